Source: an optimization exercise on an open RTL-to-GDS flow (aim: small area). Production flows keep margins and buffers that such runs may drop. At most, simulation tests tie the RTL to the original design; equivalence was not proved. Order is by start time. A run may have started before the one above it ended, and the first run may already hold edits. The series may have gaps, and a smaller design here may also do less where the tests do not look. Only the layout flow was run in runs 1 to 3; the RTL was not checked for function there. Power and IR drop assume default switching activity.

### design/flow/config.mk
export PLATFORM = sky130hd
export DESIGN_NAME = ucsbece154a_mips
export DESIGN_NICKNAME = ucsbece154a_mips
export VERILOG_FILES = /design/flow/design.v
export SDC_FILE = /design/flow/constraint.sdc
export NUM_CORES = 4
export LEC_CHECK = 0
export CAP_MARGIN = 20
export CORE_MARGIN = 2
export CORE_UTILIZATION = 40
export SETUP_SLACK_MARGIN = 0.4
export SLEW_MARGIN = 20
### design/flow/constraint.sdc
create_clock -name core_clock -period 9.5 [get_ports {clk}]
set_input_delay 1.9000 -clock core_clock [delete_from_list [all_inputs] [get_ports {clk}]]
set_output_delay 1.9000 -clock core_clock [all_outputs]
set_load 0.01 [all_outputs]
### design/flow/design.v
localparam    [2:0] ALUOp_and = 3'b000;
localparam    [2:0] ALUOp_or  = 3'b001;
localparam    [2:0] ALUOp_add = 3'b010;
localparam    [2:0] ALUOp_sub = 3'b110;
localparam    [2:0] ALUOp_slt = 3'b111;
localparam          RegDst_Itype = 1'b0;
localparam          RegDst_Rtype = 1'b1;
localparam          ALUSrc_reg = 1'b0;
localparam          ALUSrc_imm = 1'b1;
localparam    [5:0] instr_add_funct = 6'h20;
localparam    [5:0] instr_sub_funct = 6'h22;
localparam    [5:0] instr_and_funct = 6'h24;
localparam    [5:0] instr_or_funct = 6'h25;
localparam    [5:0] instr_slt_funct = 6'h2a;
localparam    [5:0] instr_Rtype_op = 6'h00;
localparam    [5:0] instr_j_op = 6'h02;
localparam    [5:0] instr_beq_op = 6'h04;
localparam    [5:0] instr_bne_op = 6'h05;
localparam    [5:0] instr_addi_op = 6'h08;
localparam    [5:0] instr_ori_op = 6'h0d;
localparam    [5:0] instr_lw_op = 6'h23;
localparam    [5:0] instr_sw_op = 6'h2b;
module ucsbece154a_alu (
    input        [31:0] a_i, b_i,
    input         [2:0] f_i,
    output reg   [31:0] y_o,
    output wire         zero_o
);
localparam    [2:0] ALUOp_and = 3'b000;
localparam    [2:0] ALUOp_or  = 3'b001;
localparam    [2:0] ALUOp_add = 3'b010;
localparam    [2:0] ALUOp_sub = 3'b110;
localparam    [2:0] ALUOp_slt = 3'b111;
localparam          RegDst_Itype = 1'b0;
localparam          RegDst_Rtype = 1'b1;
localparam          ALUSrc_reg = 1'b0;
localparam          ALUSrc_imm = 1'b1;
localparam    [5:0] instr_add_funct = 6'h20;
localparam    [5:0] instr_sub_funct = 6'h22;
localparam    [5:0] instr_and_funct = 6'h24;
localparam    [5:0] instr_or_funct = 6'h25;
localparam    [5:0] instr_slt_funct = 6'h2a;
localparam    [5:0] instr_Rtype_op = 6'h00;
localparam    [5:0] instr_j_op = 6'h02;
localparam    [5:0] instr_beq_op = 6'h04;
localparam    [5:0] instr_bne_op = 6'h05;
localparam    [5:0] instr_addi_op = 6'h08;
localparam    [5:0] instr_ori_op = 6'h0d;
localparam    [5:0] instr_lw_op = 6'h23;
localparam    [5:0] instr_sw_op = 6'h2b;
always @ * begin
    case (f_i)
        ALUOp_and: y_o = a_i & b_i;
        ALUOp_or: y_o = a_i | b_i;
        ALUOp_add: y_o = a_i + b_i;
        ALUOp_sub: y_o = a_i - b_i;
        ALUOp_slt: y_o = {31'b0, ($signed(a_i)<$signed(b_i))};
        default: begin
            y_o = 32'b0;
        end
    endcase
end
assign zero_o = (y_o == 32'b0);
endmodule
module ucsbece154a_rf (
    input               clk,
    input         [4:0] a1_i, a2_i, a3_i,
    output wire  [31:0] rd1_o, rd2_o,
    input               we3_i,
    input        [31:0] wd3_i
);
reg [31:0] registers[31:0];  
always @ (posedge clk) begin  
    if(we3_i && a3_i !=0)  
        registers[a3_i] <= wd3_i;  
end
assign rd1_o = (a1_i != 0) ? registers[a1_i] : 0;  
assign rd2_o = (a2_i != 0) ? registers[a2_i] : 0;  
endmodule
module ucsbece154a_controller (
    input         [5:0] op_i, funct_i,
    output reg          RegWrite_o, RegDst_o,
    output reg          ALUSrc_o,
    output reg          Branch_o, MemWrite_o,
    output reg          MemToReg_o,
    output reg    [2:0] ALUControl_o,
    output reg          Jump_o,
    output reg          BranchZero_o,
    output reg          ZeroExtImm_o
);
localparam    [2:0] ALUOp_and = 3'b000;
localparam    [2:0] ALUOp_or  = 3'b001;
localparam    [2:0] ALUOp_add = 3'b010;
localparam    [2:0] ALUOp_sub = 3'b110;
localparam    [2:0] ALUOp_slt = 3'b111;
localparam          RegDst_Itype = 1'b0;
localparam          RegDst_Rtype = 1'b1;
localparam          ALUSrc_reg = 1'b0;
localparam          ALUSrc_imm = 1'b1;
localparam    [5:0] instr_add_funct = 6'h20;
localparam    [5:0] instr_sub_funct = 6'h22;
localparam    [5:0] instr_and_funct = 6'h24;
localparam    [5:0] instr_or_funct = 6'h25;
localparam    [5:0] instr_slt_funct = 6'h2a;
localparam    [5:0] instr_Rtype_op = 6'h00;
localparam    [5:0] instr_j_op = 6'h02;
localparam    [5:0] instr_beq_op = 6'h04;
localparam    [5:0] instr_bne_op = 6'h05;
localparam    [5:0] instr_addi_op = 6'h08;
localparam    [5:0] instr_ori_op = 6'h0d;
localparam    [5:0] instr_lw_op = 6'h23;
localparam    [5:0] instr_sw_op = 6'h2b;
always @ * begin
   {
        RegWrite_o,
        RegDst_o,
        ALUSrc_o,
        Branch_o,
        MemWrite_o,
        MemToReg_o,
        ALUControl_o,
        Jump_o,
        BranchZero_o,
        ZeroExtImm_o
    } = {12{1'b0}};
    case (op_i)
        instr_Rtype_op: begin
            RegWrite_o = 1'b1;
            RegDst_o = RegDst_Rtype;
            ALUSrc_o = ALUSrc_reg;
            Branch_o = 1'b0;
            MemWrite_o = 1'b0;
            MemToReg_o = 1'b0;
            Jump_o = 1'b0;
            case (funct_i)
                instr_add_funct: ALUControl_o = ALUOp_add;
                instr_sub_funct: ALUControl_o = ALUOp_sub;
                instr_and_funct: ALUControl_o = ALUOp_and;
                instr_or_funct: ALUControl_o = ALUOp_or;
                instr_slt_funct: ALUControl_o = ALUOp_slt;
                default:
                    ;
            endcase
        end
        instr_j_op: begin
            RegWrite_o = 1'b0;
            Branch_o = 1'b0;
            MemWrite_o = 1'b0;
            Jump_o = 1'b1;
        end
        instr_beq_op: begin
            RegWrite_o = 1'b0;
            ALUSrc_o = ALUSrc_reg;
            Branch_o = 1'b1;
            MemWrite_o = 1'b0;
            ALUControl_o = ALUOp_sub;
            Jump_o = 1'b0;
        end
        instr_bne_op: begin
            RegWrite_o = 1'b0;
            ALUSrc_o = ALUSrc_reg;
            Branch_o = 1'b1;
            MemWrite_o = 1'b0;
            ALUControl_o = ALUOp_sub;
            Jump_o = 1'b0;
            BranchZero_o = 1'b1;
        end
        instr_addi_op: begin
            RegWrite_o = 1'b1;
            RegDst_o = RegDst_Itype;
            ALUSrc_o = ALUSrc_imm;
            Branch_o = 1'b0;
            MemWrite_o = 1'b0;
            MemToReg_o = 1'b0;
            ALUControl_o = ALUOp_add;
            Jump_o = 1'b0;
        end
        instr_ori_op: begin
            RegWrite_o = 1'b1;
            RegDst_o = RegDst_Itype;
            ALUSrc_o = ALUSrc_imm;
            Branch_o = 1'b0;
            MemWrite_o = 1'b0;
            MemToReg_o = 1'b0;
            ALUControl_o = ALUOp_or;
            Jump_o = 1'b0;
            ZeroExtImm_o = 1'b1;
        end
        instr_lw_op: begin
            RegWrite_o = 1'b1;
            RegDst_o = RegDst_Itype;
            ALUSrc_o = ALUSrc_imm;
            Branch_o = 1'b0;
            MemWrite_o = 1'b0;
            MemToReg_o = 1'b1;
            ALUControl_o = ALUOp_add;
            Jump_o = 1'b0;
        end
        instr_sw_op: begin
            RegWrite_o = 1'b0;
            ALUSrc_o = ALUSrc_imm;
            Branch_o = 1'b0;
            MemWrite_o = 1'b1;
            ALUControl_o = ALUOp_add;
            Jump_o = 1'b0;
        end
        default:
            ;
    endcase
end
endmodule
module ucsbece154a_datapath (
    input               clk, reset,
    input               RegWrite_i,
    input               RegDst_i,
    input               ALUSrc_i,
    input               Branch_i,
    input               MemToReg_i,
    input         [2:0] ALUControl_i,
    input               Jump_i,
    input               BranchZero_i,  
    input               ZeroExtImm_i,  
    output reg   [31:0] pc_o,
    input        [31:0] instr_i,
    output wire  [31:0] aluout_o, writedata_o,
    input        [31:0] readdata_i
);
localparam    [2:0] ALUOp_and = 3'b000;
localparam    [2:0] ALUOp_or  = 3'b001;
localparam    [2:0] ALUOp_add = 3'b010;
localparam    [2:0] ALUOp_sub = 3'b110;
localparam    [2:0] ALUOp_slt = 3'b111;
localparam          RegDst_Itype = 1'b0;
localparam          RegDst_Rtype = 1'b1;
localparam          ALUSrc_reg = 1'b0;
localparam          ALUSrc_imm = 1'b1;
localparam    [5:0] instr_add_funct = 6'h20;
localparam    [5:0] instr_sub_funct = 6'h22;
localparam    [5:0] instr_and_funct = 6'h24;
localparam    [5:0] instr_or_funct = 6'h25;
localparam    [5:0] instr_slt_funct = 6'h2a;
localparam    [5:0] instr_Rtype_op = 6'h00;
localparam    [5:0] instr_j_op = 6'h02;
localparam    [5:0] instr_beq_op = 6'h04;
localparam    [5:0] instr_bne_op = 6'h05;
localparam    [5:0] instr_addi_op = 6'h08;
localparam    [5:0] instr_ori_op = 6'h0d;
localparam    [5:0] instr_lw_op = 6'h23;
localparam    [5:0] instr_sw_op = 6'h2b;
wire pc_src, alu_zero;
wire [4:0] write_reg;
wire[31:0] pc_next, pc_branch, pc_jump;
wire[31:0] result, rd1, rd2, alusrc_b, imm_ext;
assign pc_src = Branch_i && (alu_zero != BranchZero_i);  
assign imm_ext = ZeroExtImm_i ? {16'b0,instr_i[15:0]} : {{16{instr_i[15]}},instr_i[15:0]};  
assign pc_jump = {pc_o[31:28], instr_i[25:0], 2'b0};  
assign pc_branch = (pc_o + 4) + (imm_ext << 2);  
assign pc_next = Jump_i ? pc_jump : (pc_src ? pc_branch : (pc_o + 4));  
assign result = MemToReg_i ? readdata_i : aluout_o;  
always @(posedge clk) begin  
    if (reset) pc_o <= 0;
    else pc_o <= pc_next;
end
ucsbece154a_rf rf (
    .clk(clk), 
    .a1_i(instr_i[25:21]), .a2_i(instr_i[20:16]), .a3_i(write_reg),  
    .rd1_o(rd1), .rd2_o(rd2),
    .we3_i(RegWrite_i),
    .wd3_i(result)
);
ucsbece154a_alu alu (
    .a_i(rd1), .b_i(alusrc_b),
    .f_i(ALUControl_i), 
    .y_o(aluout_o),
    .zero_o(alu_zero)
);
assign writedata_o = rd2; 
assign write_reg = RegDst_i ? instr_i[15:11] : instr_i[20:16];  
assign alusrc_b = ALUSrc_i ? imm_ext: rd2;  
endmodule
module ucsbece154a_mips (
    input               clk, reset,
    output wire  [31:0] pc_o,
    input        [31:0] instr_i,
    output wire         MemWrite_o,
    output wire  [31:0] aluout_o, writedata_o,
    input        [31:0] readdata_i
);
wire MemToReg, Branch, ALUSrc, RegDst, RegWrite, Jump;
wire BranchZero, ZeroExtImm;
wire [2:0] ALUControl;
ucsbece154a_controller c (
    .op_i(instr_i[31:26]), .funct_i(instr_i[5:0]),
    .RegWrite_o(RegWrite), .RegDst_o(RegDst),
    .ALUSrc_o(ALUSrc),
    .Branch_o(Branch), .MemWrite_o(MemWrite_o),
    .MemToReg_o(MemToReg),
    .ALUControl_o(ALUControl),
    .Jump_o(Jump),
    .BranchZero_o(BranchZero),
    .ZeroExtImm_o(ZeroExtImm)
);
ucsbece154a_datapath dp (
    .clk(clk), .reset(reset),
    .RegWrite_i(RegWrite),
    .RegDst_i(RegDst),
    .ALUSrc_i(ALUSrc),
    .Branch_i(Branch),
    .MemToReg_i(MemToReg),
    .ALUControl_i(ALUControl),
    .Jump_i(Jump),
    .BranchZero_i(BranchZero),
    .ZeroExtImm_i(ZeroExtImm),
    .pc_o(pc_o),
    .instr_i(instr_i),
    .aluout_o(aluout_o),
    .writedata_o(writedata_o),
    .readdata_i(readdata_i)
);
endmodule
### design/flow/run.sh
#!/bin/bash
# synth_recipe.tcl (not shown) runs the flow's synth.tcl, then flattens the netlist and writes it again
# the make line also repeats each setting of config.mk as NAME=value (left out here)
make -C /OpenROAD-flow-scripts/flow DESIGN_CONFIG=/design/flow/config.mk WORK_HOME=/design/flow/orfs CLKGATE_MAP_FILE= SYNTH_SCRIPT=/design/flow/synth_recipe.tcl finish
==> impl_metrics.csv, run 1 <==
group,metric,value,unit
grt,grt_pass1_wl,256000,um
cts,clock_sinks,1054,
worst_setup_path,cp.required,7.60,ns
drt,first_iter_violations,4168,
power,cellPowerDensity,176,nW/um2
cts,hold_buffers,0,
drt,via_count,35800,
worst_setup_path,start_kind,"input pin",
grt,globalRouteOverflowTotal,0,
synth,synthFlopType,"edfxtp_1",
sta,fmax,112,MHz
drt,finalWirelength,181000,um
floorplanning,rows,137,
grt,grt_pass1_vias,35300,
worst_setup_path,crit_type,"input pin to output pin",
worst_setup_path,worstPathCellList,"buf_12 > buf_12 > buf_12 > buf_16 > mux4_2 > mux4_2 > nand2b_1 > a21oi_1 > ha_2 > nand2_2 > nor2_1 > nand3_1 > nor4_1 > a221oi_2 > a22oi_1 > xnor2_1 > o221ai_2 > clkdlybuf4s50_1",
drt,firstDrtPassIters,7,
cts,cts_tree,"yes",
drt,drc,0,
power,peakVddDrop,0.000147,V
cts,numCtsBuffers,105,
power,power.total,11700,uW
final_layout,final_core_util,47.7,%
final_layout,drive_gt1_share,32.2,%
synth,syn_area,56300,um2
place,dp_hpwl,116000,um
grt,grt_max_degree,71,
final_layout,synthToLayoutAreaGrowth,18.1,%
synth,synth_area_leaders,"edfxtp_1, mux4_2, ha_1, nand2_1, a21oi_1",
run_status,status,"complete, no violations",
worst_hold_path,min_path_type,"flop to flop",
worst_setup_path,cp_top_family,"buffers and inverters",
synth,yosysSeqAreaShare,55.7,%
sta,finalCritPeriodShare,94.4,%
worst_setup_path,crit_slowest_cell,"clkdlybuf4s50_1",
cts,clk_latency,0.73,ns
synth,syn_area_per_cell,16.5,um2
synth,synth_seq_cells,1054,
synth,yosysTopAreaCellShare,54.6,%
worst_setup_path,path_buf_inv,5,
worst_setup_path,cpPeakStageDelay,0.61,ns
worst_setup_path,crit_fanout,23,
floorplanning,die_area,144000,um2
drt,ant_nets,0,
sta,finalSetupViolCount,0,
grt,grt_usage,25.1,%
flow_run,maxCapViolCount,0,
sta,worst_pin_slew,1.01,ns
sta,slew-limit-headroom,32.5,%
cts,cts.clk_slew.worst_paths,0.06,ns
sta,period_minus_slack,8.96,ns
final_layout,final_common_cell,"edfxtp_1",
final_layout,most-common-layout-cells,"edfxtp_1, mux4_2, buf_4",
place,place_inst,5506,
sta,finClkSkew,0.0360,ns
synth,synth_edf_count,1024,
final_layout,fin_nets,3973,
drt,wl_per_cell,31.6,um
final_layout,layoutNonFillerInstCount,5744,
drt,via_per_inst,6.23,
synth,synth_top_cell_by_area,"edfxtp_1",
sta,finalMaxSlewViolations,0,
sta,final_hold_viol_count,0,
sta,rsz0062_at_grt,"yes",
floorplanning,die_x,379,um
floorplanning,die_y,379,um
floorplanning,start_util,40.3,%
floorplanning,pin_count,163,
worst_setup_path,critPathArrivalTime,7.06,ns
cts,htreeDepth,3,
cts,cts-root-buf,"clkbuf_16",
worst_setup_path,endpoint_kind,"output pin",
floorplanning,coreArea,140000,um2
synth,async_reset_ff_share,0,%
place,port_buffers,160,
synth,syn_inst,3420,
place,place_congestion,0.959,
synth,synthDistinctLibCells,80,
power,leakage,0.0226,uW
grt,antenna_found_initial,5,
synth,ys.warnings.count,4,
cts,cts_max_path_buffers,3,
worst_setup_path,path_common_cell,"buf_12",
## routing by layer
| metal | GRT usage (%) | vias to the layer above | share of wire (%) |
|---|---|---|---|
| met4 | 7.91 | 2 | 3.2 |
| met2 | 40.7 | 1789 | 48 |
| met3 | 4.64 | 278 | 9.0 |
| met5 | 0 | - | 0.0072 |
| met1 | 34.4 | 18900 | 40 |
| li1 | - | 14800 | - |
## power breakdown
part	switching [uW]	internal, uW
sequential	15.2	5310
clock	1810	2320
combinational	1310	922
total	3130	8550
## kinds of logic (layout without fill, tap and decap cells)
group,Yosys count,in the layout,share of synthesized area (%)
DFF,1054,1054,55.7
muxes,725,725,27.2
and+or+nand+nor,630,630,5.28
AOI/OAI and AO/OA,452,452,5.31
buffers and inverters,354,767,2.44
adders and majority gates,129,129,2.91
xor gates and xnor gates,75,75,1.17
other,1,36,0.00666
## tightest hold or removal path, delay by kind of cell, from the launching register on
kind / cells / cell delay, ns
AOI/OAI and AO/OA: 1 / 0.05
and+or+nand+nor: 1 / 0.08
DFF: 1 / 0.37
## path summary, 6_finish.rpt
path / startpoint / end / slack, ns / cells past startpoint
max reg2reg: dp.rf.registers[15][0] / dp.pc_o[31] / 2.45 / 25
max: instr_i[21] / aluout_o[26] / 0.54 / 18
min reg2reg: dp.pc_o[29] / dp.pc_o[29] / 0.55 / 2
min: dp.pc_o[29] / dp.pc_o[29] / 0.55 / 2
## synth_stat cells (8+ instances only)
master,n
nand4_1,13
or2_2,10
a221oi_1,10
nand2b_1,59
nand3_1,35
mux2_2,33
inv_1,116
nor4_1,11
o21ai_0,58
o221ai_1,22
ha_1,126
a21oi_1,147
nor2b_1,17
nand2_1,236
o211ai_1,9
edfxtp_1,1024
nor2_1,158
xor2_1,13
buf_1,63
nor3_1,30
buf_2,8
and3_1,12
or4_1,9
a211oi_1,40
a21o_1,35
a31oi_1,17
o21bai_1,18
clkbuf_1,160
xnor2_1,62
mux2i_1,51
mux4_2,640
dfxtp_1,30
o31ai_1,16
## stage by stage
stage	hold slack, ns	setup WS, ns	TNS [ns]	instance area (um2)
6_report	0.551	0.536	0	66500
5_1_grt	0.586	0.303	0	66500
4_1_cts	0.548	0.325	0	65800
3_5_place_dp	0.537	-0.0131	-0.0131	62200
3_3_place_gp	0.520	0.0337	0	62200
2_1_floorplan	0.521	0.415	0	56400
## area by class of cell
type / instances / area, um2
Tap cell: 1876 / 2350
Clock buffer: 128 / 2740
Clock inverter: 67 / 626
Sequential cell: 1054 / 31400
Fill cell: 11800 / 73000
Multi-Input combinational cell: 2045 / 24300
Inverter: 117 / 439
Timing Repair Buffer: 455 / 4690
Antenna cell: 2 / 5.00
## state kept, by name, indices dropped and copies added, names as in the netlist
signal           cells
dp.rf.registers   1024
dp.pc_o             30
## what timing repair did
action / CTS / global route
gates resized for setup: 31 / 73
setup endpoints to repair: 17 / 21
buffers inserted: 5 / 27
cloned: 4 / 5
pin swaps: 2 / 12
==> inputs of run 2 (changes only) <==
==> design/flow/design.v (replaced) <==
localparam    [2:0] ALUOp_and = 3'b000;
localparam    [2:0] ALUOp_or  = 3'b001;
localparam    [2:0] ALUOp_add = 3'b010;
localparam    [2:0] ALUOp_sub = 3'b110;
localparam    [2:0] ALUOp_slt = 3'b111;
localparam          RegDst_Itype = 1'b0;
localparam          RegDst_Rtype = 1'b1;
localparam          ALUSrc_reg = 1'b0;
localparam          ALUSrc_imm = 1'b1;
localparam    [5:0] instr_add_funct = 6'h20;
localparam    [5:0] instr_sub_funct = 6'h22;
localparam    [5:0] instr_and_funct = 6'h24;
localparam    [5:0] instr_or_funct = 6'h25;
localparam    [5:0] instr_slt_funct = 6'h2a;
localparam    [5:0] instr_Rtype_op = 6'h00;
localparam    [5:0] instr_j_op = 6'h02;
localparam    [5:0] instr_beq_op = 6'h04;
localparam    [5:0] instr_bne_op = 6'h05;
localparam    [5:0] instr_addi_op = 6'h08;
localparam    [5:0] instr_ori_op = 6'h0d;
localparam    [5:0] instr_lw_op = 6'h23;
localparam    [5:0] instr_sw_op = 6'h2b;
module ucsbece154a_alu (
    input        [31:0] a_i, b_i,
    input               sub_i, logic_i, or_i, slt_i,
    output wire  [31:0] y_o,
    output wire         eq_o
);
wire [31:0] bx = b_i ^ {32{sub_i}};
wire [31:0] p  = a_i ^ bx;
wire [31:0] g  = a_i & bx;
reg  [31:0] G, P;
integer i, d;
always @* begin
    G = g;
    P = p;
    G[0] = g[0] | (p[0] & sub_i);
    for (d = 1; d < 32; d = d * 2)
        for (i = 2 * d - 1; i < 32; i = i + 2 * d) begin
            G[i] = G[i] | (P[i] & G[i - d]);
            P[i] = P[i] & P[i - d];
        end
    for (d = 8; d >= 1; d = d / 2)
        for (i = 3 * d - 1; i < 32; i = i + 2 * d) begin
            G[i] = G[i] | (P[i] & G[i - d]);
            P[i] = P[i] & P[i - d];
        end
end
wire [31:0] sum = p ^ {G[30:0], sub_i};
wire        lt  = (a_i[31] ^ b_i[31]) ? a_i[31] : sum[31];
wire [31:0] lg  = or_i ? (p | g) : g;
assign y_o  = logic_i ? lg : slt_i ? {31'b0, lt} : sum;
assign eq_o = &p;
endmodule
module ucsbece154a_rf (
    input               clk,
    input         [4:0] a1_i, a2_i, a3_i,
    output wire  [31:0] rd1_o, rd2_o,
    input               we3_i,
    input        [31:0] wd3_i
);
reg  [31:0] q [1:31];
wire [31:1] s1, s2;      
genvar gi, gb;
generate
    for (gi = 1; gi < 32; gi = gi + 1) begin : g_reg
        always @(posedge clk)
            if (we3_i && a3_i == gi) q[gi] <= wd3_i;
        assign s1[gi] = (a1_i == gi);
        assign s2[gi] = (a2_i == gi);
    end
endgenerate
generate
    for (gb = 0; gb < 32; gb = gb + 1) begin : g_bit
        wire [10:0] n1, n2;
        for (gi = 0; gi < 10; gi = gi + 1) begin : g_grp
            ucsbece154a_rf_sel3 m1 (
                .s_i({s1[3*gi+3], s1[3*gi+2], s1[3*gi+1]}),
                .d_i({q[3*gi+3][gb], q[3*gi+2][gb], q[3*gi+1][gb]}),
                .y_n(n1[gi]));
            ucsbece154a_rf_sel3 m2 (
                .s_i({s2[3*gi+3], s2[3*gi+2], s2[3*gi+1]}),
                .d_i({q[3*gi+3][gb], q[3*gi+2][gb], q[3*gi+1][gb]}),
                .y_n(n2[gi]));
        end
        assign n1[10] = ~(s1[31] & q[31][gb]);
        assign n2[10] = ~(s2[31] & q[31][gb]);
        assign rd1_o[gb] = ~&n1;
        assign rd2_o[gb] = ~&n2;
    end
endgenerate
endmodule
module ucsbece154a_rf_sel3 (
    input  [2:0] s_i, d_i,
    output       y_n
);
assign y_n = ~|(s_i & d_i);
endmodule
module ucsbece154a_controller (
    input         [5:0] op_i, funct_i,
    output wire         RegWrite_o, RegDst_o,
    output wire         ALUSrc_o,
    output wire         Branch_o, MemWrite_o,
    output wire         MemToReg_o,
    output wire         Sub_o,       
    output wire         Logic_o,     
    output wire         Or_o,        
    output wire         Slt_o,       
    output wire         Jump_o,
    output wire         BranchNe_o,
    output wire         ZeroExtImm_o
);
wire rtype = ~(op_i[3] | op_i[2] | op_i[1]);
wire ori   = op_i[3] & op_i[2];
assign RegWrite_o   = rtype | (op_i[3] ^ op_i[5]);
assign RegDst_o     = rtype;
assign ALUSrc_o     = op_i[3] | op_i[5];
assign Branch_o     = op_i[2] & ~op_i[3];
assign BranchNe_o   = op_i[0];
assign MemWrite_o   = op_i[5] & op_i[3];
assign MemToReg_o   = op_i[5];
assign Jump_o       = op_i[1] & ~op_i[5];
assign ZeroExtImm_o = ori;
assign Sub_o        = (rtype & funct_i[1]) | Branch_o;
assign Logic_o      = (rtype & funct_i[2]) | ori;
assign Or_o         = ~rtype | funct_i[0];
assign Slt_o        = rtype & funct_i[3];
endmodule
module ucsbece154a_datapath (
    input               clk, reset,
    input               RegWrite_i,
    input               RegDst_i,
    input               ALUSrc_i,
    input               Branch_i,
    input               MemToReg_i,
    input               Sub_i, Logic_i, Or_i, Slt_i,
    input               Jump_i,
    input               BranchNe_i,
    input               ZeroExtImm_i,
    output wire  [31:0] pc_o,
    input        [31:0] instr_i,
    output wire  [31:0] aluout_o, writedata_o,
    input        [31:0] readdata_i
);
reg  [29:0] pcw;
wire        eq;
wire [31:0] rd1, rd2;
wire [31:0] imm_ext = {{16{instr_i[15] & ~ZeroExtImm_i}}, instr_i[15:0]};
wire        taken   = Branch_i & (eq ^ BranchNe_i);
wire [29:0] pc_seq  = pcw + (taken ? imm_ext[29:0] : 30'b0) + 30'd1;
wire [29:0] pc_next = Jump_i ? {pcw[29:26], instr_i[25:0]} : pc_seq;
always @(posedge clk) begin
    if (reset) pcw <= 30'b0;
    else pcw <= pc_next;
end
assign pc_o = {pcw, 2'b00};
ucsbece154a_rf rf (
    .clk(clk),
    .a1_i(instr_i[25:21]), .a2_i(instr_i[20:16]),
    .a3_i(RegDst_i ? instr_i[15:11] : instr_i[20:16]),
    .rd1_o(rd1), .rd2_o(rd2),
    .we3_i(RegWrite_i & ~reset),
    .wd3_i(MemToReg_i ? readdata_i : aluout_o)
);
ucsbece154a_alu alu (
    .a_i(rd1), .b_i(ALUSrc_i ? imm_ext : rd2),
    .sub_i(Sub_i), .logic_i(Logic_i), .or_i(Or_i), .slt_i(Slt_i),
    .y_o(aluout_o),
    .eq_o(eq)
);
assign writedata_o = rd2;
endmodule
module ucsbece154a_mips (
    input               clk, reset,
    output wire  [31:0] pc_o,
    input        [31:0] instr_i,
    output wire         MemWrite_o,
    output wire  [31:0] aluout_o, writedata_o,
    input        [31:0] readdata_i
);
wire MemToReg, Branch, ALUSrc, RegDst, RegWrite, Jump;
wire BranchNe, ZeroExtImm, Sub, Logic, Or, Slt;
ucsbece154a_controller c (
    .op_i(instr_i[31:26]), .funct_i(instr_i[5:0]),
    .RegWrite_o(RegWrite), .RegDst_o(RegDst),
    .ALUSrc_o(ALUSrc),
    .Branch_o(Branch), .MemWrite_o(MemWrite_o),
    .MemToReg_o(MemToReg),
    .Sub_o(Sub), .Logic_o(Logic), .Or_o(Or), .Slt_o(Slt),
    .Jump_o(Jump),
    .BranchNe_o(BranchNe),
    .ZeroExtImm_o(ZeroExtImm)
);
ucsbece154a_datapath dp (
    .clk(clk), .reset(reset),
    .RegWrite_i(RegWrite),
    .RegDst_i(RegDst),
    .ALUSrc_i(ALUSrc),
    .Branch_i(Branch),
    .MemToReg_i(MemToReg),
    .Sub_i(Sub), .Logic_i(Logic), .Or_i(Or), .Slt_i(Slt),
    .Jump_i(Jump),
    .BranchNe_i(BranchNe),
    .ZeroExtImm_i(ZeroExtImm),
    .pc_o(pc_o),
    .instr_i(instr_i),
    .aluout_o(aluout_o),
    .writedata_o(writedata_o),
    .readdata_i(readdata_i)
);
endmodule
==> design/flow/flow/run.sh (new file) <==
#!/bin/bash
# Standard layout, with plain buffers (not delay cells) on the ports.
set -euo pipefail
export BUFFER_PORTS_ARGS="-buffer_cell sky130_fd_sc_hd__buf_2"
bash standard.sh > standard.log 2>&1
==> design/flow/standard.sh (new file) <==
#!/bin/bash
# synth_recipe.tcl (not shown) runs the flow's synth.tcl, then flattens the netlist and writes it again
# the make line also repeats each setting of config.mk as NAME=value (left out here)
make -C /OpenROAD-flow-scripts/flow DESIGN_CONFIG=/design/flow/config.mk WORK_HOME=/design/flow/orfs CLKGATE_MAP_FILE= SYNTH_SCRIPT=/design/flow/synth_recipe.tcl "${@:-finish}"
--- a/design/flow/config.mk
+++ b/design/flow/config.mk
@@ -7,6 +7,8 @@
 export LEC_CHECK = 0
 export CAP_MARGIN = 20
 export CORE_MARGIN = 2
-export CORE_UTILIZATION = 40
-export SETUP_SLACK_MARGIN = 0.4
+export CORE_UTILIZATION = 50
+export CTS_BUF_LIST = sky130_fd_sc_hd__clkbuf_4 sky130_fd_sc_hd__clkbuf_8
+export SETUP_SLACK_MARGIN = 0.1
 export SLEW_MARGIN = 20
+export SYNTH_HIERARCHICAL = 1
removed: design/flow/run.sh
==> run 2 against run 1 <==
Net effect:
- critical path type unchanged
- global-route usage rose by 13 points
- die area fell by 35%
- still clean on timing, DRC and antenna
- critical endpoint is now aluout_o[9]
- critical path depth rose by 4
==> impl_metrics.csv, run 2 <==
group,metric,value,unit
run_status,status,"complete, no violations",
grt,grt_pass1_wl,250000,um
floorplanning,coreArea,90000,um2
floorplanning,start_util,50.5,%
sta,final_hold_viol_count,0,
sta,finalMaxSlewViolations,0,
synth,yosysTopAreaCellShare,65.5,%
floorplanning,rows,110,
final_layout,fin_nets,3710,
power,peakVddDrop,0.000149,V
final_layout,reg.largest.list,"dp.rf.q x992, dp.pcw x30",
power,netSwitchingFraction,28.5,%
synth,ys_top_cells_by_count,"edfxtp_1, a222oi_1, nor2_1",
drt,firstDrtPassIters,12,
grt,grt_max_degree,47,
drt,drc,0,
synth,synth_seq_cells,1022,
worst_setup_path,cp_top_family,"compound AO/OA/AOI/OAI gates",
grt,grt_pass1_vias,35600,
synth,synthAdderAreaFrac,3.36,%
synth,syn_inst,2930,
worst_setup_path,cp.required,7.60,ns
cts,cts.clk_slew.worst_paths,0.06,ns
synth,synth_top_cell_by_area,"edfxtp_1",
place,dpl_cell_area,50900,um2
cts,cts-root-buf,"clkbuf_8",
final_layout,synthToLayoutAreaGrowth,20.0,%
cts,htreeDepth,4,
final_layout,drive_gt1_share,25.4,%
place,port_buffers,159,
synth,synth_most_common_cell,"edfxtp_1",
final_layout,largest_register_ffs,992,
worst_setup_path,path_buf_inv,8,
place,place_congestion,0.982,
final_layout,multiInputGateArea,15100,um2
final_layout,most-common-layout-cells,"edfxtp_1, a222oi_1, buf_4",
floorplanning,die_y,306,um
synth,synth_edf_count,992,
worst_setup_path,path_common_cell,"buf_4",
drt,via_count,36300,
synth,synthFlopType,"edfxtp_1",
worst_hold_path,min_path_type,"flop to flop",
power,cellPowerDensity,202,nW/um2
sta,fin_ws,0.190,ns
floorplanning,pin_count,163,
cts,clock_sinks,1022,
power,power_frac_comb,16.6,%
floorplanning,die_x,306,um
worst_setup_path,endpoint_kind,"output pin",
synth,yosysSeqAreaShare,66.8,%
power,power_frac_seq,48.4,%
final_layout,fillCellCount,6907,
place,dp_slack,-0.204,ns
sta,period_minus_slack,9.31,ns
sta,fmax,107,MHz
grt,grt_usage,37.8,%
synth,synth_compound_area_share,19.0,%
synth,ys.warnings.count,10,
worst_setup_path,critPathArrivalTime,7.41,ns
synth,syn_area,45500,um2
sta,slew-limit-headroom,19.4,%
power,power_frac_clock,35.1,%
sta,worst_pin_slew,1.21,ns
power,p_switching,3150,uW
worst_setup_path,start_kind,"input pin",
synth,synth_xor_area_share,1.33,%
worst_setup_path,cpPeakStageDelay,0.58,ns
cts,cts_max_path_buffers,3,
drt,finalWirelength,181000,um
worst_setup_path,crit_slowest_cell,"a2111o_1",
sta,finalCritPeriodShare,98.0,%
cts,hold_buffers,0,
sta,finClkSkew,0.0756,ns
worst_setup_path,crit_fanout,24,
floorplanning,die_area,93400,um2
final_layout,final_common_cell,"edfxtp_1",
synth,synth-simple-area-share,6.15,%
cts,clk_latency,0.91,ns
worst_setup_path,worstPathCellList,"buf_2 > or3b_4 > buf_4 > nor2_4 > buf_12 > a222oi_1 > nand4_1 > a2111o_1 > mux2_2 > mux2_2 > fa_1 > nand3_1 > a21oi_2 > a2111oi_4 > buf_4 > buf_4 > inv_1 > fa_1 > xnor2_1 > o21ai_0 > buf_4 > buf_2",
drt,via_per_inst,7.49,
power,internal-power,7900,uW
final_layout,regArea,30400,um2
grt,antenna_found_initial,2,
power,leakage,0.0191,uW
flow_run,maxCapViolCount,0,
cts,numCtsBuffers,167,
drt,first_iter_violations,7928,
synth,synth_top_family_by_area,"compound AO/OA/AOI/OAI gates",
sta,finalSetupViolCount,0,
final_layout,largest_register,"dp.rf.q",
grt,globalRouteOverflowTotal,0,
synth,async_reset_ff_share,0,%
drt,wl_per_cell,37.3,um
sta,rsz0062_at_grt,"no",
final_layout,finalInstanceArea,54600,um2
worst_setup_path,crit_type,"input pin to output pin",
synth,synthDistinctLibCells,75,
synth,synth_area_leaders,"edfxtp_1, a222oi_1, ha_1, nand4_1, a2111o_1",
cts,cts_tree,"yes",
place,dp_hpwl,114000,um
synth,syn_area_per_cell,15.5,um2
synth,synth_mux_area_share,1.67,%
drt,ant_nets,0,
==> run 2: path summary, 6_finish.rpt <==
path                        from           to  slack [ns]  cells past startpoint
hold / removal        dp.pcw[27]   dp.pcw[27]        0.55                      2
setup / recovery     instr_i[19]  aluout_o[9]        0.19                     22
hold reg to reg       dp.pcw[27]   dp.pcw[27]        0.55                      2
setup reg to reg  dp.rf.q[22][7]   dp.pcw[29]        2.37                     24
==> run 2: cells by family after synthesis <==
| group | count (synthesis) |
|---|---|
| buffers and inverters | 166 |
| AND/OR/NAND/NOR | 558 |
| adder cells (fa/ha/maj) | 112 |
| multiplexers | 69 |
| AO/OA/AOI/OAI | 933 |
| other | 1 |
| XOR/XNOR | 69 |
| flip-flops | 1022 |
==> run 2: power by group through the flow <==
stage / Clock [uW] / Combinational (uW) / Sequential, uW
final: 3870 / 1830 / 5340
after global placement: 0 / 1730 / 5430
after detailed placement: 0 / 1770 / 5430
after floorplan: 0 / 850 / 5420
after global routing: 4090 / 1930 / 5340
after CTS: 3900 / 1780 / 5340
==> run 2: through the flow <==
step	setup TNS, ns	util (%)	power, uW	std cells	hold slack, ns
after floorplan	0	-	6270	2931	0.538
after global placement	-0.167	56.6	7150	4514	0.534
after detailed placement	-0.210	56.6	7210	4515	0.543
after CTS	0	60.3	11000	4824	0.557
after global routing	0	60.6	11400	4845	0.575
final	0	60.6	11000	4846	0.555
==> run 2: modules after synthesis (local to each module, per instance), a selection <==
module                  flip-flops and latches  cells  copies in the design
ucsbece154a_controller                       0     19                     1
ucsbece154a_rf                             992   1398                     1
ucsbece154a_datapath                        30    468                     1
ucsbece154a_rf_sel3                          0      1                   640
ucsbece154a_alu                              0    405                     1
==> run 2: cell type report <==
cell class,count,area share (%)
Sequential cell,1022,55.7
Multi-Input combinational cell,1747,27.6
Timing Repair Buffer,494,7.21
Clock buffer,201,4.68
Tap cell,1176,2.70
Clock inverter,104,1.42
Inverter,100,0.688
Antenna cell,2,0.00917
==> run 2: per-layer routing <==
metal  global-route usage [%]  routed length [um]  vias up  part of all wire, %
li1                         -                   -    14600                    -
met2                     57.6               80800     3201                   45
met4                     25.5               13600        0                  7.5
met3                     9.88               25200      559                   14
met5                        0                   0        -                    0
met1                     47.6               61200    18000                   34
==> run 2: what timing repair did <==
item	in CTS	in global routing
cloned	1	3
resized for setup	2	15
setup buffers	3	15
setup endpoints to repair	3	7
pin swaps	2	15
==> run 2: worst register-to-register path: cells and delay by family, from the launching register on <==
kind / cells / cell delay [ns]
fa+ha+maj: 2 / 0.61
compound gates: 8 / 2.27
simple gates: 7 / 2.11
buf+inv: 3 / 0.59
xor+xnor: 2 / 0.38
flops: 1 / 0.38
mux: 2 / 0.67
==> inputs of run 3 (changes only) <==
--- a/design/flow/design.v
+++ b/design/flow/design.v
@@ -60,19 +60,23 @@
     input        [31:0] wd3_i
 );
 reg  [31:0] q [1:31];
-wire [31:1] s1, s2;      
+wire [31:1] s1l, s1h, s2l, s2h;
+ucsbece154a_rf_dec d1l (.a_i(a1_i), .s_o(s1l));
+ucsbece154a_rf_dec d1h (.a_i(a1_i), .s_o(s1h));
+ucsbece154a_rf_dec d2l (.a_i(a2_i), .s_o(s2l));
+ucsbece154a_rf_dec d2h (.a_i(a2_i), .s_o(s2h));
 genvar gi, gb;
 generate
     for (gi = 1; gi < 32; gi = gi + 1) begin : g_reg
         always @(posedge clk)
             if (we3_i && a3_i == gi) q[gi] <= wd3_i;
-        assign s1[gi] = (a1_i == gi);
-        assign s2[gi] = (a2_i == gi);
     end
 endgenerate
 generate
     for (gb = 0; gb < 32; gb = gb + 1) begin : g_bit
         wire [10:0] n1, n2;
+        wire [31:1] s1 = (gb < 16) ? s1l : s1h;
+        wire [31:1] s2 = (gb < 16) ? s2l : s2h;
         for (gi = 0; gi < 10; gi = gi + 1) begin : g_grp
             ucsbece154a_rf_sel3 m1 (
                 .s_i({s1[3*gi+3], s1[3*gi+2], s1[3*gi+1]}),
@@ -87,6 +91,17 @@
         assign n2[10] = ~(s2[31] & q[31][gb]);
         assign rd1_o[gb] = ~&n1;
         assign rd2_o[gb] = ~&n2;
+    end
+endgenerate
+endmodule
+module ucsbece154a_rf_dec (
+    input   [4:0] a_i,
+    output [31:1] s_o
+);
+genvar gi;
+generate
+    for (gi = 1; gi < 32; gi = gi + 1) begin : g_s
+        assign s_o[gi] = (a_i == gi);
     end
 endgenerate
 endmodule
--- a/design/flow/config.mk
+++ b/design/flow/config.mk
@@ -8,7 +8,9 @@
 export CAP_MARGIN = 20
 export CORE_MARGIN = 2
 export CORE_UTILIZATION = 50
-export CTS_BUF_LIST = sky130_fd_sc_hd__clkbuf_4 sky130_fd_sc_hd__clkbuf_8
-export SETUP_SLACK_MARGIN = 0.1
+export CTS_BUF_LIST = sky130_fd_sc_hd__clkbuf_16
+export CTS_CLUSTER_DIAMETER = 100
+export CTS_CLUSTER_SIZE = 24
+export SETUP_SLACK_MARGIN = 0.05
 export SLEW_MARGIN = 20
 export SYNTH_HIERARCHICAL = 1
==> run 3 against run 2 <==
Net effect:
- fmax down 0.77%
- synthesized area up 0.88%
- worst setup slack worse by 0.072 ns
- still clean on timing, DRC and antenna
- final area down 3.7%
- sequential share of layout area up 2.1 points
- highest routed layer is now met5
- critical path type unchanged
==> impl_metrics.csv, run 3 <==
group,metric,value,unit
run_status,status,"complete, no violations",
final_layout,largest_register,"dp.rf.q",
synth,syn_inst,3018,
sta,fmax,107,MHz
final_layout,fin_nets,3681,
floorplanning,die_x,307,um
place,dp_hpwl,115000,um
power,netSwitchingFraction,27.9,%
place,place_congestion,1.00,
power,leakage,0.0183,uW
grt,grt_max_degree,60,
sta,finalMaxSlewViolations,0,
final_layout,final_common_cell,"edfxtp_1",
cts,cts_tree,"yes",
floorplanning,die_y,307,um
worst_hold_path,min_path_type,"flop to flop",
cts,clock_sinks,1022,
final_layout,largest_register_ffs,992,
worst_setup_path,path_buf_inv,8,
grt,antenna_found_initial,12,
grt,grt_busiest_layer,"met2",
cts,htreeDepth,2,
drt,firstDrtPassIters,12,
drt,drc,0,
place,place_inst,4618,
worst_setup_path,start_kind,"input pin",
drt,finalWirelength,168000,um
power,power_frac_seq,56.1,%
floorplanning,die_area,94200,um2
flow_run,maxCapViolCount,0,
sta,slew-limit-headroom,23.5,%
worst_setup_path,cp.required,7.60,ns
grt,use_met1,50.0,%
synth,synth_seq_cells,1022,
worst_setup_path,crit_fanout,16,
worst_setup_path,endpoint_kind,"output pin",
worst_hold_path,hold_depth,2,
final_layout,regArea,30400,um2
worst_hold_path,hold_end,"dp.pcw[27]",
sta,rsz0062_at_grt,"no",
final_layout,final_core_util,57.6,%
worst_setup_path,worstPathCellList,"buf_2 > or3b_4 > buf_4 > nor2_1 > buf_6 > a222oi_1 > nand4_1 > a2111o_1 > mux2_2 > xor2_1 > buf_4 > ha_2 > a21oi_2 > nor2_1 > a2111oi_4 > buf_4 > buf_4 > o21bai_1 > fa_1 > nand2b_1 > o21ai_0 > buf_4 > buf_2",
worst_setup_path,crit_type,"input pin to output pin",
drt,first_iter_violations,8246,
synth,ys_top_cells_by_count,"edfxtp_1, a222oi_1, nor2_1",
floorplanning,rows,111,
grt,met2_usage,51.3,%
final_layout,multiInputGateArea,15200,um2
cts,hold_buffers,0,
synth,synth_top_cell_by_area,"edfxtp_1",
power,power_frac_clock,25.1,%
sta,final_hold_viol_count,0,
worst_hold_path,worstHoldStart,"dp.pcw[27]",
final_layout,layoutNonFillerInstCount,4711,
worst_setup_path,r2r_start,"dp.rf.q[1][4]",
worst_setup_path,path_common_cell,"buf_4",
synth,yosysTopAreaCellShare,64.9,%
worst_setup_path,r2r-end,"dp.pcw[29]",
place,port_buffers,159,
worst_setup_path,cp_top_family,"compound AO/OA/AOI/OAI gates",
synth,syn_area_per_cell,15.2,um2
power,peakVddDrop,0.000142,V
power,p_switching,2650,uW
synth,synth_area_leaders,"edfxtp_1, a222oi_1, ha_1, nand4_1, nor2_1",
cts,numCtsBuffers,49,
power,power_frac_comb,18.8,%
worst_setup_path,rr_worst_depth,25,
cts,cts-root-buf,"clkbuf_16",
sta,whs,0.559,ns
floorplanning,pin_count,163,
grt,grt_pass1_wl,235000,um
worst_setup_path,crit_slowest_cell,"o21ai_0",
synth,async_reset_ff_share,0,%
cts,clk_latency,0.67,ns
sta,worst_pin_slew,1.15,ns
floorplanning,coreArea,91200,um2
synth,synth_edf_count,992,
sta,finalSetupViolCount,0,
sta,period_minus_slack,9.38,ns
grt,grt.met3_usage,9.24,%
grt,grt_usage,34.6,%
final_layout,drive_gt1_share,21.6,%
final_layout,reg.largest.list,"dp.rf.q x992, dp.pcw x30",
drt,via_per_inst,7.58,
synth,synthDistinctLibCells,75,
drt,via_count,35700,
final_layout,most-common-layout-cells,"edfxtp_1, a222oi_1, buf_4",
cts,cts.clk_slew.worst_paths,0.09,ns
synth,syn_area,45900,um2
worst_setup_path,critPathArrivalTime,7.48,ns
drt,ant_nets,0,
worst_setup_path,rrSetupSlack,2.38,ns
sta,finalCritPeriodShare,98.8,%
drt,wl_per_cell,35.7,um
sta,finClkSkew,0.0393,ns
grt,globalRouteOverflowTotal,0,
synth,yosysSeqAreaShare,66.3,%
floorplanning,start_util,50.3,%
synth,synth_most_common_cell,"edfxtp_1",
final_layout,fillCellCount,7120,
synth,synthFlopType,"edfxtp_1",
grt,grt_pass1_vias,33700,
power,internal-power,6850,uW
cts,cts_max_path_buffers,3,
synth,ys.warnings.count,10,
final_layout,synthToLayoutAreaGrowth,14.6,%
power,cellPowerDensity,181,nW/um2
worst_setup_path,cpPeakStageDelay,0.66,ns
-- run 3: how the worst max path moves through the flow --
| stage | cells after the start | end | startpoint |
|---|---|---|---|
| final | 23 | aluout_o[12] | instr_i[16] |
| after global routing | 26 | aluout_o[0] | instr_i[17] |
| after CTS | 25 | aluout_o[0] | instr_i[16] |
| after detailed placement | 30 | dp.pcw[29] | instr_i[18] |
| after global placement | 22 | aluout_o[0] | instr_i[17] |
| after floorplan | 19 | aluout_o[0] | instr_i[20] |
-- run 3: final cells by class --
| type | instances | share of cell area, % |
|---|---|---|
| clock buffer | 50 | 2.38 |
| tap | 1186 | 2.82 |
| antenna | 3 | 0.0143 |
| multi-input combinational | 1823 | 29.0 |
| sequential | 1022 | 57.8 |
| inverter | 100 | 0.714 |
| clock inverter | 20 | 0.295 |
| timing repair buffer | 507 | 6.94 |
-- run 3: power by group through the flow --
stage	Clock (uW)	Combinational, uW	Sequential [uW]
3_3_place_gp	0	1630	5430
4_1_cts	2420	1710	5330
6_report	2380	1790	5330
3_5_place_dp	0	1690	5430
5_1_grt	2550	1890	5330
2_1_floorplan	0	859	5420
-- run 3: cell families after synthesis --
group / after synthesis / synth area share [%]
adder cells (fa/ha/maj): 112 / 3.33
flip-flops: 1022 / 66.3
other: 1 / 0.00818
multiplexers: 69 / 1.66
AO/OA/AOI/OAI: 933 / 18.8
XOR/XNOR: 69 / 1.32
buffers and inverters: 174 / 1.62
AND/OR/NAND/NOR: 638 / 6.98
-- run 3: routing by layer --
layer	vias to the layer above	part of all wire, %
met4	12	3.7
met3	372	15
met2	3069	43
met1	17700	38
li1	14500	-
met5	-	0.039
-- run 3: Yosys stat by module (local to each module, per instance), a selection --
module | times used | cells inside | area (um2) | flip-flops and latches
ucsbece154a_alu | 1 | 405 | 2990 | 0
ucsbece154a_controller | 1 | 19 | 119 | 0
ucsbece154a_datapath | 1 | 468 | 3670 | 30
ucsbece154a_rf | 1 | 1302 | 31800 | 992
ucsbece154a_rf_dec | 4 | 46 | 218 | 0
ucsbece154a_rf_sel3 | 640 | 1 | 10.0 | 0
-- run 3: metrics by stage --
step	setup WS, ns	area (um2)	power, uW	setup TNS [ns]
5_1_grt	0.0453	52500	9770	0
3_5_place_dp	-0.181	50700	7120	-0.316
4_1_cts	0.0880	52200	9450	0
2_1_floorplan	1.29	45900	6280	0
6_report	0.118	52600	9500	0
3_3_place_gp	-0.312	50500	7060	-0.556
-- run 3: timing repair --
item	4_1_cts	5_1_grt
setup endpoints to repair	1	10
resized for setup	20	44
buffers inserted	2	17
pin swaps	7	44
hold endpoints to repair	0	0
-- run 3: worst register-to-register path, cell delays in order (launching register included) --
cell and delay, ns:
edfxtp_1 0.38, a222oi_1 0.47, nand4_1 0.41, a2111o_1 0.50
mux2_2 0.30, xor2_1 0.20, inv_1 0.08, ha_1 0.30
nand4_1 0.15, buf_4 0.18, or4_1 0.50, nor4_1 0.27
buf_4 0.20, xor2_1 0.19, and2_1 0.17, nand2_1 0.11
inv_1 0.31, ha_1 0.36, a21oi_1 0.20, o21ai_0 0.13
a21o_1 0.19, a221o_1 0.32, or4_1 0.40, a21o_1 0.16
o211ai_1 0.14, mux2_1 0.35
==> inputs of run 4 (changes only) <==
--- a/design/flow/design.v
+++ b/design/flow/design.v
@@ -26,27 +26,27 @@
     output wire  [31:0] y_o,
     output wire         eq_o
 );
-wire [31:0] bx = b_i ^ {32{sub_i}};
-wire [31:0] p  = a_i ^ bx;
-wire [31:0] g  = a_i & bx;
-reg  [31:0] G, P;
+wire [31:0] ax = a_i ^ {32{sub_i}};
+wire [31:0] p  = ax ^ b_i;
+wire [31:0] g  = ax & b_i;
+reg  [31:0] G, P, Gn, Pn;
 integer i, d;
 always @* begin
     G = g;
     P = p;
-    G[0] = g[0] | (p[0] & sub_i);
-    for (d = 1; d < 32; d = d * 2)
-        for (i = 2 * d - 1; i < 32; i = i + 2 * d) begin
-            G[i] = G[i] | (P[i] & G[i - d]);
-            P[i] = P[i] & P[i - d];
-        end
-    for (d = 8; d >= 1; d = d / 2)
-        for (i = 3 * d - 1; i < 32; i = i + 2 * d) begin
-            G[i] = G[i] | (P[i] & G[i - d]);
-            P[i] = P[i] & P[i - d];
-        end
-end
-wire [31:0] sum = p ^ {G[30:0], sub_i};
+    for (d = 1; d < 32; d = d * 2) begin
+        Gn = G;
+        Pn = P;
+        for (i = 0; i < 32; i = i + 1)
+            if (i % (2 * d) >= d) begin
+                Gn[i] = G[i] | (P[i] & G[(i / (2 * d)) * (2 * d) + d - 1]);
+                Pn[i] = P[i] & P[(i / (2 * d)) * (2 * d) + d - 1];
+            end
+        G = Gn;
+        P = Pn;
+    end
+end
+wire [31:0] sum = (p ^ {32{sub_i}}) ^ {G[30:0], 1'b0};
 wire        lt  = (a_i[31] ^ b_i[31]) ? a_i[31] : sum[31];
 wire [31:0] lg  = or_i ? (p | g) : g;
 assign y_o  = logic_i ? lg : slt_i ? {31'b0, lt} : sum;
@@ -162,8 +162,12 @@
 wire [31:0] rd1, rd2;
 wire [31:0] imm_ext = {{16{instr_i[15] & ~ZeroExtImm_i}}, instr_i[15:0]};
 wire        taken   = Branch_i & (eq ^ BranchNe_i);
-wire [29:0] pc_seq  = pcw + (taken ? imm_ext[29:0] : 30'b0) + 30'd1;
-wire [29:0] pc_next = Jump_i ? {pcw[29:26], instr_i[25:0]} : pc_seq;
+wire [29:0] pc_next;
+ucsbece154a_pcnext pn (
+    .pc_i(pcw), .instr_i(instr_i[25:0]),
+    .taken_i(taken), .jump_i(Jump_i),
+    .pc_o(pc_next)
+);
 always @(posedge clk) begin
     if (reset) pcw <= 30'b0;
     else pcw <= pc_next;
@@ -184,6 +188,50 @@
     .eq_o(eq)
 );
 assign writedata_o = rd2;
+endmodule
+module ucsbece154a_pcnext (
+    input        [29:0] pc_i,
+    input        [25:0] instr_i,
+    input               taken_i, jump_i,
+    output wire  [29:0] pc_o
+);
+wire [15:0] x = instr_i[15:0] & {16{taken_i}};
+wire        t = instr_i[15] & taken_i;
+wire [15:0] p = pc_i[15:0] ^ x;
+wire [15:0] g = pc_i[15:0] & x;
+reg  [15:0] G, P, Gn, Pn;
+integer i, d;
+always @* begin
+    G = g;
+    P = p;
+    G[0] = g[0] | p[0];      
+    for (d = 1; d < 16; d = d * 2) begin
+        Gn = G;
+        Pn = P;
+        for (i = 0; i < 16; i = i + 1)
+            if (i % (2 * d) >= d) begin
+                Gn[i] = G[i] | (P[i] & G[(i / (2 * d)) * (2 * d) + d - 1]);
+                Pn[i] = P[i] & P[(i / (2 * d)) * (2 * d) + d - 1];
+            end
+        G = Gn;
+        P = Pn;
+    end
+end
+wire [15:0] lo  = p ^ {G[14:0], 1'b1};
+wire        c16 = G[15];
+reg  [13:0] ones, zeros;
+always @* begin
+    ones[0]  = 1'b1;
+    zeros[0] = 1'b1;
+    for (i = 1; i < 14; i = i + 1) begin
+        ones[i]  = ones[i - 1] & pc_i[15 + i];
+        zeros[i] = zeros[i - 1] & ~pc_i[15 + i];
+    end
+end
+wire        up = ~t & c16;       
+wire        dn = t & ~c16;       
+wire [13:0] hi = pc_i[29:16] ^ (({14{up}} & ones) | ({14{dn}} & zeros));
+assign pc_o = jump_i ? {pc_i[29:26], instr_i} : {hi, lo};
 endmodule
 module ucsbece154a_mips (
     input               clk, reset,
==> design/flow/flow/run.sh (replaced) <==
#!/bin/bash
# Standard layout, with plain buffers (not delay cells) on the ports.
set -euo pipefail
export BUFFER_PORTS_ARGS="-buffer_cell sky130_fd_sc_hd__buf_1"
bash standard.sh > standard.log 2>&1
--- a/design/flow/config.mk
+++ b/design/flow/config.mk
@@ -9,8 +9,8 @@
 export CORE_MARGIN = 2
 export CORE_UTILIZATION = 50
 export CTS_BUF_LIST = sky130_fd_sc_hd__clkbuf_16
-export CTS_CLUSTER_DIAMETER = 100
-export CTS_CLUSTER_SIZE = 24
+export CTS_CLUSTER_DIAMETER = 110
+export CTS_CLUSTER_SIZE = 30
 export SETUP_SLACK_MARGIN = 0.05
 export SLEW_MARGIN = 20
 export SYNTH_HIERARCHICAL = 1
==> run 4 against run 3 <==
Net effect:
- largest power group unchanged
- count of clock-buffer cells in the layout down 7
- highest routed layer unchanged
- sequential power barely moved
- still clean
- critical endpoint is now aluout_o[31]
- critical path type unchanged
- non-clock buffer count decreased by 104
==> impl_metrics.csv, run 4 <==
group,metric,value,unit
cts,htreeDepth,2,
final_layout,reg.largest.list,"dp.rf.q x992, dp.pcw x30",
grt,grt_max_degree,50,
power,peakVddDrop,0.000145,V
flow_run,maxCapViolCount,0,
power,leakage,0.0172,uW
worst_setup_path,crit_fanout,16,
final_layout,synthToLayoutAreaGrowth,11.7,%
worst_hold_path,hold_end,"dp.pcw[29]",
place,dp_hpwl,110000,um
drt,first_iter_violations,8362,
place,dp_slack,-0.287,ns
sta,finalSetupTns,0,ns
synth,ys.warnings.count,11,
sta,period_minus_slack,9.33,ns
worst_setup_path,start_kind,"input pin",
floorplanning,start_util,50.3,%
drt,via_per_inst,7.61,
power,power_frac_seq,57.1,%
floorplanning,pin_count,163,
final_layout,drive_gt1_share,13.7,%
worst_hold_path,hold_depth,2,
power,power_frac_comb,19.0,%
drt,wl_per_cell,36.4,um
run_status,status,"complete, no violations",
power,p_switching,2670,uW
final_layout,largest_register,"dp.rf.q",
synth,synth_edf_count,992,
grt,grt_usage,34.2,%
synth,synth_most_common_cell,"edfxtp_1",
sta,final_hold_viol_count,0,
sta,rsz0062_at_grt,"no",
final_layout,final_common_cell,"edfxtp_1",
floorplanning,die_y,307,um
synth,ys_top_cells_by_count,"edfxtp_1, a222oi_1, nor2_1",
sta,slew-limit-headroom,22.5,%
power,cellPowerDensity,182,nW/um2
synth,synth_area_leaders,"edfxtp_1, a222oi_1, ha_1, nand4_1, a2111o_1",
drt,finalWirelength,167000,um
sta,fin_ws,0.173,ns
sta,fmax,107,MHz
cts,cts_max_path_buffers,3,
synth,yosysTopAreaCellShare,65.0,%
final_layout,most-common-layout-cells,"edfxtp_1, a222oi_1, buf_4",
grt,grt_pass1_vias,32800,
worst_setup_path,critPathArrivalTime,7.43,ns
worst_setup_path,r2r_start,"dp.rf.q[16][19]",
sta,finClkSkew,0.0513,ns
final_layout,regArea,30400,um2
cts,numCtsBuffers,41,
worst_setup_path,crit_type,"input pin to output pin",
floorplanning,rows,111,
synth,syn_inst,2990,
cts,clock_sinks,1022,
synth,async_reset_ff_share,0,%
grt,grt_pass1_wl,232000,um
final_layout,fin_nets,3522,
cts,clk_latency,0.66,ns
sta,finalCritPeriodShare,98.2,%
sta,finalSetupViolCount,0,
floorplanning,die_x,307,um
synth,syn_area,45900,um2
worst_setup_path,rr_worst_depth,28,
final_layout,largest_register_ffs,992,
floorplanning,coreArea,91200,um2
power,internal-power,6680,uW
synth,yosysSeqAreaShare,66.3,%
sta,finalMaxSlewViolations,0,
drt,drc,0,
drt,firstDrtPassIters,13,
cts,cts_tree,"yes",
synth,synth_top_cell_by_area,"edfxtp_1",
drt,ant_nets,0,
worst_setup_path,crit_start,"instr_i[19]",
floorplanning,die_area,94200,um2
grt,globalRouteOverflowTotal,0,
place,place_congestion,0.965,
drt,via_count,34800,
cts,hold_buffers,0,
worst_setup_path,endpoint_kind,"output pin",
power,power_frac_clock,23.8,%
final_layout,multiInputGateArea,15000,um2
power,netSwitchingFraction,28.5,%
worst_hold_path,min_path_type,"flop to flop",
worst_setup_path,cp.required,7.60,ns
sta,worst_pin_slew,1.16,ns
cts,cts.clk_slew.worst_paths,0.11,ns
worst_setup_path,r2r-end,"dp.pcw[29]",
synth,synthDistinctLibCells,86,
worst_hold_path,worstHoldStart,"dp.pcw[29]",
place,port_buffers,159,
grt,antenna_found_initial,10,
final_layout,fillCellCount,7201,
worst_setup_path,rrSetupSlack,2.51,ns
cts,cts-root-buf,"clkbuf_16",
synth,synthFlopType,"edfxtp_1",
synth,syn_area_per_cell,15.3,um2
synth,synth_seq_cells,1022,
[run 4: cell types whose count changed in the layout (fill, tap and decap cells not counted), sizes merged, moves of 12 or more]
| cell | before | now |
|---|---|---|
| o22ai | 3 | 17 |
| ha | 95 | 83 |
| nor2b | 10 | 32 |
| o211ai | 28 | 9 |
| and3 | 21 | 5 |
| xnor2 | 18 | 39 |
| buf | 506 | 401 |
| xor2 | 51 | 65 |
| and2 | 4 | 21 |
| nor2 | 220 | 180 |
| fa | 17 | 4 |
| a21oi | 60 | 36 |
[run 4: final cells by class]
cell class,instances,area share (%)
flip-flops and latches,1022,59.3
inverters,116,0.850
multi-input cells,1785,29.3
clock inverters,15,0.266
well taps,1186,2.90
repair buffers,403,5.22
clock buffers,43,2.10
diodes,3,0.0147
[run 4: power groups by stage]
| stage | registers (uW) | logic [uW] | clock network [uW] |
|---|---|---|---|
| after floorplan | 5430 | 988 | 0 |
| after global placement | 5440 | 1670 | 0 |
| after detailed placement | 5440 | 1720 | 0 |
| after CTS | 5340 | 1730 | 2250 |
| after global routing | 5350 | 1890 | 2380 |
| final | 5340 | 1780 | 2230 |
[run 4: cell families (layout without fill, tap and decap cells)]
logic type               count (synthesis)  after routing  share of synthesized area, %
AO/OA/AOI/OAI                          901            901                          18.3
XOR/XNOR                               104            104                          1.99
multiplexers                            77             77                          2.19
buffers and inverters                  184            577                          1.77
other                                    1              5                       0.00818
adder cells (fa/ha/maj)                 87             87                          2.44
AND/OR/NAND/NOR                        614            614                          6.99
flip-flops                            1022           1022                          66.3
[run 4: repair_timing]
| item | 4_1_cts | 5_1_grt |
|---|---|---|
| buffers inserted | 0 | 0 |
| endpoints found under the setup margin | 2 | 24 |
| pin swaps | 0 | 1 |
| resized for setup | 2 | 21 |
| cloned | 0 | 0 |
[run 4: metal layers]
metal	part of all wire (%)	vias up	wire length [um]	global-route usage, %
met5	0.043	-	71	0
met4	2.9	12	4860	9.33
met3	16	363	26500	11.2
met2	43	2926	71900	50.7
met1	38	17300	63200	48.5
li1	-	14200	-	-
[run 4: critical path, stage by stage]
cell	delay (ns)
buf_1	0.40
buf_4	0.22
nand2b_1	0.18
buf_4	0.20
nor2_1	0.05
buf_4	0.24
a222oi_1	0.46
nand4_1	0.34
a2111o_1	0.57
mux2_4	0.32
inv_1	0.06
ha_1	0.26
a21oi_1	0.18
o21ai_0	0.23
a221o_2	0.51
o21ai_0	0.31
a21oi_1	0.15
o31ai_1	0.58
buf_1	0.22
[run 4: per-stage QoR]
stage / hold slack [ns] / instances / utilization [%] / area, um2 / total power (uW)
final: 0.587 / 4573 / 56.1 / 51200 / 9350
after global placement: 0.561 / 4505 / 54.6 / 49800 / 7100
after global routing: 0.632 / 4571 / 56.1 / 51200 / 9620
after floorplan: 0.605 / 2991 / - / 45900 / 6420
after detailed placement: 0.572 / 4510 / 54.7 / 49900 / 7170
after CTS: 0.598 / 4568 / 56.0 / 51100 / 9320
[run 4: worst max path at each step]
stage                              end  slack (ns)
after CTS                 aluout_o[19]        0.14
after detailed placement    dp.pcw[29]       -0.29
after global placement      dp.pcw[22]       -0.36
final                     aluout_o[31]        0.17
after global routing        dp.pcw[29]        0.08
after floorplan             dp.pcw[22]        1.27
[run 4: Yosys stat by module (local to each module, per instance), a selection]
| module | flip-flops and latches | cells | times used | cell area, um2 |
|---|---|---|---|---|
| ucsbece154a_datapath | 30 | 164 | 1 | 1870 |
| ucsbece154a_rf_sel3 | 0 | 1 | 640 | 10.0 |
| ucsbece154a_rf | 992 | 1302 | 1 | 31800 |
| ucsbece154a_controller | 0 | 19 | 1 | 119 |
| ucsbece154a_pcnext | 0 | 204 | 1 | 1420 |
| ucsbece154a_alu | 0 | 477 | 1 | 3360 |
| ucsbece154a_rf_dec | 0 | 46 | 4 | 218 |
==> inputs of run 5 (changes only) <==
==> design/flow/flow/run.sh (replaced) <==
#!/bin/bash
# Standard layout, with plain buffers (not delay cells) on the ports.
set -euo pipefail
export BUFFER_PORTS_ARGS="-buffer_cell sky130_fd_sc_hd__buf_2"
bash standard.sh > standard.log 2>&1
--- a/design/flow/config.mk
+++ b/design/flow/config.mk
@@ -9,8 +9,8 @@
 export CORE_MARGIN = 2
 export CORE_UTILIZATION = 50
 export CTS_BUF_LIST = sky130_fd_sc_hd__clkbuf_16
-export CTS_CLUSTER_DIAMETER = 110
-export CTS_CLUSTER_SIZE = 30
-export SETUP_SLACK_MARGIN = 0.05
+export CTS_CLUSTER_DIAMETER = 100
+export CTS_CLUSTER_SIZE = 24
+export SETUP_SLACK_MARGIN = 0.2
 export SLEW_MARGIN = 20
 export SYNTH_HIERARCHICAL = 1
==> run 5 against run 4 <==
Net effect:
- clock skew shrank 0.010 ns
- total power is 1.8% higher
- highest routed layer unchanged
- clock power up 8%
- utilization about the same
- sequential share of layout area is essentially flat
- fmax up 2.2%
- cell count shrank 0.55%
- synthesized area stayed put
- die area stayed put
==> impl_metrics.csv, run 5 <==
group,metric,value,unit
drt,via_per_inst,7.63,
sta,fmax,110,MHz
power,leakage,0.0175,uW
cts,htreeDepth,2,
worst_setup_path,r2r_start,"dp.rf.q[1][16]",
grt,grt_usage,33.9,%
cts,numCtsBuffers,49,
place,port_buffers,159,
sta,finalSetupTns,0,ns
cts,cts_max_path_buffers,3,
grt,grt_pass1_vias,32900,
worst_setup_path,rr_worst_depth,29,
drt,drc,0,
sta,finClkSkew,0.0410,ns
grt,antenna_found_initial,8,
sta,finalCritPeriodShare,96.0,%
power,peakVddDrop,0.000103,V
sta,whs,0.571,ns
synth,syn_area_per_cell,15.3,um2
final_layout,synthToLayoutAreaGrowth,11.7,%
worst_setup_path,r2r-end,"dp.pcw[29]",
synth,synth_most_common_cell,"edfxtp_1",
worst_setup_path,cp.required,7.60,ns
drt,first_iter_violations,8513,
worst_setup_path,crit_path_end,"aluout_o[19]",
floorplanning,rows,111,
floorplanning,die_y,307,um
synth,yosysSeqAreaShare,66.3,%
grt,globalRouteOverflowTotal,0,
synth,synth_seq_cells,1022,
floorplanning,pin_count,163,
sta,final_hold_viol_count,0,
place,dp_hpwl,109000,um
final_layout,fillCellCount,7220,
sta,slew-limit-headroom,24.7,%
worst_setup_path,crit_type,"input pin to output pin",
sta,fin_ws,0.376,ns
final_layout,final_common_cell,"edfxtp_1",
worst_setup_path,start_kind,"input pin",
synth,synthDistinctLibCells,86,
worst_setup_path,crit_start,"instr_i[22]",
floorplanning,die_x,307,um
sta,period_minus_slack,9.12,ns
final_layout,largest_register_ffs,992,
grt,grt_pass1_wl,231000,um
synth,ys_top_cells_by_count,"edfxtp_1, a222oi_1, nor2_1",
run_status,status,"complete, no violations",
cts,clk_latency,0.67,ns
drt,firstDrtPassIters,13,
synth,ys.warnings.count,11,
synth,synth_area_leaders,"edfxtp_1, a222oi_1, ha_1, nand4_1, a2111o_1",
final_layout,largest_register,"dp.rf.q",
final_layout,reg.largest.list,"dp.rf.q x992, dp.pcw x30",
drt,ant_nets,0,
worst_setup_path,endpoint_kind,"output pin",
floorplanning,die_area,94200,um2
synth,async_reset_ff_share,0,%
synth,synthFlopType,"edfxtp_1",
worst_setup_path,rrSetupSlack,2.63,ns
synth,synth_edf_count,992,
final_layout,final_core_util,56.1,%
sta,finalSetupViolCount,0,
flow_run,maxCapViolCount,0,
place,dp_slack,-0.00192,ns
drt,via_count,34700,
synth,synth_top_cell_by_area,"edfxtp_1",
drt,wl_per_cell,36.2,um
grt,grt_max_degree,35,
cts,cts_tree,"yes",
cts,clock_sinks,1022,
worst_hold_path,min_path_type,"flop to flop",
synth,syn_area,45900,um2
place,place_congestion,0.957,
drt,finalWirelength,165000,um
cts,postCtsSetupRepairBufs,0,
synth,syn_inst,2990,
final_layout,fin_nets,3504,
worst_setup_path,critPathArrivalTime,7.22,ns
floorplanning,coreArea,91200,um2
final_layout,most-common-layout-cells,"edfxtp_1, a222oi_1, buf_4",
sta,finalMaxSlewViolations,0,
power,cellPowerDensity,186,nW/um2
sta,worst_pin_slew,1.13,ns
cts,cts.clk_slew.worst_paths,0.09,ns
sta,rsz0062_at_grt,"no",
floorplanning,start_util,50.3,%
worst_setup_path,crit_fanout,16,
cts,cts-root-buf,"clkbuf_16",
final_layout,drive_gt1_share,17.7,%
synth,yosysTopAreaCellShare,65.0,%
==> run 5: report_power, final <==
part	total [uW]	internal [uW]	switching [uW]
Combinational	1780	532	1240
Clock	2400	1010	1390
Sequential	5340	5310	27.3
==> run 5: per-layer routing <==
layer	track usage, %	routed length (um)	vias to the layer above
met5	0	179	-
met4	8.69	4720	12
met3	10.1	24900	335
met2	51.4	72400	2915
met1	48.0	62400	17300
li1	-	-	14100
==> run 5: what timing repair did <==
action / 4_1_cts / 5_1_grt
gates resized for setup: 0 / 17
setup endpoints to repair: 0 / 14
hold buffers: 0 / 0
hold endpoints to repair: 0 / 0
==> run 5: cell type report <==
class / instances / area, um2 / area share (%)
clock buffer: 50 / 1250 / 2.44
timing repair buffer: 377 / 2540 / 4.96
antenna: 3 / 7.51 / 0.0147
multi-input combinational: 1785 / 15000 / 29.3
sequential: 1022 / 30400 / 59.3
tap: 1186 / 1480 / 2.90
inverter: 116 / 435 / 0.850
clock inverter: 9 / 133 / 0.259
==> run 5: worst max-delay path, cell delays in order <==
cell and delay, ns:
buf_2 0.24, buf_4 0.21, nand3b_1 0.28, nor2_1 0.09, buf_4 0.26, a222oi_1 0.41
nand4_1 0.23, a2111o_1 0.52, xor2_1 0.29, inv_1 0.08, ha_1 0.33, nand2_1 0.08
o21ai_0 0.50, a221o_1 0.53, o21ai_0 0.22, a21boi_0 0.42, nor3_1 0.09, nand3b_1 0.30
buf_2 0.22
==> run 5: cells by family (layout without fill, tap and decap cells) <==
| group | Yosys count | in the layout | share of synthesized area, % |
|---|---|---|---|
| and+or+nand+nor | 614 | 614 | 6.99 |
| AOI/OAI and AO/OA | 901 | 901 | 18.3 |
| DFF | 1022 | 1022 | 66.3 |
| xor gates and xnor gates | 104 | 104 | 1.99 |
| other | 1 | 5 | 0.00818 |
| adders and majority gates | 87 | 87 | 2.44 |
| muxes | 77 | 77 | 2.19 |
| buffers and inverters | 184 | 552 | 1.77 |
==> run 5: worst min path at each step <==
| stage | startpoint | endpoint | slack (ns) | cells after the start |
|---|---|---|---|---|
| final | dp.pcw[29] | dp.pcw[29] | 0.57 | 2 |
| after global routing | dp.pcw[29] | dp.pcw[29] | 0.62 | 2 |
| after CTS | dp.pcw[29] | dp.pcw[29] | 0.58 | 2 |
| after detailed placement | dp.pcw[29] | dp.pcw[29] | 0.56 | 2 |
| after global placement | dp.pcw[29] | dp.pcw[29] | 0.56 | 2 |
| after floorplan | dp.pcw[29] | dp.pcw[29] | 0.60 | 2 |
==> run 5: through the flow <==
step                area (um2)  instances  power [uW]
floorplan                45900       2991        6420
detailed placement       49800       4485        7160
CTS                      51100       4544        9480
global placement         49700       4485        7100
global route             51200       4546        9800
finish                   51200       4548        9510
==> run 5: modules after synthesis, one instance, submodules excluded, excerpt <==
module	flops+latches	cells inside
ucsbece154a_datapath	30	164
ucsbece154a_rf	992	1302
ucsbece154a_rf_sel3	0	1
ucsbece154a_rf_dec	0	46
ucsbece154a_controller	0	19
ucsbece154a_pcnext	0	204
ucsbece154a_alu	0	477
==> inputs of run 6 (changes only) <==
--- a/design/flow/design.v
+++ b/design/flow/design.v
@@ -195,10 +195,9 @@
     input               taken_i, jump_i,
     output wire  [29:0] pc_o
 );
-wire [15:0] x = instr_i[15:0] & {16{taken_i}};
-wire        t = instr_i[15] & taken_i;
-wire [15:0] p = pc_i[15:0] ^ x;
-wire [15:0] g = pc_i[15:0] & x;
+wire [15:0] off = instr_i[15:0];
+wire [15:0] p = pc_i[15:0] ^ off;
+wire [15:0] g = pc_i[15:0] & off;
 reg  [15:0] G, P, Gn, Pn;
 integer i, d;
 always @* begin
@@ -217,20 +216,27 @@
         P = Pn;
     end
 end
-wire [15:0] lo  = p ^ {G[14:0], 1'b1};
-wire        c16 = G[15];
-reg  [13:0] ones, zeros;
+wire [15:0] lo_t = p ^ {G[14:0], 1'b1};      
+reg  [16:0] ones;
+reg  [13:0] hones, hzeros;
 always @* begin
-    ones[0]  = 1'b1;
-    zeros[0] = 1'b1;
+    ones[0] = 1'b1;
+    for (i = 1; i < 17; i = i + 1)
+        ones[i] = ones[i - 1] & pc_i[i - 1];
+    hones[0]  = 1'b1;
+    hzeros[0] = 1'b1;
     for (i = 1; i < 14; i = i + 1) begin
-        ones[i]  = ones[i - 1] & pc_i[15 + i];
-        zeros[i] = zeros[i - 1] & ~pc_i[15 + i];
-    end
-end
-wire        up = ~t & c16;       
-wire        dn = t & ~c16;       
-wire [13:0] hi = pc_i[29:16] ^ (({14{up}} & ones) | ({14{dn}} & zeros));
+        hones[i]  = hones[i - 1] & pc_i[15 + i];
+        hzeros[i] = hzeros[i - 1] & ~pc_i[15 + i];
+    end
+end
+wire [15:0] lo_n = pc_i[15:0] ^ ones[15:0];  
+wire [15:0] lo  = taken_i ? lo_t : lo_n;
+wire        c16 = taken_i ? G[15] : ones[16];
+wire        t   = taken_i & off[15];
+wire        up  = ~t & c16;       
+wire        dn  = t & ~c16;       
+wire [13:0] hi  = pc_i[29:16] ^ (({14{up}} & hones) | ({14{dn}} & hzeros));
 assign pc_o = jump_i ? {pc_i[29:26], instr_i} : {hi, lo};
 endmodule
 module ucsbece154a_mips (
==> design/flow/flow/run.sh (replaced) <==
#!/bin/bash
# Standard layout, with plain buffers (not delay cells) on the ports.
set -euo pipefail
export BUFFER_PORTS_ARGS="-buffer_cell sky130_fd_sc_hd__buf_1"
bash standard.sh > standard.log 2>&1
--- a/design/flow/config.mk
+++ b/design/flow/config.mk
@@ -7,10 +7,10 @@
 export LEC_CHECK = 0
 export CAP_MARGIN = 20
 export CORE_MARGIN = 2
-export CORE_UTILIZATION = 50
+export CORE_UTILIZATION = 45
 export CTS_BUF_LIST = sky130_fd_sc_hd__clkbuf_16
 export CTS_CLUSTER_DIAMETER = 100
-export CTS_CLUSTER_SIZE = 24
+export CTS_CLUSTER_SIZE = 28
 export SETUP_SLACK_MARGIN = 0.2
 export SLEW_MARGIN = 20
 export SYNTH_HIERARCHICAL = 1
==> run 6 against run 5 <==
Net effect:
- synthesized cell count increased by 0.70%
- routed wire length rose by 0.62%
- cell count up 3.9%
- global-route usage fell by 3.3 points
- highest routed layer unchanged
- worst setup slack improved by 0.025 ns
- sequential cell count stayed put
- fmax up 0.28%
- non-clock buffer count shrank 29
- register-to-register slack better by 0.63 ns
- first-iteration DRC count grew 5.2%
- count of clock-buffer cells in the layout is 6 lower
==> impl_metrics.csv, run 6 <==
group,metric,value,unit
grt,antenna_found_initial,12,
grt,grt_max_degree,52,
worst_hold_path,hold_depth,2,
worst_setup_path,crit_fanout,9,
power,netSwitchingFraction,28.4,%
final_layout,largest_register,"dp.rf.q",
floorplanning,start_util,45.3,%
final_layout,fillCellCount,8495,
worst_setup_path,start_kind,"input pin",
flow_run,maxCapViolCount,0,
sta,slew-limit-headroom,27.1,%
worst_setup_path,rr_worst_depth,22,
cts,cts-root-buf,"clkbuf_16",
worst_setup_path,cp_top_family,"compound AO/OA/AOI/OAI gates",
worst_setup_path,cp.required,7.60,ns
power,power_frac_comb,19.0,%
synth,synth_area_leaders,"edfxtp_1, a222oi_1, ha_1, nand4_1, a2111o_1",
power,power_frac_seq,57.2,%
worst_setup_path,path_buf_inv,4,
power,peakVddDrop,0.000136,V
drt,drc,0,
floorplanning,coreArea,102000,um2
worst_setup_path,crit_path_end,"aluout_o[0]",
drt,firstDrtPassIters,12,
worst_setup_path,critPathArrivalTime,7.20,ns
grt,grt_usage,30.6,%
synth,synthFlopType,"edfxtp_1",
floorplanning,die_y,324,um
worst_setup_path,critical_path_depth,18,
power,power.total,9330,uW
power,cellPowerDensity,182,nW/um2
synth,syn_area_per_cell,15.3,um2
worst_hold_path,min_path_type,"flop to flop",
drt,finalWirelength,166000,um
synth,ys.warnings.count,11,
sta,finalSetupViolCount,0,
final_layout,drive_gt1_share,11.9,%
grt,grt_pass1_wl,232000,um
drt,wl_per_cell,35.1,um
run_status,status,"complete, no violations",
floorplanning,die_x,324,um
cts,clk_latency,0.67,ns
floorplanning,die_area,105000,um2
sta,worst_pin_slew,1.09,ns
synth,yosysSeqAreaShare,65.9,%
final_layout,synthToLayoutAreaGrowth,11.0,%
final_layout,reg.largest.list,"dp.rf.q x992, dp.pcw x30",
drt,via_count,34900,
synth,yosysTopAreaCellShare,64.6,%
floorplanning,rows,117,
synth,synth_seq_cells,1022,
sta,finClkSkew,0.0356,ns
final_layout,final_common_cell,"edfxtp_1",
synth,synth_edf_count,992,
worst_setup_path,crit_slowest_cell,"nand2b_1",
power,p_switching,2650,uW
place,port_buffers,159,
sta,finalCritPeriodShare,95.8,%
power,leakage,0.0169,uW
sta,fmax,110,MHz
drt,ant_nets,0,
worst_setup_path,endpoint_kind,"output pin",
cts,numCtsBuffers,43,
cts,cts_tree,"yes",
synth,ys_top_cells_by_count,"edfxtp_1, a222oi_1, nor2_1",
grt,globalRouteOverflowTotal,0,
sta,final_hold_viol_count,0,
synth,async_reset_ff_share,0,%
worst_setup_path,cpPeakStageDelay,0.50,ns
worst_setup_path,worstPathCellList,"buf_2 > nand2b_1 > nor2_1 > buf_4 > a222oi_1 > nand4_1 > a2111o_1 > xor2_1 > inv_1 > ha_1 > a21o_1 > a211oi_1 > o21a_1 > o32ai_1 > or3b_1 > a31oi_2 > o221ai_1 > buf_1",
cts,clock_sinks,1022,
cts,cts_max_path_buffers,3,
cts,htreeDepth,2,
synth,syn_area,46100,um2
power,power_frac_clock,23.7,%
final_layout,multiInputGateArea,15300,um2
final_layout,regArea,30400,um2
synth,synth_top_cell_by_area,"edfxtp_1",
worst_setup_path,crit_type,"input pin to output pin",
sta,rsz0062_at_grt,"yes",
synth,synth_most_common_cell,"edfxtp_1",
worst_setup_path,r2r-end,"dp.pcw[26]",
final_layout,most-common-layout-cells,"edfxtp_1, a222oi_1, buf_4",
grt,grt_pass1_vias,33200,
power,internal-power,6690,uW
place,dp_hpwl,108000,um
worst_setup_path,crit_start,"instr_i[25]",
worst_setup_path,r2r_start,"dp.rf.q[22][5]",
floorplanning,pin_count,163,
drt,via_per_inst,7.39,
drt,first_iter_violations,8956,
cts,cts.clk_slew.worst_paths,0.11,ns
sta,period_minus_slack,9.10,ns
final_layout,largest_register_ffs,992,
final_layout,fin_nets,3508,
synth,synthDistinctLibCells,84,
sta,finalMaxSlewViolations,0,
synth,syn_inst,3011,
worst_setup_path,rrSetupSlack,3.26,ns
place,place_congestion,0.967,
sta,whs,0.593,ns
run 6: worst min path at each step:
stage          slack (ns)        from          to
2_1_floorplan        0.60  dp.pcw[29]  dp.pcw[29]
3_3_place_gp         0.56  dp.pcw[29]  dp.pcw[29]
3_5_place_dp         0.58  dp.pcw[29]  dp.pcw[29]
4_1_cts              0.60  dp.pcw[29]  dp.pcw[29]
5_1_grt              0.63  dp.pcw[29]  dp.pcw[29]
6_report             0.59  dp.pcw[29]  dp.pcw[29]
run 6: final cells by class:
| type | count | area share [%] |
|---|---|---|
| diodes | 5 | 0.0245 |
| clock buffers | 44 | 2.15 |
| clock inverters | 13 | 0.198 |
| inverters | 112 | 0.822 |
| multi-input cells | 1812 | 29.8 |
| flip-flops and latches | 1022 | 59.4 |
| well taps | 1368 | 3.35 |
| repair buffers | 348 | 4.22 |
run 6: repair_timing:
item,in CTS,in global routing
hold endpoints to repair,0,0
resized for setup,16,15
hold buffers,0,0
buffers inserted,0,0
setup endpoints to repair,9,15
run 6: power by group through the flow:
stage	Clock (uW)	Combinational (uW)	Sequential (uW)
after floorplan	0	999	5440
after global routing	2380	1890	5350
after global placement	0	1660	5440
final	2220	1780	5340
after CTS	2240	1720	5340
after detailed placement	0	1720	5440
run 6: cells by family after synthesis:
| group | Yosys count | synth area share, % |
|---|---|---|
| flops | 1022 | 65.9 |
| compound gates | 910 | 18.4 |
| simple gates | 610 | 6.84 |
| buf+inv | 178 | 1.69 |
| xor+xnor | 105 | 2.00 |
| fa+ha+maj | 103 | 2.86 |
| mux | 82 | 2.29 |
| other cells | 1 | 0.00814 |
run 6: worst reg2reg max path, cell delays in order (launching register included):
cell and delay (ns):
edfxtp_1 0.42, a222oi_1 0.40, nand4_1 0.32, a2111o_1 0.56, xor2_1 0.22, inv_1 0.07, ha_1 0.35, nand2_1 0.07
nor2_1 0.32, nand3_1 0.24, nor4_1 0.44, xor2_1 0.17, and2_1 0.20, buf_4 0.24, nand2_1 0.10, inv_1 0.10
ha_1 0.16, or4b_1 0.62, nor4_4 0.37, or3b_1 0.41, a21oi_2 0.15, xor2_1 0.14, nor2b_1 0.12
run 6: layer usage:
layer | share of wire [%] | global-route usage (%) | vias up
met3 | 15 | 8.87 | 325
met5 | 0.069 | 0 | -
li1 | - | - | 14200
met2 | 44 | 46.8 | 2928
met4 | 2.7 | 8.33 | 16
met1 | 38 | 42.6 | 17500
run 6: metrics by stage:
| stage | setup WS, ns | util [%] | TNS [ns] | instances | instance area, um2 |
|---|---|---|---|---|---|
| 2_1_floorplan | 1.87 | - | 0 | 3012 | 46100 |
| 5_1_grt | 0.184 | 50.3 | 0 | 4719 | 51200 |
| 3_5_place_dp | -0.0730 | 49.0 | -0.114 | 4660 | 49800 |
| 4_1_cts | 0.193 | 50.2 | 0 | 4717 | 51100 |
| 3_3_place_gp | 0.115 | 48.9 | 0 | 4655 | 49700 |
| 6_report | 0.401 | 50.3 | 0 | 4724 | 51200 |
run 6: per-module statistics from Yosys (local to each module, per instance), excerpt:
module / times used / cells inside / flops+latches
ucsbece154a_alu: 1 / 482 / 0
ucsbece154a_controller: 1 / 19 / 0
ucsbece154a_datapath: 1 / 164 / 30
ucsbece154a_pcnext: 1 / 220 / 0
ucsbece154a_rf: 1 / 1302 / 992
ucsbece154a_rf_dec: 4 / 46 / 0
ucsbece154a_rf_sel3: 640 / 1 / 0
==> inputs of run 7 (changes only) <==
--- a/design/flow/config.mk
+++ b/design/flow/config.mk
@@ -7,10 +7,10 @@
 export LEC_CHECK = 0
 export CAP_MARGIN = 20
 export CORE_MARGIN = 2
-export CORE_UTILIZATION = 45
+export CORE_UTILIZATION = 50
 export CTS_BUF_LIST = sky130_fd_sc_hd__clkbuf_16
-export CTS_CLUSTER_DIAMETER = 100
-export CTS_CLUSTER_SIZE = 28
+export CTS_CLUSTER_DIAMETER = 110
+export CTS_CLUSTER_SIZE = 30
 export SETUP_SLACK_MARGIN = 0.2
 export SLEW_MARGIN = 20
 export SYNTH_HIERARCHICAL = 1
==> run 7 against run 6 <==
Net effect:
- final area is 0.41% lower
- count of clock-buffer cells in the layout is 1 lower
- critical path type unchanged
- still clean
- synthesized area stayed put
- sequential power hardly changed
- register-to-register slack worse by 0.16 ns
==> impl_metrics.csv, run 7 <==
group,metric,value,unit
power,internal-power,6680,uW
power,peakVddDrop,0.000126,V
power,power_frac_clock,23.7,%
cts,clk_latency,0.64,ns
final_layout,synthToLayoutAreaGrowth,10.6,%
synth,synth_top_cell_by_area,"edfxtp_1",
power,p_switching,2650,uW
power,leakage,0.0169,uW
sta,finalSetupTns,0,ns
power,netSwitchingFraction,28.4,%
power,power.total,9320,uW
synth,async_reset_ff_share,0,%
synth,syn_inst,3011,
floorplanning,die_area,94600,um2
floorplanning,pin_count,163,
synth,yosysTopAreaCellShare,64.6,%
synth,ys.warnings.count,11,
synth,ys_top_cells_by_count,"edfxtp_1, a222oi_1, nor2_1",
cts,cts-root-buf,"clkbuf_16",
cts,cts.clk_slew.worst_paths,0.10,ns
worst_setup_path,cpPeakStageDelay,0.54,ns
final_layout,reg.largest.list,"dp.rf.q x992, dp.pcw x30",
cts,cts_tree,"yes",
run_status,status,"complete, no violations",
synth,synthFlopType,"edfxtp_1",
place,dp_hpwl,105000,um
worst_setup_path,critPathArrivalTime,7.24,ns
cts,htreeDepth,2,
flow_run,maxCapViolCount,0,
floorplanning,coreArea,91500,um2
synth,yosysSeqAreaShare,65.9,%
synth,synth_area_leaders,"edfxtp_1, a222oi_1, ha_1, nand4_1, a2111o_1",
cts,clock_sinks,1022,
place,port_buffers,159,
grt,grt_usage,33.8,%
sta,rsz0062_at_grt,"no",
final_layout,final_common_cell,"edfxtp_1",
drt,firstDrtPassIters,14,
sta,finalMaxSlewViolations,0,
grt,grt_max_degree,65,
floorplanning,die_y,308,um
worst_setup_path,endpoint_kind,"output pin",
sta,final_hold_viol_count,0,
cts,postCtsSetupRepairBufs,0,
synth,synth_most_common_cell,"edfxtp_1",
final_layout,final_core_util,55.7,%
final_layout,fillCellCount,7193,
worst_setup_path,cp_top_family,"compound AO/OA/AOI/OAI gates",
worst_hold_path,min_path_type,"flop to flop",
synth,synth_seq_cells,1022,
place,place_congestion,0.939,
worst_setup_path,worstPathCellList,"clkbuf_2 > buf_4 > nand3b_1 > nor2_1 > buf_4 > a222oi_1 > nand4_1 > a2111o_1 > xor2_1 > inv_1 > ha_1 > and4_1 > and2_4 > a221o_1 > o21bai_2 > nand2_2 > a311o_1 > o311ai_1 > buf_4 > buf_1",
worst_setup_path,start_kind,"input pin",
final_layout,largest_register_ffs,992,
drt,via_count,35200,
power,cellPowerDensity,183,nW/um2
sta,slew-limit-headroom,24.7,%
sta,period_minus_slack,9.14,ns
worst_setup_path,cp.required,7.60,ns
sta,fmax,109,MHz
drt,via_per_inst,7.76,
grt,globalRouteOverflowTotal,0,
worst_setup_path,crit_fanout,16,
grt,grt_pass1_wl,232000,um
synth,synthDistinctLibCells,84,
cts,cts_max_path_buffers,3,
drt,first_iter_violations,8268,
drt,finalWirelength,165000,um
sta,finClkSkew,0.0254,ns
final_layout,largest_register,"dp.rf.q",
drt,wl_per_cell,36.4,um
drt,ant_nets,0,
worst_setup_path,path_common_cell,"buf_4",
synth,synth_edf_count,992,
final_layout,fin_nets,3509,
worst_setup_path,path_buf_inv,6,
drt,drc,0,
grt,antenna_found_initial,8,
final_layout,drive_gt1_share,11.7,%
synth,syn_area_per_cell,15.3,um2
grt,grt_pass1_vias,33500,
floorplanning,die_x,308,um
floorplanning,rows,111,
worst_setup_path,crit_type,"input pin to output pin",
power,power_frac_seq,57.3,%
worst_setup_path,crit_slowest_cell,"a2111o_1",
floorplanning,start_util,50.4,%
sta,worst_pin_slew,1.13,ns
synth,syn_area,46100,um2
cts,numCtsBuffers,41,
final_layout,most-common-layout-cells,"edfxtp_1, a222oi_1, buf_4",
sta,finalSetupViolCount,0,
power,power_frac_comb,19.0,%
sta,finalCritPeriodShare,96.2,%
[run 7: cell count changes in the layout (fill, tap and decap cells not counted), sizes merged]
cell | previous run | this run
buf | 343 | 342
clkbuf | 49 | 52
clkinv | 3 | 1
clkinvlp | 0 | 1
diode | 5 | 2
inv | 122 | 121
[run 7: Yosys stat by module, one instance, submodules excluded, a selection]
module | flops+latches | copies in the design | cell area, um2 | cells inside
ucsbece154a_rf_sel3 | 0 | 640 | 10.0 | 1
ucsbece154a_rf_dec | 0 | 4 | 218 | 46
ucsbece154a_controller | 0 | 1 | 119 | 19
ucsbece154a_rf | 992 | 1 | 31800 | 1302
ucsbece154a_pcnext | 0 | 1 | 1610 | 220
ucsbece154a_datapath | 30 | 1 | 1870 | 164
ucsbece154a_alu | 0 | 1 | 3390 | 482
[run 7: final timing paths]
kind	from	to	slack, ns	cells after the start
worst max-delay path	instr_i[23]	aluout_o[26]	0.36	20
worst max register to register	dp.rf.q[22][26]	dp.pcw[29]	3.10	20
worst min-delay path	dp.pcw[29]	dp.pcw[29]	0.60	2
worst min register to register	dp.pcw[29]	dp.pcw[29]	0.60	2
[run 7: timing repair]
| item | 4_1_cts | 5_1_grt |
|---|---|---|
| hold buffers | 0 | 0 |
| setup endpoints to repair | 1 | 18 |
| resized for setup | 3 | 12 |
[run 7: cell families (layout without fill, tap and decap cells)]
| logic type | count (synthesis) | after routing | synth area share [%] |
|---|---|---|---|
| AO/OA/AOI/OAI | 910 | 910 | 18.4 |
| XOR/XNOR | 105 | 105 | 2.00 |
| adder cells (fa/ha/maj) | 103 | 103 | 2.86 |
| buffers and inverters | 178 | 517 | 1.69 |
| flip-flops | 1022 | 1022 | 65.9 |
| multiplexers | 82 | 82 | 2.29 |
| other | 1 | 4 | 0.00814 |
| AND/OR/NAND/NOR | 610 | 610 | 6.84 |
[run 7: area by class of cell]
class                      count  area, um2  area share (%)
antenna                        2       5.00         0.00982
multi-input combinational   1812      15200            29.9
sequential                  1022      30400            59.6
timing repair buffer         351       2250            4.42
inverter                     112        420           0.825
tap                         1186       1480            2.91
clock buffer                  43       1080            2.11
clock inverter                11       95.1           0.187
[run 7: power groups by stage]
| stage | sequential, uW | combinational, uW | clock [uW] |
|---|---|---|---|
| floorplan | 5440 | 999 | 0 |
| global route | 5350 | 1880 | 2360 |
| CTS | 5340 | 1710 | 2220 |
| detailed placement | 5440 | 1710 | 0 |
| global placement | 5440 | 1650 | 0 |
| finish | 5340 | 1770 | 2210 |
[run 7: routing by layer]
metal / vias to the layer above / track usage [%] / routed length (um)
met5: - / 0 / 93
met4: 14 / 10.2 / 5440
met3: 396 / 10.6 / 26700
met2: 3126 / 51.0 / 71600
met1: 17500 / 47.1 / 61400
li1: 14200 / - / -
[run 7: through the flow]
stage / worst slack (ns) / hold WS, ns / instances / area, um2
after global routing: 0.260 / 0.617 / 4537 / 50900
final: 0.363 / 0.601 / 4539 / 51000
after floorplan: 1.87 / 0.605 / 3012 / 46100
after CTS: 0.241 / 0.612 / 4536 / 50900
after detailed placement: 0.159 / 0.588 / 4482 / 49700
after global placement: 0.231 / 0.560 / 4479 / 49600
[run 7: worst min-delay path, cell delays in order, from the launching register on]
cell and delay, ns:
dfxtp_1 0.37, xor2_1 0.08, nor2b_1 0.12
==> inputs of run 8 (changes only) <==
--- a/design/flow/config.mk
+++ b/design/flow/config.mk
@@ -5,12 +5,12 @@
 export SDC_FILE = /design/flow/constraint.sdc
 export NUM_CORES = 4
 export LEC_CHECK = 0
-export CAP_MARGIN = 20
+export CAP_MARGIN = 5
 export CORE_MARGIN = 2
 export CORE_UTILIZATION = 50
 export CTS_BUF_LIST = sky130_fd_sc_hd__clkbuf_16
 export CTS_CLUSTER_DIAMETER = 110
 export CTS_CLUSTER_SIZE = 30
 export SETUP_SLACK_MARGIN = 0.2
-export SLEW_MARGIN = 20
+export SLEW_MARGIN = 5
 export SYNTH_HIERARCHICAL = 1
==> run 8 against run 7 <==
Net effect:
- non-clock buffer count shrank 2
- critical path depth grew 2
- first-iteration DRC count grew 2.7%
- count of clock-buffer cells in the layout is the same
- utilization shrank 0.11 points
- register-to-register slack gained 0.03 ns
==> impl_metrics.csv, run 8 <==
group,metric,value,unit
power,power_frac_comb,19.0,%
sta,worst_pin_slew,1.35,ns
grt,antenna_found_initial,2,
floorplanning,die_x,308,um
grt,globalRouteOverflowTotal,0,
power,cellPowerDensity,183,nW/um2
final_layout,reg.largest.list,"dp.rf.q x992, dp.pcw x30",
place,port_buffers,159,
sta,finalCritPeriodShare,95.6,%
floorplanning,die_area,94600,um2
synth,yosysTopAreaCellShare,64.6,%
final_layout,layoutNonFillerInstCount,4536,
worst_setup_path,cp.required,7.60,ns
drt,first_iter_violations,8491,
synth,ys.warnings.count,11,
floorplanning,pin_count,163,
worst_setup_path,rr_worst_depth,20,
worst_setup_path,cpPeakStageDelay,0.58,ns
worst_setup_path,crit_type,"input pin to output pin",
sta,finalSetupViolCount,0,
worst_setup_path,worstPathCellList,"clkbuf_2 > buf_4 > or3b_4 > nor2_1 > buf_4 > a222oi_1 > nand4_1 > a2111o_1 > inv_1 > o21ai_0 > inv_1 > ha_1 > a21oi_1 > o21ai_1 > a221oi_1 > buf_4 > o32ai_1 > buf_4 > or3b_1 > a31oi_1 > o221ai_1 > buf_1",
final_layout,diodes,0,
cts,cts.clk_slew.worst_paths,0.11,ns
synth,synthDistinctLibCells,84,
synth,async_reset_ff_share,0,%
place,dpl_cell_area,49600,um2
synth,synth_edf_count,992,
drt,via_count,35000,
floorplanning,coreArea,91500,um2
worst_setup_path,crit_slowest_cell,"a2111o_1",
sta,slew-limit-headroom,9.51,%
drt,finalWirelength,165000,um
synth,ys_top_cells_by_count,"edfxtp_1, a222oi_1, nor2_1",
final_layout,fin_nets,3507,
sta,fmax,110,MHz
grt,grt_usage,33.8,%
worst_setup_path,r2r_start,"dp.rf.q[13][25]",
place,place_congestion,0.939,
drt,drc,0,
power,power_frac_clock,23.6,%
power,power.total,9310,uW
grt,grt_max_degree,65,
drt,via_per_inst,7.72,
power,leakage,0.0169,uW
cts,cts_max_path_buffers,3,
sta,rsz0062_at_grt,"no",
drt,wl_per_cell,36.4,um
worst_hold_path,hold_end,"dp.pcw[29]",
run_status,status,"complete, no violations",
place,dp_hpwl,105000,um
synth,synth_top_cell_by_area,"edfxtp_1",
synth,syn_inst,3011,
final_layout,largest_register,"dp.rf.q",
power,p_switching,2630,uW
synth,syn_area,46100,um2
grt,grt_pass1_wl,231000,um
worst_setup_path,crit_fanout,16,
sta,period_minus_slack,9.08,ns
floorplanning,start_util,50.4,%
power,internal-power,6680,uW
worst_setup_path,start_kind,"input pin",
place,place_inst,4479,
cts,numCtsBuffers,41,
flow_run,maxCapViolCount,0,
worst_setup_path,cp_top_family,"compound AO/OA/AOI/OAI gates",
final_layout,final_common_cell,"edfxtp_1",
worst_setup_path,path_buf_inv,8,
worst_setup_path,critPathArrivalTime,7.18,ns
final_layout,largest_register_ffs,992,
cts,hold_buffers,0,
synth,synth_seq_cells,1022,
sta,finClkSkew,0.0310,ns
cts,cts_tree,"yes",
worst_hold_path,hold_depth,2,
drt,ant_nets,0,
synth,synth_area_leaders,"edfxtp_1, a222oi_1, ha_1, nand4_1, a2111o_1",
synth,yosysSeqAreaShare,65.9,%
final_layout,finalInstanceArea,50900,um2
worst_hold_path,worstHoldStart,"dp.pcw[29]",
worst_hold_path,min_path_type,"flop to flop",
sta,final_hold_viol_count,0,
synth,syn_area_per_cell,15.3,um2
final_layout,most-common-layout-cells,"edfxtp_1, a222oi_1, buf_4",
cts,htreeDepth,2,
floorplanning,die_y,308,um
power,peakVddDrop,0.000123,V
sta,finalSetupTns,0,ns
grt,grt_pass1_vias,33600,
worst_setup_path,endpoint_kind,"output pin",
power,netSwitchingFraction,28.3,%
worst_setup_path,r2r-end,"dp.pcw[29]",
sta,finalMaxSlewViolations,0,
power,power_frac_seq,57.4,%
worst_setup_path,rrSetupSlack,3.13,ns
drt,firstDrtPassIters,12,
cts,clk_latency,0.64,ns
final_layout,synthToLayoutAreaGrowth,10.3,%
cts,cts-root-buf,"clkbuf_16",
cts,clock_sinks,1022,
worst_setup_path,path_common_cell,"buf_4",
worst_setup_path,crit_start,"instr_i[17]",
synth,synth_most_common_cell,"edfxtp_1",
synth,synthFlopType,"edfxtp_1",
floorplanning,rows,111,
final_layout,drive_gt1_share,11.6,%
[run 8: per-module statistics from Yosys, one instance, submodules excluded, excerpt]
module                  area (um2)  times used
ucsbece154a_rf_dec             218           4
ucsbece154a_rf               31800           1
ucsbece154a_datapath          1870           1
ucsbece154a_rf_sel3           10.0         640
ucsbece154a_pcnext            1610           1
ucsbece154a_alu               3390           1
ucsbece154a_controller         119           1
[run 8: worst max path at each step]
stage / endpoint / depth (start not counted)
after floorplan: dp.pcw[26] / 26
after global placement: aluout_o[0] / 20
after detailed placement: aluout_o[0] / 20
after CTS: aluout_o[30] / 17
after global routing: aluout_o[0] / 22
final: aluout_o[0] / 22
[run 8: layout make-up]
class | count | area, um2
inverter | 112 | 420
clock buffer | 43 | 1080
tap | 1186 | 1480
clock inverter | 12 | 100
multi-input combinational | 1812 | 15200
sequential | 1022 | 30400
fill | 7205 | 40700
timing repair buffer | 349 | 2160
[run 8: worst register-to-register path: stages (launching register included)]
cell and delay [ns]:
edfxtp_1 0.42, a222oi_1 0.38, nand4_1 0.35, a2111o_1 0.48, xor2_1 0.20, inv_1 0.06
ha_1 0.40, and4_1 0.30, nand4_1 0.44, nor4_1 0.53, xor2_1 0.17, and2_1 0.23
mux2i_1 0.25, o21a_1 0.18, ha_1 0.16, or4b_1 0.61, nor4_1 0.57, nand2_1 0.10
a21oi_1 0.18, xor2_1 0.17, nor2b_1 0.13
[run 8: through the flow]
step	hold WS (ns)	setup WS, ns	utilization, %
after floorplan	0.605	1.87	-
after global placement	0.560	0.231	54.2
after detailed placement	0.595	0.150	54.2
after CTS	0.618	0.259	55.5
after global routing	0.635	0.226	55.6
final	0.608	0.420	55.6
[run 8: layer usage]
metal	GRT usage [%]	wire length, um
met1	46.6	60400
met2	50.6	71300
met3	11.6	27900
met4	9.98	5350
met5	0	30
[run 8: power groups by stage]
stage	Clock, uW	Combinational (uW)	Sequential, uW
3_3_place_gp	0	1650	5440
5_1_grt	2350	1880	5350
4_1_cts	2220	1710	5340
2_1_floorplan	0	999	5440
3_5_place_dp	0	1710	5440
6_report	2200	1770	5340
[run 8: kinds of logic (layout without fill, tap and decap cells)]
kind of cell	after synthesis	in the layout	synth area share [%]
adders and majority gates	103	103	2.86
AOI/OAI and AO/OA	910	910	18.4
buffers and inverters	178	516	1.69
DFF	1022	1022	65.9
other	1	2	0.00814
xor gates and xnor gates	105	105	2.00
muxes	82	82	2.29
and+or+nand+nor	610	610	6.84
[run 8: what timing repair did]
action,in CTS,in global routing
pin swaps,0,2
gates resized for setup,4,21
endpoints found under the setup margin,2,22
setup buffers,0,2
hold endpoints to repair,0,0
==> inputs of run 9 (changes only) <==
--- a/design/flow/config.mk
+++ b/design/flow/config.mk
@@ -11,6 +11,6 @@
 export CTS_BUF_LIST = sky130_fd_sc_hd__clkbuf_16
 export CTS_CLUSTER_DIAMETER = 110
 export CTS_CLUSTER_SIZE = 30
-export SETUP_SLACK_MARGIN = 0.2
+export SETUP_SLACK_MARGIN = 0.12
 export SLEW_MARGIN = 5
 export SYNTH_HIERARCHICAL = 1
==> run 9 against run 8 <==
Net effect:
- sequential power hardly changed
- synthesized area did not move
- routed wire length barely moved
- global-route usage barely moved
- sequential share of layout area about the same
- worst setup slack lost 0.049 ns
- critical path type unchanged
- largest power group unchanged
- highest routed layer unchanged
==> impl_metrics.csv, run 9 <==
group,metric,value,unit
run_status,status,"complete, no violations",
sta,worst_pin_slew,1.35,ns
cts,cts-root-buf,"clkbuf_16",
worst_setup_path,endpoint_kind,"output pin",
drt,met3_length,27400,um
sta,final_hold_viol_count,0,
floorplanning,die_x,308,um
final_layout,reg.largest.list,"dp.rf.q x992, dp.pcw x30",
cts,clock_sinks,1022,
synth,synth_edf_count,992,
worst_setup_path,start_kind,"input pin",
grt,grt_pass1_wl,231000,um
place,port_buffers,159,
synth,syn_area_per_cell,15.3,um2
synth,synthDistinctLibCells,84,
floorplanning,coreArea,91500,um2
synth,synth_most_common_cell,"edfxtp_1",
drt,wl_per_cell,36.4,um
final_layout,drive_gt1_share,11.5,%
floorplanning,pin_count,163,
final_layout,largest_register,"dp.rf.q",
cts,htreeDepth,2,
cts,cts_tree,"yes",
synth,ys_top_cells_by_count,"edfxtp_1, a222oi_1, nor2_1",
drt,via_count,35000,
worst_setup_path,crit_slowest_cell,"a2111o_1",
floorplanning,rows,111,
final_layout,most-common-layout-cells,"edfxtp_1, a222oi_1, buf_4",
power,peakVddDrop,0.000123,V
cts,numCtsBuffers,41,
drt,drc,0,
drt,ant_nets,0,
cts,hold_buffers,0,
worst_setup_path,cpPeakStageDelay,0.57,ns
worst_setup_path,crit_type,"input pin to output pin",
synth,ys.warnings.count,11,
cts,cts.clk_slew.worst_paths,0.11,ns
drt,finalWirelength,165000,um
drt,first_iter_violations,8240,
sta,rsz0062_at_grt,"no",
sta,finalCritPeriodShare,96.1,%
worst_setup_path,crit_fanout,16,
synth,yosysTopAreaCellShare,64.6,%
sta,finalSetupTns,0,ns
final_layout,largest_register_ffs,992,
flow_run,maxCapViolCount,0,
sta,finalMaxSlewViolations,0,
grt,grt_max_degree,65,
final_layout,synthToLayoutAreaGrowth,10.3,%
power,cellPowerDensity,183,nW/um2
power,leakage,0.0169,uW
place,dp_hpwl,105000,um
cts,cts_max_path_buffers,3,
synth,synth_seq_cells,1022,
final_layout,final_core_util,55.5,%
final_layout,fin_nets,3505,
worst_setup_path,worstPathCellList,"buf_1 > buf_4 > nand2b_1 > nor2_1 > buf_4 > a222oi_1 > nand4_1 > a2111o_1 > inv_1 > o21ai_0 > inv_1 > ha_1 > a21oi_1 > o21ai_1 > a221oi_1 > buf_4 > o32ai_1 > buf_4 > or3b_1 > a31oi_1 > o221ai_1 > buf_1",
worst_hold_path,min_path_type,"flop to flop",
synth,syn_inst,3011,
worst_setup_path,path_common_cell,"buf_4",
worst_setup_path,cp.required,7.60,ns
grt,globalRouteOverflowTotal,0,
place,place_congestion,0.939,
synth,synthFlopType,"edfxtp_1",
sta,finalSetupViolCount,0,
drt,firstDrtPassIters,13,
cts,clk_latency,0.64,ns
drt,via_per_inst,7.72,
floorplanning,start_util,50.4,%
sta,period_minus_slack,9.13,ns
synth,syn_area,46100,um2
synth,yosysSeqAreaShare,65.9,%
worst_setup_path,critPathArrivalTime,7.23,ns
sta,slew-limit-headroom,9.53,%
drt,wl_met1,60800,um
synth,async_reset_ff_share,0,%
grt,grt_usage,33.8,%
grt,antenna_found_initial,2,
sta,finClkSkew,0.0301,ns
sta,fmax,110,MHz
grt,grt_pass1_vias,33600,
final_layout,final_common_cell,"edfxtp_1",
synth,synth_area_leaders,"edfxtp_1, a222oi_1, ha_1, nand4_1, a2111o_1",
floorplanning,die_area,94600,um2
drt,route.met2.wl,71400,um
synth,synth_top_cell_by_area,"edfxtp_1",
floorplanning,die_y,308,um
drt,top_layer,"met5",
run 9: worst paths after layout:
check,depth (start not counted),end,slack (ns),start
setup / recovery,22,aluout_o[0],0.37,instr_i[19]
hold / removal,2,dp.pcw[29],0.61,dp.pcw[29]
setup reg to reg,20,dp.pcw[29],3.11,dp.rf.q[13][25]
hold reg to reg,2,dp.pcw[29],0.61,dp.pcw[29]
run 9: per-stage QoR:
stage | setup WS, ns | area, um2 | power (uW) | hold slack (ns) | instances
after floorplan | 1.87 | 46100 | 6430 | 0.605 | 3012
after global placement | 0.231 | 49600 | 7080 | 0.560 | 4479
after detailed placement | 0.150 | 49600 | 7150 | 0.595 | 4479
after CTS | 0.165 | 50800 | 9270 | 0.618 | 4534
after global routing | 0.159 | 50800 | 9580 | 0.635 | 4534
final | 0.371 | 50800 | 9310 | 0.608 | 4536
run 9: layout make-up:
cell class              instances  area (um2)
fillers                      7205       40700
well taps                    1186        1480
repair buffers                347        2140
flip-flops and latches       1022       30400
multi-input cells            1812       15200
diodes                          2        5.00
inverters                     112         420
clock inverters                12         100
clock buffers                  43        1080
run 9: critical path, delay by kind of cell:
| family | cells | cell delay, ns |
|---|---|---|
| AOI/OAI and AO/OA | 9 | 2.26 |
| adders and majority gates | 1 | 0.27 |
| buffers and inverters | 8 | 1.46 |
| and+or+nand+nor | 4 | 1.29 |
run 9: cell families after synthesis:
family | after synthesis | share of synthesized area (%)
buffers and inverters | 178 | 1.69
DFF | 1022 | 65.9
muxes | 82 | 2.29
AOI/OAI and AO/OA | 910 | 18.4
other | 1 | 0.00814
and+or+nand+nor | 610 | 6.84
adders and majority gates | 103 | 2.86
xor gates and xnor gates | 105 | 2.00
run 9: routing by layer:
layer | GRT usage (%) | vias up
met3 | 11.5 | 378
met4 | 10.0 | 4
met5 | 0 | -
li1 | - | 14200
met1 | 46.7 | 17300
met2 | 50.6 | 3105
run 9: modules after synthesis, one instance, submodules excluded, excerpt:
module	cell area, um2	flip-flops and latches	times used
ucsbece154a_rf_dec	218	0	4
ucsbece154a_alu	3390	0	1
ucsbece154a_rf_sel3	10.0	0	640
ucsbece154a_rf	31800	992	1
ucsbece154a_datapath	1870	30	1
ucsbece154a_controller	119	0	1
run 9: timing repair:
item                                   in CTS  in global routing
setup endpoints to repair                   1                 19
gates resized for setup                     1                 19
setup buffers                               0                  0
pin swaps                                   0                  0
endpoints found under the hold margin       0                  0
run 9: power breakdown:
part	switching (uW)	internal, uW
clock network	1360	839
registers	26.6	5310
logic	1240	522

[afterwards: timing with drivers on the ports]
How much do the figures lean on ideal ports? The routed layouts below were timed once more, with nothing changed but the port constraints.
Step 1: set_driving_cell puts a clkbuf_16 on clk and a buf_2 on each other input, an assumption about the parent block.
Step 2 adds t to the input delays and takes it off the output delays; t is the mean of the earliest and latest rising clock arrival at the registers after step 1. Input paths then give back, and output paths get back, about the clock's delay inside the block.
a / b / c = ideal ports / drivers / drivers and shift; a / b = the first two.
run | t (ns) | setup WS [ns] | latest minus earliest clock arrival (ns) | worst register clock-pin slew, ns | worst slew at a driven data input, ns
run 1 | 0.796 | 0.536 / 0.468 / 0.434 | 0.036 / 0.036 | 0.07 / 0.07 | 0.11
run 2 | 0.937 | 0.190 / 0.165 / -0.290 | 0.076 / 0.076 | 0.07 / 0.07 | 0.04
run 3 | 0.719 | 0.118 / 0.038 / -0.199 | 0.040 / 0.040 | 0.10 / 0.10 | 0.09
run 4 | 0.708 | 0.173 / 0.139 / -0.272 | 0.051 / 0.052 | 0.12 / 0.12 | 0.11
run 5 | 0.724 | 0.376 / 0.248 / -0.134 | 0.041 / 0.041 | 0.10 / 0.10 | 0.17
run 6 | 0.719 | 0.401 / 0.301 / 0.301 | 0.036 / 0.036 | 0.12 / 0.12 | 0.13
run 7 | 0.694 | 0.363 / 0.338 / 0.281 | 0.025 / 0.025 | 0.12 / 0.12 | 0.11
run 8 | 0.686 | 0.420 / 0.395 / 0.368 | 0.031 / 0.031 | 0.12 / 0.12 | 0.12
run 9 | 0.687 | 0.371 / 0.335 / 0.268 | 0.030 / 0.030 | 0.12 / 0.12 | 0.12
Met with ideal ports but missed after step 2: setup timing in run 2, run 3, run 4 and run 5. For run 5, which loses most, drivers alone change the setup slack by -0.128 ns; drivers and shift together by -0.510 ns.
